This is an optimization exercise on Yosys and OpenROAD, whose aim is small area and a short achievable clock period, not a production implementation.
The RTL was checked by simulation tests, not by an equivalence proof against the original design.
Order is by start time. A run may have started before the one above it ended, and the first run may already hold edits.
Some runs may be left out. An edit can pass the tests and still lose a function that they never use.
In runs 6 to 9 the design's own scripts or RTL, not TritonCTS, make the clock network.
No driver is modelled on the clock port, so clock power and skew are understated where the tree is cut down; a real chip needs a root buffer or a tree.
Power figures rest on the tool's default switching activity, not on a simulated workload.

File: flow/design.v
module hornet (
	input  clk, reset_n,
	output logic [17:0] s, r, t,
	input  logic [17:0] rsq, dsq,
	output logic  [8:0] mem_a,
	input  logic [17:0] mem_d
);
logic [8:0] mem_adr;
logic       mem_req, mem_ack;
always_ff @ (posedge clk or negedge reset_n) if (~reset_n) mem_req <= 0; else mem_req <= 1;
always_ff @ (posedge clk or negedge reset_n) if (~reset_n) mem_ack <= 0; else mem_ack <= mem_req;
logic [17:0] t_nxt, s_nxt, r_nxt, r_dec, a, a_nxt, i, i_nxt, mem_sda;
logic [18:0] ts, tsa;
logic  [9:0] p, p_nxt, p_inca;
logic  [8:0] b, b_nxt;
logic  [1:0] slot, slot_nxt;
logic  [6:0] p_inc;
logic cf;
assign cf = 1'b0;
logic  [4:0] slot0, slot1, slot2, slot3, instr;
assign slot0 =   i [17:13] ^ 5'b01010;
assign slot1 =   i [12: 8] ^ 5'b10101;
assign slot2 =   i [ 7: 3] ^ 5'b01010;
assign slot3 = {(i [ 2: 0] ^   3'b101), 2'b00};
always_comb
	case (slot)
		    0 : instr = slot0;
		    1 : instr = slot1;
		    2 : instr = slot2;
		default instr = slot3;
	endcase
logic [7:0] jumpa;
always_comb
	case (slot)
		    0 : jumpa = {           i [ 9: 0]};
		    1 : jumpa = {p [ 9: 8], i [ 7: 0]};
		    2 : jumpa = {p [ 9: 3], i [ 2: 0]};
		default jumpa = {           i [ 9: 0]};  
	endcase
assign p_inc = p[6:0] + 6'b000001;
assign r_dec = r - 1;
assign p_inca = {p [9:7], p_inc};
assign ts  = {t[17], t} + {s[17], s};
assign tsa = a[0] ? ts : {t[17], t};
always_comb
	case (instr)  
		   0 : r_nxt = rsq;
		   1 : r_nxt = {7'b0000000, p};
		   3 : r_nxt = {7'b0000000, p};
		   4 : r_nxt = |r ? r_dec : rsq;
		   5 : r_nxt = |r ? r_dec : rsq;
		  25 : r_nxt = rsq;
		  29 : r_nxt = t;
		default          r_nxt = r;
	endcase
always_comb
	case (instr)  
		   0 : p_nxt = r [9:0];
		   1 : p_nxt = r [9:0];
		   2 : p_nxt = jumpa;
		   3 : p_nxt = jumpa;
		   5 : p_nxt = |r           ? jumpa : p;
		   6 : p_nxt = (t     == 0) ? jumpa : p_inca;
		   7 : p_nxt = (t[17] == 0) ? jumpa : p_inca;
		   8 : p_nxt = p_inca;
		  12 : p_nxt = p_inca;
		default          p_nxt = p_inca;
	endcase
always_comb
	case (instr)  
		   8 : t_nxt = mem_sda;
		   9 : t_nxt = mem_sda;
		  10 : t_nxt = mem_sda;
		  11 : t_nxt = mem_sda;
		  12 : t_nxt = s;
		  13 : t_nxt = s;
		  14 : t_nxt = s;
		  15 : t_nxt = s;
		  16 : t_nxt = tsa[18:1];
		  17 : t_nxt = {t [16: 0], t [    0]};
		  18 : t_nxt = {t [17   ], t [17: 1]};
		  19 : t_nxt = ~t;
		  20 : t_nxt = p [9] ? (t + s + cf) : ts;
		  21 : t_nxt = t & s;
		  22 : t_nxt = t ^ s;
		  23 : t_nxt = s;
		  25 : t_nxt = r;
		  26 : t_nxt = mem_sda;
		  27 : t_nxt = a;
		default          t_nxt = t;
	endcase
always_comb
	case (instr)  
		  16 : a_nxt = {tsa[0], a[17:1]};
		  31 : a_nxt = t;
		default          a_nxt = a;
	endcase
always_comb
	case (instr)  
		  30 : b_nxt = t [8:0];
		default          b_nxt = b;
	endcase
always_comb
	case (instr)  
		   8 : s_nxt = t;
		   9 : s_nxt = t;
		  10 : s_nxt = t;
		  11 : s_nxt = t;
		  12 : s_nxt = dsq;
		  13 : s_nxt = dsq;
		  14 : s_nxt = dsq;
		  15 : s_nxt = dsq;
		  20 : s_nxt = dsq;
		  21 : s_nxt = dsq;
		  22 : s_nxt = dsq;
		  23 : s_nxt = dsq;
		  24 : s_nxt = t;
		  25 : s_nxt = t;
		  26 : s_nxt = t;
		  27 : s_nxt = t;
		  29 : s_nxt = dsq;
		  30 : s_nxt = dsq;
		  31 : s_nxt = dsq;
		default          s_nxt = s;
	endcase
always_comb
	case (instr)  
		   0 : mem_adr  = r [8:0];
		   2 : mem_adr  = jumpa;
		   3 : mem_adr  = jumpa;
		   5 : mem_adr  = |r           ? jumpa : p;
		   6 : mem_adr  = (t     == 0) ? jumpa : p;
		   7 : mem_adr  = (t[17] == 0) ? jumpa : p;
		   9 : mem_adr  = a;
		  10 : mem_adr  = b;
		  11 : mem_adr  = a;
		  13 : mem_adr  = a;
		  14 : mem_adr  = b;
		  15 : mem_adr  = a;
		default          mem_adr  = p;
	endcase
always_comb
	case (slot)
		    3 : i_nxt = mem_sda;
		default i_nxt = i;
	endcase
always_comb
	case (slot)
		    0 : slot_nxt = 1;
		    1 : slot_nxt = 2;
		    2 : slot_nxt = 3;
		default slot_nxt = mem_ack ? 0 : slot;
	endcase
always_ff @ (posedge clk or negedge reset_n)
	if (~reset_n)     i <= 18'b 101100100110110010;
	else if (mem_ack) i <= i_nxt;
always_ff @ (posedge clk or negedge reset_n)
	if (~reset_n)     p <= 0;
	else if (mem_ack) p <= p_nxt;
always_ff @ (posedge clk or negedge reset_n)
	if (~reset_n) slot <= 3;
	else          slot <= slot_nxt;
always_ff @ (posedge clk or negedge reset_n) if (~reset_n) t <= 0; else t <= t_nxt;
always_ff @ (posedge clk or negedge reset_n) if (~reset_n) s <= 0; else s <= s_nxt;
always_ff @ (posedge clk or negedge reset_n) if (~reset_n) r <= 0; else r <= r_nxt;
always_ff @ (posedge clk or negedge reset_n) if (~reset_n) a <= 0; else a <= a_nxt;
always_ff @ (posedge clk or negedge reset_n) if (~reset_n) b <= 0; else b <= b_nxt;
logic  [8:0] addr_mem;
always_ff @ (posedge clk or negedge reset_n) if (~reset_n) addr_mem <= 0; else if (mem_req) addr_mem <= mem_adr;
assign mem_a   = addr_mem;
assign mem_sda = mem_d;
endmodule  
File: flow/run.sh
#!/bin/bash
# synth_recipe.tcl (not shown) runs the flow's synth.tcl, then flattens the netlist and writes it again
# the make line also repeats each setting of config.mk as NAME=value (left out here)
make -C /OpenROAD-flow-scripts/flow DESIGN_CONFIG=/design/flow/config.mk WORK_HOME=/design/flow/orfs CLKGATE_MAP_FILE= SYNTH_SCRIPT=/design/flow/synth_recipe.tcl finish
File: flow/config.mk
export PLATFORM = sky130hd
export DESIGN_NAME = hornet
export DESIGN_NICKNAME = hornet
export VERILOG_FILES = /design/flow/design.v
export SDC_FILE = /design/flow/constraint.sdc
export NUM_CORES = 4
export LEC_CHECK = 0
export CAP_MARGIN = 20
export CORE_MARGIN = 2
export CORE_UTILIZATION = 40
export SLEW_MARGIN = 20
File: flow/constraint.sdc
create_clock -name core_clock -period 5.0 [get_ports {clk}]
set_input_delay 1.0000 -clock core_clock [delete_from_list [all_inputs] [get_ports {clk}]]
set_output_delay 1.0000 -clock core_clock [all_outputs]
set_load 0.01 [all_outputs]
==> reports/qor.csv, run 1 <==
metric,value,unit
status,timing/DRC/antenna clean,
Slew @ Worst Pin,0.859,ns
Final Max Slew Viols,0,
CORE AREA,23500,µm²
worst-path fanout max,20,
final hold violation count,0,
"area leader, netlist",dfrtp_1,
final worst path period share,0.813,
IO Port Bufs,118,
Post-DP HPWL,28.0,mm
CTS root buffer,clkbuf_16,
RSZ-0062 raised after global routing,false,
First-pass DRT Iterations,8,
total CTS buffers,17,
synthesized cell area,9590,µm²
Synth Net Count,1184,
post-route setup TNS,0,ns
H-tree levels,4,
Yosys cell types,93,
Worst setup EP type,flop,
Die Height,159,µm
die width,159,µm
post-CTS resize count,0,
synthesis-to-finish area growth,21.5,%
final setup vio count,0,
Initial Utilization,0.408,
clk buf depth,2,
Area contributors post-synth,"dfrtp_1, mux2i_1, mux2_2",
worst path required time,5.30,ns
Post-Syn Instances,1102,
antenna violations before repair,0,
multi-input logic area,6080,µm²
DRC violations left,0,
CTS tree,done,
gr usage total,0.305,
vias in the first global route,9691,
drt wl/cell,25.3,µm
Post-synth EDFFs,0,
initial DRC count,1053,
largest net degree at the start of global routing,50,
YS warnings,1,
# fillers,2247,
final setup skew,0.0137,ns
fin nets,1270,
sequential cell area fraction in the yosys report,0.320,
Tmin final,4.07,ns
number of synthesized register bits,122,
setup repair bufs after CTS,0,
layout cell share with drive strength beyond 1,0.130,
critical path class,flop to flop,
clock transition at the registers of the reported paths,0.06,ns
Hold Path Class,flop to flop,
synthesized area per cell,8.70,µm²
maximum clock frequency,246,MHz
arrival time worst endpoint,4.37,ns
remaining global-route overflow,0,
vias,9935,
Post-synth top flop,dfrtp_1,
IO Count,119,
clock latency on the worst-skew pair,0.44,ns
DRT antenna net count,0,
slew margin rel.,0.413,
die area,25200,µm²
post-synth top area share,0.290,
Clock Sinks,122,
final wirelength,38.5,mm
CTS Hold Bufs,0,
# rows,56,
Register Area,3070,µm²
crit start category,flop,
Max-cap violations,0,
Vias/cell,6.54,
async set or reset register ratio after synthesis,1.00,
RePlAce Congestion,0.960,
first-pass GRT wire length,59.5,mm
==> routing by layer <==
layer  global-route usage  routed length [µm]  up-vias
met2                0.484               17500      597
met4                0.153                2000        0
met5                    0                   0        -
met3               0.0687                3370      137
li1                     -                   -     4375
met1                0.390               15600     4826
==> final timing paths <==
kind / start / end / slack [ns] / cells after the start
setup / recovery: slot[1] / s[17] / 0.93 / 8
hold / removal: b[2] / b[2] / 0.51 / 1
min in group asynchronous: reset_n / i[2] / 0.58 / 1
setup reg to reg: slot[1] / s[17] / 0.93 / 8
max in group asynchronous: reset_n / a[15] / 3.42 / 2
hold reg to reg: b[2] / b[2] / 0.51 / 1
==> area by class of cell <==
type                    count  area share
inverters                  18     0.00580
multi-input cells         876       0.522
well taps                 319      0.0343
diodes                      1    0.000215
clock buffers              19      0.0389
clock inverters            12      0.0120
repair buffers            153       0.124
flip-flops and latches    122       0.263
==> flip-flops by register name, indices dropped and copies added, names as in the netlist <==
signal and cells:
mem_ack 1, r 18, t 18, p 10
mem_req 1, s 18, i 18, a 18
slot 2, addr_mem 9, b 9
==> critical path, cell delays in order, from the launching register on <==
cell	delay, ns
dfstp_2	0.57
ha_1	0.64
a221o_1	0.76
nand3_1	0.56
o21ai_1	0.28
a21oi_2	0.08
buf_4	0.23
and2_1	0.41
a221o_1	0.39
==> cell families (layout without fill, tap and decap cells) <==
group | Yosys count | in the layout | synth area share
AOI/OAI and AO/OA | 379 | 379 | 0.292
xor gates and xnor gates | 31 | 31 | 0.0283
adders and majority gates | 26 | 26 | 0.0347
buffers and inverters | 104 | 202 | 0.0474
DFF | 122 | 122 | 0.320
muxes | 78 | 78 | 0.0861
other | 1 | 2 | 0.000391
and+or+nand+nor | 361 | 361 | 0.191
==> cells in the final DEF (no fill, tap or decap), types with 18 or more instances in the layout <==
master,n
a21oi_1,75
a221o_1,32
a221oi_1,20
a22oi_1,37
buf_4,36
clkdlybuf4s50_1,117
dfrtp_1,111
ha_1,25
inv_1,18
mux2_2,36
mux2i_1,42
nand2_1,108
nand3_1,32
nor2_1,87
nor2b_1,32
nor3_1,20
o21ai_0,64
==> cell usage after synthesis, drive strengths merged, types with 7 or more instances <==
library cell  number
dfrtp            111
nand2            109
nor2              91
a21oi             78
o21ai             69
clkbuf            57
mux2i             42
a22oi             38
mux2              36
a221o             33
nand3             33
nor2b             32
buf               29
nor3              28
ha                25
a221oi            22
inv               18
xnor2             17
o22ai             14
xor2              14
nand2b            13
nor4              13
a222oi            11
dfstp             11
a31oi             10
a211oi             9
o31ai              9
a21o               8
nand4              8
o211ai             8
a2111oi            7
a22o               7
==> metrics by stage <==
| step | setup slack [ns] | util | instances | cell area (µm²) | hold WS, ns |
|---|---|---|---|---|---|
| floorplan | 2.01 | - | 1102 | 9590 | 0.352 |
| global placement | 1.04 | 0.471 | 1488 | 11100 | 0.481 |
| detailed placement | 0.977 | 0.471 | 1488 | 11100 | 0.495 |
| CTS | 0.967 | 0.496 | 1519 | 11600 | 0.508 |
| global route | 0.662 | 0.496 | 1519 | 11600 | 0.533 |
| finish | 0.934 | 0.496 | 1520 | 11600 | 0.507 |
Power of run 1 is not shown: the default activity estimate is doubtful for this run.
==> run 2, diff against run 1 <==
==> flow/design.v (replaced) <==
module hornet (
	input  clk, reset_n,
	output logic [17:0] s, r, t,
	input  logic [17:0] rsq, dsq,
	output logic  [8:0] mem_a,
	input  logic [17:0] mem_d
);
logic [1:0]  slot;
logic [4:0]  op, op_nxt;
logic [12:0] ir;
logic [9:0]  p, p_nxt, p_inca;
logic [17:0] a, t_nxt, s_nxt, r_nxt, a_nxt;
logic [8:0]  b, b_nxt, am_nxt;
logic [7:0]  jumpa;
logic [18:0] ts;
logic        rnz, tz;
assign jumpa  = slot[1] ? {p[7:3], ir[2:0]} : ir[7:0];
assign p_inca = {p[9:7], p[6:0] + 7'd1};
assign ts     = {t[17], t} + {s[17], s};
assign rnz    = |r;
assign tz     = ~|t;
always_comb
	case (slot)
		0 : op_nxt = ir[12:8] ^ 5'b10101;
		1 : op_nxt = ir[ 7:3] ^ 5'b01010;
		2 : op_nxt = {ir[2:0] ^ 3'b101, 2'b00};
		default op_nxt = mem_d[17:13] ^ 5'b01010;
	endcase
always_comb
	case (op)
		8, 9, 10, 11, 26 : t_nxt = mem_d;
		12, 13, 14, 15, 23 : t_nxt = s;
		16 : t_nxt = a[0] ? ts[18:1] : {t[17], t[17:1]};
		17 : t_nxt = {t[16:0], t[0]};
		18 : t_nxt = {t[17], t[17:1]};
		19 : t_nxt = ~t;
		20 : t_nxt = ts[17:0];
		21 : t_nxt = t & s;
		22 : t_nxt = t ^ s;
		25 : t_nxt = r;
		27 : t_nxt = a;
		default t_nxt = t;
	endcase
always_comb
	case (op)
		8, 9, 10, 11, 24, 25, 26, 27 : s_nxt = t;
		12, 13, 14, 15, 20, 21, 22, 23, 29, 30, 31 : s_nxt = dsq;
		default s_nxt = s;
	endcase
always_comb
	case (op)
		0, 25 : r_nxt = rsq;
		1, 3  : r_nxt = {8'd0, p};
		4, 5  : r_nxt = rnz ? r - 18'd1 : rsq;
		29    : r_nxt = t;
		default r_nxt = r;
	endcase
always_comb
	case (op)
		16 : a_nxt = {a[0] ? ts[0] : t[0], a[17:1]};
		31 : a_nxt = t;
		default a_nxt = a;
	endcase
assign b_nxt = (op == 30) ? t[8:0] : b;
always_comb
	case (op)
		0, 1 : p_nxt = r[9:0];
		2, 3 : p_nxt = {2'b00, jumpa};
		5    : p_nxt = rnz    ? {2'b00, jumpa} : p;
		6    : p_nxt = tz     ? {2'b00, jumpa} : p_inca;
		7    : p_nxt = ~t[17] ? {2'b00, jumpa} : p_inca;
		default p_nxt = p_inca;
	endcase
always_comb
	case (op)
		0    : am_nxt = r[8:0];
		2, 3 : am_nxt = {1'b0, jumpa};
		5    : am_nxt = rnz    ? {1'b0, jumpa} : p[8:0];
		6    : am_nxt = tz     ? {1'b0, jumpa} : p[8:0];
		7    : am_nxt = ~t[17] ? {1'b0, jumpa} : p[8:0];
		9, 11, 13, 15 : am_nxt = a[8:0];
		10, 14 : am_nxt = b;
		default am_nxt = p[8:0];
	endcase
always_ff @ (posedge clk or negedge reset_n)
	if (~reset_n) begin
		slot  <= 2'd1;
		op    <= 5'd1;
		p     <= 0;
		t     <= 0;
		s     <= 0;
		r     <= 0;
		a     <= 0;
		b     <= 0;
		mem_a <= 0;
		ir[7:0] <= 8'b01011010;
	end else begin
		slot  <= slot + 2'd1;
		op    <= op_nxt;
		p     <= p_nxt;
		t     <= t_nxt;
		s     <= s_nxt;
		r     <= r_nxt;
		a     <= a_nxt;
		b     <= b_nxt;
		mem_a <= am_nxt;
		if (slot == 3) ir[7:0] <= mem_d[7:0];
	end
always_ff @ (posedge clk)
	if (slot == 3) ir[12:8] <= mem_d[12:8];
endmodule  
==> run 2 against run 1 <==
Sequential share of layout area increased by 0.93 points. First-iteration DRC count increased by 35%. Utilization decreased by 0.44 points. Clock skew decreased by 0.0045 ns. Die area decreased by 3.8%. Highest routed layer unchanged. Synthesized cell count increased by 3.5%. Worst hold slack got worse by 0.0035 ns. Register-to-register slack improved by 0.61 ns.
==> reports/qor.csv, run 2 <==
metric,value,unit,change
status,timing/DRC/antenna clean,,
# rows,55,,-1.8%
CTS root buffer,clkbuf_16,,
Post-DP HPWL,29.8,mm,+6.4%
crit start category,flop,,
first-pass GRT wire length,61.8,mm,+3.9%
worst path required time,5.36,ns,+0.06 ns
arrival time worst endpoint,3.81,ns,-0.56 ns
CP max-delay cell,and2_0,,
fin nets,1295,,+2.0%
worst-path fanout max,21,,+5.0%
largest net degree at the start of global routing,66,,+32%
RePlAce Congestion,1.01,,+5.3%
die width,156,µm,-1.9%
Worst setup EP type,flop,,
"Cell Chain, Critical Path",buf_4 > or3b_1 > nor3_4 > and2_0 > a22oi_1 > and3_1 > o21ai_1,,
Max-cap violations,0,,unchanged
antenna cells,0,,-1
# fillers,2227,,-0.89%
clock transition at the registers of the reported paths,0.06,ns,about the same
H-tree levels,4,,unchanged
DRC violations left,0,,unchanged
multi-input logic area,5660,µm²,-6.9%
vias in the first global route,9619,,-0.74%
synthesis-to-finish area growth,20.8,%,
CTS Hold Bufs,0,,unchanged
Area contributors post-synth,"dfrtp_1, a21oi_1, nand2_1",,
Synth Net Count,1223,,+3.3%
post-CTS resize count,0,,unchanged
maximum clock frequency,289,MHz,+18%
IO Count,119,,unchanged
die area,24300,µm²,-3.8%
Crit path buffers/inverters,1,,unchanged
RSZ-0062 raised after global routing,false,,
synthesized area per cell,8.08,µm²,-7.2%
Seq pwr share,0.363,,
Vias/cell,6.68,,+2.2%
Post-synth EDFFs,5,,+5
IO Port Bufs,118,,unchanged
vias,10100,,+1.6%
"most common cell after layout, fill and taps aside",nand2_1,,
final worst path period share,0.691,,-0.122
post-route setup TNS,0,ns,unchanged
critical path class,flop to flop,,
First-pass DRT Iterations,6,,-2
Post-Syn Instances,1141,,+3.5%
PD cells,429,nW/µm²,
Internal Power,2690,µW,
Yosys cell types,80,,-14%
clk buf depth,2,,unchanged
"Largest stage delay, worst path",0.84,ns,+0.08 ns
drt wl/cell,27.5,µm,+8.5%
slew margin rel.,0.261,,-0.152
Initial Utilization,0.407,,-0.00140
critical path's top delay family,simple AND/OR/NAND/NOR gates,,
post-synth top area share,0.296,,+0.00625
CTS tree,done,,
CORE AREA,22600,µm²,-3.5%
Register Area,3040,µm²,-1.0%
top post-synthesis cells by count,"nand2_1, a21oi_1, dfrtp_1, nor2_1, o21ai_0",,
remaining global-route overflow,0,,unchanged
most frequent cell after synthesis,nand2_1,,
"commonest non-fill, non-tap cells in the layout","nand2_1, clkdlybuf4s50_1, a21oi_1, dfrtp_1, nor2_1",,
Post-synth top flop,dfrtp_1,,
layout cell share with drive strength beyond 1,0.0914,,-0.0386
synthesized cell area,9220,µm²,-3.9%
final core occ,0.492,,-0.00437
leakage power,0.00451,µW,
gr usage total,0.341,,+0.0367
sequential cell area fraction in the yosys report,0.329,,+0.00951
total CTS buffers,17,,unchanged
async set or reset register ratio after synthesis,0.958,,-0.0417
antenna violations before repair,0,,unchanged
Tot Pwr,4780,µW,
setup repair bufs after CTS,0,,unchanged
Comb power frac,0.388,,
Hold Path Class,flop to flop,,
"area leader, netlist",dfrtp_1,,
number of synthesized register bits,120,,-1.6%
Clock Sinks,120,,-1.6%
clock latency on the worst-skew pair,0.43,ns,about the same
maximum vdd drop,0.230,mV,
DRT antenna net count,0,,unchanged
Slew @ Worst Pin,1.10,ns,+0.244 ns
final wirelength,41.5,mm,+7.8%
Tmin final,3.46,ns,-0.609 ns
final setup vio count,0,,unchanged
P_sw,2090,µW,
clock power share,0.249,,
Final Max Slew Viols,0,,unchanged
Net Sw Frac,0.437,,
final setup skew,0.00918,ns,-0.00452 ns
Die Height,156,µm,-1.9%
final hold violation count,0,,unchanged
YS warnings,1,,unchanged
initial DRC count,1425,,+35%
## run 2: cell types whose count changed in the layout (fill, tap and decap cells not counted), moves of 6 or more
cell      change
a21oi_1      +37
a221o_1      -24
a221oi_1      +7
a31oi_1       +6
and3_1        +6
inv_1         +7
mux2_2       -18
nand2_1      +41
nand3_1      +10
nor2b_1      -19
nor3_1        -8
o211ai_1      +8
o22ai_1      +12
xor2_1        -8
## run 2: cell type report
class                      count  share of cell area
timing repair buffer         152               0.129
sequential                   120               0.273
multi-input combinational    893               0.508
tap                          285              0.0320
clock inverter                14              0.0101
clock buffer                  18              0.0385
inverter                      29             0.00978
## run 2: metrics by stage
| step | setup WS (ns) | area (µm²) | std cells | hold WS (ns) |
|---|---|---|---|---|
| after floorplan | 2.39 | 9220 | 1141 | 0.465 |
| after global placement | 1.69 | 10600 | 1479 | 0.487 |
| after detailed placement | 1.62 | 10600 | 1479 | 0.495 |
| after CTS | 1.61 | 11100 | 1511 | 0.509 |
| after global routing | 1.29 | 11100 | 1511 | 0.524 |
| final | 1.54 | 11100 | 1511 | 0.504 |
## run 2: worst reg2reg max path: cells and delay by family (launching register included)
| family | cells | cell delay [ns] |
|---|---|---|
| flops | 1 | 0.68 |
| compound gates | 2 | 0.32 |
| buf+inv | 1 | 0.34 |
| simple gates | 4 | 2.04 |
## run 2: worst paths after layout
kind	startpoint	end	slack, ns	depth (start not counted)
setup / recovery	op[3]	t[3]	1.54	7
min in group asynchronous	reset_n	s[4]	0.65	1
setup reg to reg	op[3]	t[3]	1.54	7
hold / removal	p[9]	p[9]	0.50	1
max in group asynchronous	reset_n	t[5]	3.38	2
hold reg to reg	p[9]	p[9]	0.50	1
## run 2: logic make-up after synthesis
logic type,after synthesis,share of synthesized area
XOR/XNOR,25,0.0238
buffers and inverters,128,0.0577
AND/OR/NAND/NOR,377,0.193
adder cells (fa/ha/maj),26,0.0361
AO/OA/AOI/OAI,409,0.297
flip-flops,120,0.329
multiplexers,56,0.0633
## run 2: routing by layer
layer	wire (µm)	vias up	track usage
li1	-	4422	-
met1	17700	4873	0.474
met2	17800	687	0.510
met3	4190	111	0.0778
met4	1740	0	0.147
met5	0	-	0
## run 2: power groups by stage
| stage | Combinational, µW | Clock [µW] | Sequential, µW |
|---|---|---|---|
| 2_1_floorplan | 1180 | 0 | 1480 |
| 3_3_place_gp | 1800 | 0 | 1730 |
| 3_5_place_dp | 1810 | 0 | 1720 |
| 4_1_cts | 1820 | 1210 | 1710 |
| 5_1_grt | 2000 | 1240 | 1760 |
| 6_report | 1850 | 1190 | 1740 |
==> run 3, diff against run 2 <==
==> flow/design.v (replaced) <==
module hornet (
	input  clk, reset_n,
	output logic [17:0] s, r, t,
	input  logic [17:0] rsq, dsq,
	output logic  [8:0] mem_a,
	input  logic [17:0] mem_d
);
localparam int TMEM = 0, TS = 1, TAND = 2, TR = 3, TA = 4, TSHL = 5, TSHR = 6, ADD = 7, MS = 8, TXOR = 9, TNOT = 10, ST = 11, SD = 12, RRSQ = 13, RP = 14, RNX = 15, RT = 16, AT = 17, BT = 18, J = 19, NX = 20, TIF = 21, MIF = 22, PR = 23, AMR = 24, AMA = 25, AMB = 26;
localparam int NC = 27;
function automatic [NC-1:0] dec(input logic [4:0] o);
	dec = {NC{1'b0}};
	case (o)
		0  : begin dec[RRSQ] = 1'b1; dec[PR] = 1'b1; dec[AMR] = 1'b1; end
		1  : begin dec[RP] = 1'b1; dec[PR] = 1'b1; end
		2  : begin dec[J] = 1'b1; end
		3  : begin dec[J] = 1'b1; dec[RP] = 1'b1; end
		4  : begin dec[RNX] = 1'b1; end
		5  : begin dec[RNX] = 1'b1; dec[NX] = 1'b1; end
		6  : begin dec[TIF] = 1'b1; end
		7  : begin dec[MIF] = 1'b1; end
		8  : begin dec[TMEM] = 1'b1; dec[ST] = 1'b1; end
		9  : begin dec[TMEM] = 1'b1; dec[ST] = 1'b1; dec[AMA] = 1'b1; end
		10 : begin dec[TMEM] = 1'b1; dec[ST] = 1'b1; dec[AMB] = 1'b1; end
		11 : begin dec[TMEM] = 1'b1; dec[ST] = 1'b1; dec[AMA] = 1'b1; end
		12 : begin dec[TS] = 1'b1; dec[SD] = 1'b1; end
		13 : begin dec[TS] = 1'b1; dec[SD] = 1'b1; dec[AMA] = 1'b1; end
		14 : begin dec[TS] = 1'b1; dec[SD] = 1'b1; dec[AMB] = 1'b1; end
		15 : begin dec[TS] = 1'b1; dec[SD] = 1'b1; dec[AMA] = 1'b1; end
		16 : begin dec[TSHR] = 1'b1; dec[MS] = 1'b1; end
		17 : begin dec[TSHL] = 1'b1; end
		18 : begin dec[TSHR] = 1'b1; end
		19 : begin dec[TNOT] = 1'b1; end
		20 : begin dec[ADD] = 1'b1; dec[SD] = 1'b1; end
		21 : begin dec[TAND] = 1'b1; dec[SD] = 1'b1; end
		22 : begin dec[TXOR] = 1'b1; dec[SD] = 1'b1; end
		23 : begin dec[TS] = 1'b1; dec[SD] = 1'b1; end
		24 : begin dec[ST] = 1'b1; end
		25 : begin dec[TR] = 1'b1; dec[ST] = 1'b1; dec[RRSQ] = 1'b1; end
		26 : begin dec[TMEM] = 1'b1; dec[ST] = 1'b1; end
		27 : begin dec[TA] = 1'b1; dec[ST] = 1'b1; end
		28 : ;
		29 : begin dec[RT] = 1'b1; dec[SD] = 1'b1; end
		30 : begin dec[BT] = 1'b1; dec[SD] = 1'b1; end
		31 : begin dec[AT] = 1'b1; dec[SD] = 1'b1; end
	endcase
endfunction
localparam [NC-1:0] C_EX = (NC'(1) << RP) | (NC'(1) << PR);
logic [1:0]  slot;
logic [NC-1:0] c;
logic [4:0]  op_nxt;
logic [12:0] ir;
logic [9:0]  p, p_nxt, p_inca;
logic [17:0] a, t_nxt, s_nxt, r_nxt, a_nxt, r_dec;
logic [8:0]  b, b_nxt, am_nxt;
logic [7:0]  jumpa;
logic        rnz, tz;
always_comb
	case (slot)
		0 : op_nxt = ir[12:8] ^ 5'b10101;
		1 : op_nxt = ir[ 7:3] ^ 5'b01010;
		2 : op_nxt = {ir[2:0] ^ 3'b101, 2'b00};
		default op_nxt = mem_d[17:13] ^ 5'b01010;
	endcase
assign jumpa  = slot[1] ? {p[7:3], ir[2:0]} : ir[7:0];
assign p_inca = {p[9:7], p[6:0] + 7'd1};
assign r_dec  = r - 18'd1;
assign rnz    = |r;
assign tz     = ~|t;
logic        addx;
logic [18:0] ts, m, x;
assign addx = c[ADD] | (c[MS] & a[0]);
assign ts   = {t[17], t} + {s[17], s};
assign m    = ({19{addx}} & (ts ^ {t[17], t})) | ({19{c[TXOR]}} & {1'b0, s}) | {19{c[TNOT]}};
assign x    = {t[17], t} ^ m;
logic tx;
assign tx = ~(c[TMEM] | c[TS] | c[TAND] | c[TR] | c[TA] | c[TSHL] | c[TSHR]);
assign t_nxt = ({18{c[TMEM]}} & mem_d)
             | ({18{c[TS]  }} & s)
             | ({18{c[TAND]}} & (t & s))
             | ({18{c[TR]  }} & r)
             | ({18{c[TA]  }} & a)
             | ({18{c[TSHL]}} & {t[16:0], t[0]})
             | ({18{c[TSHR]}} & x[18:1])
             | ({18{tx    }} & x[17:0]);
assign s_nxt = ({18{c[ST]}} & t) | ({18{c[SD]}} & dsq) | ({18{~(c[ST] | c[SD])}} & s);
logic r_rsq, r_dc, r_h;
assign r_dc  = c[RNX] & rnz;
assign r_rsq = c[RRSQ] | (c[RNX] & ~rnz);
assign r_h   = ~(c[RRSQ] | c[RP] | c[RNX] | c[RT]);
assign r_nxt = ({18{r_rsq}} & rsq) | ({18{c[RP]}} & {8'd0, p}) | ({18{r_dc}} & r_dec)
             | ({18{c[RT]}} & t) | ({18{r_h}} & r);
assign a_nxt = c[MS] ? {x[0], a[17:1]} : c[AT] ? t : a;
assign b_nxt = c[BT] ? t[8:0] : b;
logic jmp, p_h, p_i, am_p;
assign jmp    = c[J] | (c[NX] & rnz) | (c[TIF] & tz) | (c[MIF] & ~t[17]);
assign p_h    = c[NX] & ~rnz;
assign p_i    = ~(c[PR] | c[J] | c[NX]) & ~jmp;
assign p_nxt  = ({10{c[PR]}} & r[9:0]) | ({10{jmp}} & {2'b00, jumpa}) | ({10{p_h}} & p) | ({10{p_i}} & p_inca);
assign am_p   = ~(c[AMR] | c[AMA] | c[AMB]) & ~jmp;
assign am_nxt = ({9{c[AMR]}} & r[8:0]) | ({9{jmp}} & {1'b0, jumpa}) | ({9{c[AMA]}} & a[8:0])
              | ({9{c[AMB]}} & b) | ({9{am_p}} & p[8:0]);
always_ff @ (posedge clk or negedge reset_n)
	if (~reset_n) begin
		slot  <= 2'd1;
		c     <= C_EX;
		p     <= 0;
		t     <= 0;
		s     <= 0;
		r     <= 0;
		a     <= 0;
		b     <= 0;
		mem_a <= 0;
		ir[7:0] <= 8'b01011010;
	end else begin
		slot  <= slot + 2'd1;
		c     <= dec(op_nxt);
		p     <= p_nxt;
		t     <= t_nxt;
		s     <= s_nxt;
		r     <= r_nxt;
		a     <= a_nxt;
		b     <= b_nxt;
		mem_a <= am_nxt;
		if (slot == 3) ir[7:0] <= mem_d[7:0];
	end
always_ff @ (posedge clk)
	if (slot == 3) ir[12:8] <= mem_d[12:8];
endmodule  
==> flow/flow/run.sh (new file) <==
#!/bin/bash
# Layout flow: the standard layout (standard.sh), with the standard
# synthesis unchanged, but with the smallest buffer on each port instead of
# the one buffer_ports picks by itself.
set -euo pipefail
bash standard.sh synth > synth.log 2>&1
bash standard.sh "BUFFER_PORTS_ARGS=-buffer_cell sky130_fd_sc_hd__buf_1" finish > layout.log 2>&1
==> flow/standard.sh (new file) <==
#!/bin/bash
# synth_recipe.tcl (not shown) runs the flow's synth.tcl, then flattens the netlist and writes it again
# the make line also repeats each setting of config.mk as NAME=value (left out here)
make -C /OpenROAD-flow-scripts/flow DESIGN_CONFIG=/design/flow/config.mk WORK_HOME=/design/flow/orfs CLKGATE_MAP_FILE= SYNTH_SCRIPT=/design/flow/synth_recipe.tcl "${@:-finish}"
--- a/flow/config.mk
+++ b/flow/config.mk
@@ -8,4 +8,6 @@
 export CAP_MARGIN = 20
 export CORE_MARGIN = 2
 export CORE_UTILIZATION = 40
+export CTS_BUF_LIST = sky130_fd_sc_hd__clkbuf_8
+export SETUP_SLACK_MARGIN = 2.0
 export SLEW_MARGIN = 20
removed: flow/run.sh
==> run 3 against run 2 <==
Clock skew rose by 0.0088 ns. Worst hold slack worse by 0.084 ns. Utilization decreased by 2.7 points. First-iteration DRC count is 38% lower. Critical path type unchanged. Count of clock-buffer cells in the layout down 1. Fmax increased by 18%. Global-route usage decreased by 7.0 points.
==> reports/qor.csv, run 3 <==
metric,value,unit,change
status,timing/DRC/antenna clean,,
die area,22000,µm²,-9.2%
worst-path fanout max,5,,-76%
post-synthesis mux area share,0.0528,,-0.0105
Max-cap violations,0,,unchanged
sequential cell area fraction in the yosys report,0.430,,+0.101
arrival time worst endpoint,3.28,ns,-0.53 ns
Post-synth top flop,dfrtp_1,,
final setup skew,0.0180,ns,+0.00878 ns
async set or reset register ratio after synthesis,0.965,,+0.00646
Die Height,148,µm,-4.7%
RR Endpoint,t[15],,
DRT antenna net count,0,,unchanged
# rows,52,,-5.5%
reg2reg setup slack,2.07,ns,+0.53 ns
largest family of logic cells by synthesized area,compound AO/OA/AOI/OAI gates,,
largest register by flop count,c,,
H-tree levels,4,,unchanged
max FFs per register,27,,
final hold violation count,0,,unchanged
CORE AREA,20400,µm²,-10%
first-pass GRT wire length,44.9,mm,-27%
post-route cell area,9470,µm²,-15%
post-synthesis simple-gate area fraction,0.160,,-0.0329
Final Max Slew Viols,0,,unchanged
fraction of the mapped netlist area in adder cells,0.0399,,+0.00378
post-synth top area share,0.390,,+0.0940
Initial Utilization,0.410,,+0.00260
fin nets,1072,,-17%
initial DRC count,886,,-38%
final core occ,0.465,,-0.0268
largest net degree at the start of global routing,70,,+6.1%
IO Count,119,,unchanged
DP Area,8950,µm²,-16%
multi-input logic area,4450,µm²,-21%
die width,148,µm,-4.7%
critical path class,flop to flop,,
Synth Area in Compound Gates,0.255,,-0.0425
clock latency on the worst-skew pair,0.48,ns,+0.05 ns
Yosys cell types,68,,-15%
leakage power,0.00389,µW,-14%
Worst setup EP type,flop,,
CTS root buffer,clkbuf_8,,
antenna violations before repair,0,,unchanged
antenna cells,0,,unchanged
number of synthesized register bits,142,,+18%
R2R depth,10,,+3
YS warnings,1,,unchanged
final setup vio count,0,,unchanged
final worst path period share,0.585,,-0.106
"commonest non-fill, non-tap cells in the layout","dfrtp_1, nand2_1, buf_1, a22oi_1, o21ai_0",,
Register Area,3590,µm²,+18%
Post-Syn Instances,906,,-21%
Post-Synth XOR/XNOR Area,0.0199,,-0.00381
DRC violations left,0,,unchanged
worst reg2reg startpoint,s[0],,
Clock Sinks,142,,+18%
First-pass DRT Iterations,7,,+1
Tmin final,2.93,ns,-0.530 ns
clock transition at the registers of the reported paths,0.10,ns,+0.04 ns
layout cell share with drive strength beyond 1,0.0957,,+0.00436
most frequent cell after synthesis,dfrtp_1,,
slew margin rel.,0.303,,+0.0422
Post-synth EDFFs,5,,unchanged
Post-DP HPWL,21.7,mm,-27%
Hold Path Class,primary input to async pin,,
final wirelength,29.8,mm,-28%
IO Port Bufs,118,,unchanged
gr usage total,0.271,,-0.0703
maximum clock frequency,342,MHz,+18%
RePlAce Congestion,0.910,,-9.9%
CTS tree,done,,
"most common cell after layout, fill and taps aside",dfrtp_1,,
post-route setup TNS,0,ns,unchanged
crit start category,flop,,
Synth Net Count,988,,-19%
drt wl/cell,23.4,µm,-15%
PD cells,467,nW/µm²,+8.7%
Vias/cell,6.25,,-6.4%
synthesis-to-finish area growth,13.5,%,
synthesized cell area,8340,µm²,-9.5%
# fillers,2037,,-8.5%
synthesized area per cell,9.21,µm²,+14%
total CTS buffers,17,,unchanged
worst path required time,5.35,ns,about the same
remaining global-route overflow,0,,unchanged
vias,7961,,-21%
maximum vdd drop,0.196,mV,-15%
Slew @ Worst Pin,1.05,ns,-0.0579 ns
clk buf depth,2,,unchanged
RSZ-0062 raised after global routing,false,,
vias in the first global route,7353,,-24%
"area leader, netlist",dfrtp_1,,
Area contributors post-synth,"dfrtp_1, a22oi_1, nand2_1",,
CTS Hold Bufs,0,,unchanged
top post-synthesis cells by count,"dfrtp_1, nand2_1, a22oi_1, o21ai_0, clkbuf_1",,
run 3: cell count changes after synthesis, sizes merged, moves of 12 or more:
cell    delta
a221oi    -20
nor2      -43
mux2i     -12
dfrtp     +21
nand2     -29
buf       -24
a22oi     +34
a21oi     -70
o22ai     -25
run 3: final cells by class:
class                      count  share of cell area
timing repair buffer         133              0.0612
tap                          270              0.0357
clock inverter                15              0.0197
inverter                      24             0.00951
sequential                   142               0.379
multi-input combinational    672               0.470
clock buffer                  17              0.0247
run 3: how the worst max path moves through the flow:
stage | from | to | slack [ns]
floorplan | s[0] | t[15] | 2.23
global placement | t[0] | t[15] | 1.86
finish | s[0] | t[15] | 2.07
global route | s[0] | t[15] | 1.93
detailed placement | t[0] | t[15] | 1.82
CTS | t[0] | t[15] | 2.06
run 3: routing by layer:
metal  GRT usage  part of all wire  routed length (µm)  up-vias
met4      0.0862             0.027                 808        0
met2       0.412              0.46               13600      378
met1       0.386              0.43               12900     3938
li1            -                 -                   -     3593
met3      0.0604             0.083                2470       52
met5           0                 0                   0        -
run 3: cells by family (layout without fill, tap and decap cells):
logic type                 Yosys count  count (layout)
adders and majority gates           26              26
muxes                               42              42
DFF                                142             142
xor gates and xnor gates            19              19
AOI/OAI and AO/OA                  299             299
buffers and inverters               92             189
and+or+nand+nor                    286             286
run 3: worst max-delay path: stages (launching register included):
cell and delay (ns):
dfrtp_1 0.44, ha_1 0.27, fa_1 0.42, a21o_1 0.24, a221oi_4 0.34, a211oi_2 0.16
o31ai_2 0.26, xnor2_1 0.19, a21oi_1 0.10, a211oi_1 0.29, o31ai_1 0.11
run 3: what timing repair did:
action                                  4_1_cts  5_1_grt
setup buffers                                 0        3
endpoints found under the setup margin        7       16
hold endpoints to repair                      0        0
pin swaps                                     2        1
resized for setup                             4        9
run 3: stage by stage:
| stage | std cells | worst slack (ns) | total power (µW) | hold slack, ns |
|---|---|---|---|---|
| floorplan | 906 | 2.23 | 2770 | 0.464 |
| global placement | 1237 | 1.86 | 3350 | 0.482 |
| detailed placement | 1237 | 1.82 | 3360 | 0.488 |
| CTS | 1269 | 2.06 | 4380 | 0.503 |
| global route | 1273 | 1.93 | 4670 | 0.415 |
| finish | 1273 | 2.07 | 4420 | 0.420 |
run 3: power by group:
group	internal [µW]	switching (µW)
clock	432	563
combinational	630	854
sequential	1420	519
==> run 4, diff against run 3 <==
--- a/flow/design.v
+++ b/flow/design.v
@@ -63,25 +63,60 @@
 	endcase
 assign jumpa  = slot[1] ? {p[7:3], ir[2:0]} : ir[7:0];
 assign p_inca = {p[9:7], p[6:0] + 7'd1};
-assign r_dec  = r - 18'd1;
-assign rnz    = |r;
+genvar gl, gi;
+logic [17:0] ro [0:5];
+assign ro[0] = r;
+generate
+	for (gl = 0; gl < 5; gl++) begin : rlvl
+		for (gi = 0; gi < 18; gi++) begin : bit_
+			if (gi >= (1 << gl)) begin : comb
+				assign ro[gl+1][gi] = ro[gl][gi] | ro[gl][gi - (1 << gl)];
+			end else begin : pass
+				assign ro[gl+1][gi] = ro[gl][gi];
+			end
+		end
+	end
+endgenerate
+assign r_dec  = r ^ ~{ro[5][16:0], 1'b0};
+assign rnz    = ro[5][17];
 assign tz     = ~|t;
-logic        addx;
-logic [18:0] ts, m, x;
-assign addx = c[ADD] | (c[MS] & a[0]);
-assign ts   = {t[17], t} + {s[17], s};
-assign m    = ({19{addx}} & (ts ^ {t[17], t})) | ({19{c[TXOR]}} & {1'b0, s}) | {19{c[TNOT]}};
-assign x    = {t[17], t} ^ m;
-logic tx;
-assign tx = ~(c[TMEM] | c[TS] | c[TAND] | c[TR] | c[TA] | c[TSHL] | c[TSHR]);
-assign t_nxt = ({18{c[TMEM]}} & mem_d)
-             | ({18{c[TS]  }} & s)
-             | ({18{c[TAND]}} & (t & s))
-             | ({18{c[TR]  }} & r)
-             | ({18{c[TA]  }} & a)
-             | ({18{c[TSHL]}} & {t[16:0], t[0]})
-             | ({18{c[TSHR]}} & x[18:1])
-             | ({18{tx    }} & x[17:0]);
+logic [17:0] pr, gk [0:5], pk [0:5];
+logic [18:0] cy;
+assign pr    = t ^ s;
+assign gk[0] = t & s;
+assign pk[0] = pr;
+generate
+	for (gl = 0; gl < 5; gl++) begin : lvl
+		for (gi = 0; gi < 18; gi++) begin : bit_
+			if (gi >= (1 << gl)) begin : comb
+				assign gk[gl+1][gi] = gk[gl][gi] | (pk[gl][gi] & gk[gl][gi - (1 << gl)]);
+				assign pk[gl+1][gi] = pk[gl][gi] & pk[gl][gi - (1 << gl)];
+			end else begin : pass
+				assign gk[gl+1][gi] = gk[gl][gi];
+				assign pk[gl+1][gi] = pk[gl][gi];
+			end
+		end
+	end
+endgenerate
+assign cy = {gk[5], 1'b0};
+logic sel_ms1, sel_asr, sel_x;
+assign sel_ms1 = c[MS] & a[0];
+assign sel_asr = c[TSHR] & ~sel_ms1;
+assign sel_x   = ~(c[TMEM] | c[TS] | c[TAND] | c[TR] | c[TA] | c[TSHL] | c[TSHR] | c[ADD]);
+logic [17:0] rest, q;
+assign rest = ({18{c[TMEM]}} & mem_d)
+            | ({18{c[TS]  }} & s)
+            | ({18{c[TAND]}} & (t & s))
+            | ({18{c[TR]  }} & r)
+            | ({18{c[TA]  }} & a)
+            | ({18{c[TSHL]}} & {t[16:0], t[0]})
+            | ({18{sel_asr}} & {t[17], t[17:1]})
+            | ({18{sel_x  }} & (t ^ (({18{c[TXOR]}} & s) | {18{c[TNOT]}})));
+assign q    = {pr[17], pr[17:1]};
+always_comb
+	for (int i = 0; i < 18; i++)
+		t_nxt[i] = (cy[i]   ? (rest[i] | (c[ADD] & ~pr[i])) : (rest[i] | (c[ADD] & pr[i])))
+		         | (cy[i+1] ? (sel_ms1 & ~q[i])             : (sel_ms1 & q[i]));
 assign s_nxt = ({18{c[ST]}} & t) | ({18{c[SD]}} & dsq) | ({18{~(c[ST] | c[SD])}} & s);
 logic r_rsq, r_dc, r_h;
 assign r_dc  = c[RNX] & rnz;
@@ -89,7 +124,7 @@
 assign r_h   = ~(c[RRSQ] | c[RP] | c[RNX] | c[RT]);
 assign r_nxt = ({18{r_rsq}} & rsq) | ({18{c[RP]}} & {8'd0, p}) | ({18{r_dc}} & r_dec)
              | ({18{c[RT]}} & t) | ({18{r_h}} & r);
-assign a_nxt = c[MS] ? {x[0], a[17:1]} : c[AT] ? t : a;
+assign a_nxt = c[MS] ? {a[0] ? pr[0] : t[0], a[17:1]} : c[AT] ? t : a;
 assign b_nxt = c[BT] ? t[8:0] : b;
 logic jmp, p_h, p_i, am_p;
 assign jmp    = c[J] | (c[NX] & rnz) | (c[TIF] & tz) | (c[MIF] & ~t[17]);
==> flow/config.mk (replaced) <==
export PLATFORM = sky130hd
export DESIGN_NAME = hornet
export DESIGN_NICKNAME = hornet
export VERILOG_FILES = /design/flow/design.v
export SDC_FILE = /design/flow/constraint.sdc
export NUM_CORES = 4
export LEC_CHECK = 0
export ABC_AREA = 1
export CAP_MARGIN = 20
export CORE_MARGIN = 2
export CORE_UTILIZATION = 60
export CTS_BUF_LIST = sky130_fd_sc_hd__clkbuf_8
export SETUP_SLACK_MARGIN = 3.0
export SLEW_MARGIN = 20
==> run 4 against run 3 <==
Synthesized area rose by 7.8%. Fmax rose by 39%. Sequential power fell by 6%. Final cell count rose by 25%. Critical path type is now flop to primary output. Largest cell class unchanged. Utilization rose by 31 points.
==> reports/qor.csv, run 4 <==
metric,value,unit,change
initial DRC count,1645,,+86%
maximum vdd drop,0.412,mV,+110%
"most common cell after layout, fill and taps aside",nand2_1,,
final worst path period share,0.421,,-0.164
slew margin rel.,0.430,,+0.127
pre-CTS WS,2.78,ns,+0.958 ns
worst-path fanout max,5,,unchanged
Internal Power,3370,µW,+36%
CTS tree,done,,
die area,16000,µm²,-27%
CTS Hold Bufs,0,,unchanged
antenna cells,0,,unchanged
DRT antenna net count,0,,unchanged
Hold Path Origin,ir[6],,
Post-synth top flop,dfrtp_1,,
# rows,44,,-15%
IO Port Bufs,118,,unchanged
vias in the first global route,8988,,+22%
Post-Syn Instances,1204,,+33%
"Largest stage delay, worst path",0.46,ns,+0.02 ns
maximum clock frequency,475,MHz,+39%
critical path's top delay family,flip-flops,,
DP Area,9490,µm²,+6.1%
vias,10100,,+27%
synthesized cell area,8990,µm²,+7.8%
remaining global-route overflow,0,,unchanged
# fillers,1114,,-45%
Net Sw Frac,0.451,,+0.0126
worst path required time,4.00,ns,-1.35 ns
top post-synthesis cells by count,"nand2_1, dfrtp_1, inv_1, a21oi_1, nor2_1",,
CP Launch Point,s[6],,
leakage power,0.00510,µW,+31%
Register Area,3640,µm²,+1.5%
RePlAce Congestion,1.04,,+14%
DRC violations left,0,,unchanged
largest family of logic cells by synthesized area,simple AND/OR/NAND/NOR gates,,
post-synthesis simple-gate area fraction,0.264,,+0.104
Layout Cells excl Fill,1585,,+25%
post-route setup TNS,0,ns,unchanged
status,timing/DRC/antenna clean,,
Worst setup EP type,primary output,,
max FFs per register,27,,unchanged
CP max-delay cell,dfrtp_2,,
Top Usage Layer GRT,met2,,
Area contributors post-synth,"dfrtp_1, nand2_1, a21oi_1",,
met3 Track Usage GR,0.0831,,+0.0227
Hold Path Class,flop to flop,,
worst reg2reg startpoint,t[17],,
YS warnings,4,,+3
arrival time worst endpoint,1.11,ns,-2.17 ns
H-tree levels,4,,unchanged
post-synthesis mux area share,0.00125,,-0.0515
synthesis-to-finish area growth,25.2,%,
"area leader, netlist",dfrtp_1,,
fraction of the mapped netlist area in adder cells,0.0370,,-0.00289
total CTS buffers,17,,unchanged
layout cell share with drive strength beyond 1,0.236,,+0.140
Max-cap violations,0,,unchanged
clock latency on the worst-skew pair,0.48,ns,about the same
final wirelength,34.0,mm,+14%
Tmin final,2.11,ns,-0.820 ns
Post-Synth XOR/XNOR Area,0.0302,,+0.0102
Synth Net Count,1286,,+30%
Slew @ Worst Pin,0.849,ns,-0.196 ns
async set or reset register ratio after synthesis,0.965,,unchanged
sequential cell area fraction in the yosys report,0.399,,-0.0312
final setup vio count,0,,unchanged
placed insts,1463,,+18%
clock power share,0.185,,-0.040
drt wl/cell,21.5,µm,-8.5%
"Cell Chain, Critical Path",buf_1,,
fin nets,1470,,+37%
Comb power frac,0.519,,+0.183
first-pass GRT wire length,49.7,mm,+11%
critical path class,flop to primary output,,
largest register by flop count,c,,
number of synthesized register bits,142,,unchanged
clock transition at the registers of the reported paths,0.08,ns,-0.02 ns
Tot Pwr,6140,µW,+39%
Clock Sinks,142,,unchanged
P_sw,2770,µW,+43%
RSZ-0062 raised after global routing,true,,
Initial Utilization,0.616,,+0.207
"commonest non-fill, non-tap cells in the layout","nand2_1, inv_1, a21oi_1, nor2_1, buf_4",,
First-pass DRT Iterations,6,,-1
Seq pwr share,0.296,,-0.143
Post-synth EDFFs,5,,unchanged
Crit path buffers/inverters,1,,+1
Die Height,126,µm,-15%
CTS root buffer,clkbuf_8,,
die width,126,µm,-15%
post-route cell area,11300,µm²,+19%
synthesized area per cell,7.47,µm²,-19%
Yosys cell types,50,,-26%
multi-input logic area,5050,µm²,+13%
largest net degree at the start of global routing,77,,+10%
antenna violations before repair,0,,unchanged
met1 Usage GRT,0.557,,+0.171
Post-DP HPWL,23.4,mm,+7.6%
Synth Area in Compound Gates,0.194,,-0.0612
CORE AREA,14600,µm²,-28%
gr usage total,0.405,,+0.134
Vias/cell,6.38,,+2.0%
clk buf depth,2,,unchanged
most frequent cell after synthesis,nand2_1,,
Final Max Slew Viols,0,,unchanged
IO Count,119,,unchanged
post-synth top area share,0.362,,-0.0283
met2 Use GR,0.628,,+0.216
final hold violation count,0,,unchanged
crit start category,flop,,
final setup skew,0.0135,ns,-0.00449 ns
PD cells,546,nW/µm²,+17%
final worst slack,2.89,ns,+0.820 ns
-- run 4: final timing paths --
kind | endpoint | slack [ns] | depth (start not counted)
max | s[6] | 2.89 | 1
min reg2reg | ir[6] | 0.49 | 2
max reg2reg | t[17] | 2.94 | 11
max in group asynchronous | t[12] | 3.44 | 2
min in group asynchronous | p[3] | 0.64 | 1
min | ir[6] | 0.49 | 2
-- run 4: timing repair --
item	in CTS	in global routing
setup buffers	73	16
gates cloned	0	1
pin swaps	2	13
resized for setup	76	147
hold endpoints to repair	0	0
setup endpoints to repair	100	111
-- run 4: cell type report --
cell class                      instances  share of cell area
Sequential cell                       142               0.324
Inverter                              123              0.0436
Tap cell                              184              0.0205
Multi-Input combinational cell        894               0.448
Clock inverter                         15              0.0217
Clock buffer                           17              0.0208
Timing Repair Buffer                  210               0.121
-- run 4: kinds of logic (layout without fill, tap and decap cells) --
| logic type | count (synthesis) | count (layout) |
|---|---|---|
| simple gates | 552 | 553 |
| compound gates | 283 | 283 |
| xor+xnor | 31 | 31 |
| fa+ha+maj | 26 | 26 |
| mux | 1 | 1 |
| flops | 142 | 142 |
| buf+inv | 169 | 365 |
-- run 4: power by group through the flow --
stage	Clock [µW]	Sequential, µW	Combinational [µW]
after global placement	0	1950	2130
after global routing	1170	1840	3400
final	1130	1820	3190
after detailed placement	0	1950	2140
after floorplan	0	1840	1460
after CTS	1120	1780	2720
-- run 4: metal layers --
| metal | vias to the layer above | share of wire |
|---|---|---|
| met5 | - | 0 |
| met4 | 0 | 0.052 |
| met3 | 152 | 0.12 |
| met2 | 854 | 0.45 |
| met1 | 4636 | 0.38 |
| li1 | 4467 | - |
-- run 4: metrics by stage --
stage	hold slack, ns	utilization
floorplan	0.442	-
detailed placement	0.468	0.650
finish	0.495	0.772
global route	0.520	0.772
CTS	0.493	0.733
global placement	0.473	0.650
==> run 5, diff against run 4 <==
--- a/flow/design.v
+++ b/flow/design.v
@@ -136,26 +136,30 @@
               | ({9{c[AMB]}} & b) | ({9{am_p}} & p[8:0]);
 always_ff @ (posedge clk or negedge reset_n)
 	if (~reset_n) begin
-		slot  <= 2'd1;
-		c     <= C_EX;
-		p     <= 0;
 		t     <= 0;
 		s     <= 0;
 		r     <= 0;
-		a     <= 0;
-		b     <= 0;
 		mem_a <= 0;
+	end else begin
+		t     <= t_nxt;
+		s     <= s_nxt;
+		r     <= r_nxt;
+		mem_a <= am_nxt;
+	end
+always_ff @ (posedge clk)
+	if (~reset_n) begin
+		slot    <= 2'd1;
+		c       <= C_EX;
+		p       <= 0;
+		a       <= 0;
+		b       <= 0;
 		ir[7:0] <= 8'b01011010;
 	end else begin
 		slot  <= slot + 2'd1;
 		c     <= dec(op_nxt);
 		p     <= p_nxt;
-		t     <= t_nxt;
-		s     <= s_nxt;
-		r     <= r_nxt;
 		a     <= a_nxt;
 		b     <= b_nxt;
-		mem_a <= am_nxt;
 		if (slot == 3) ir[7:0] <= mem_d[7:0];
 	end
 always_ff @ (posedge clk)
==> run 5 against run 4 <==
Final area shrank 1.8%. Register-to-register slack is essentially flat. Worst hold slack lost 0.056 ns. Critical path type unchanged. Largest cell class unchanged.
==> reports/qor.csv, run 5 <==
metric,value,unit,change
layout cell share with drive strength beyond 1,0.238,,+0.00272
vias,10200,,+0.79%
clock latency on the worst-skew pair,0.46,ns,-0.02 ns
initial DRC count,1596,,-3.0%
top post-synthesis cells by count,"nand2_1, a21oi_1, inv_1, nor2_1, nand3_1",,
"most common cell after layout, fill and taps aside",nand2_1,,
Worst setup EP type,primary output,,
max FFs per register,27,,unchanged
"area leader, netlist",dfrtp_1,,
Initial Utilization,0.617,,+0.00102
first-pass GRT wire length,48.1,mm,-3.3%
Final Max Slew Viols,0,,unchanged
Max-cap violations,0,,unchanged
Hold Path Class,flop to flop,,
final setup vio count,0,,unchanged
Post-DP HPWL,22.7,mm,-2.9%
die area,15300,µm²,-4.2%
post-synth top area share,0.183,,-0.178
number of synthesized register bits,142,,unchanged
Slew @ Worst Pin,0.998,ns,+0.149 ns
Crit path buffers/inverters,2,,+1
final worst path period share,0.424,,+0.00327
largest register by flop count,c,,
critical path class,flop to primary output,,
Tmin final,2.12,ns,+0.0164 ns
synthesized area per cell,7.21,µm²,-3.4%
Area contributors post-synth,"dfrtp_1, dfxtp_1, nand2_1",,
CTS Hold Bufs,0,,unchanged
Fin Hold WS,0.439,ns,-0.0560 ns
CP max-delay cell,dfrtp_2,,
antenna cells,0,,unchanged
slew margin rel.,0.334,,-0.0957
total CTS buffers,17,,unchanged
"Largest stage delay, worst path",0.43,ns,-0.03 ns
DP Area,9070,µm²,-4.4%
antenna violations before repair,0,,unchanged
most frequent cell after synthesis,nand2_1,,
# fillers,986,,-11%
remaining global-route overflow,0,,unchanged
H-tree levels,4,,unchanged
CORE AREA,13900,µm²,-4.5%
Tot Pwr,6810,µW,+11%
worst path required time,4.00,ns,about the same
post-synthesis simple-gate area fraction,0.260,,-0.00407
"Cell Chain, Critical Path",buf_6 > buf_6,,
crit start category,flop,,
post-synthesis mux area share,0,,-0.00125
most common cell type on the critical path,buf_6,,
worst-path fanout max,2,,-3
sequential cell area fraction in the yosys report,0.373,,-0.0260
YS warnings,4,,unchanged
CTS root buffer,clkbuf_8,,
RePlAce Congestion,0.980,,-5.6%
fin nets,1454,,-1.1%
final hold violation count,0,,unchanged
final worst slack,2.88,ns,-0.0164 ns
Post-synth top flop,dfxtp_1,,
final setup skew,0.0132,ns,-0.000297 ns
Synth Area in Compound Gates,0.213,,+0.0199
maximum clock frequency,471,MHz,-0.77%
Die Height,124,µm,-2.1%
clk buf depth,2,,unchanged
IO Count,119,,unchanged
fraction of the mapped netlist area in adder cells,0.0387,,+0.00167
DRC violations left,0,,unchanged
pre-CTS WS,2.22,ns,-0.560 ns
final wirelength,33.9,mm,-0.43%
synthesized cell area,8600,µm²,-4.3%
leakage power,0.00478,µW,-6.3%
Post-Syn Instances,1193,,-0.91%
critical path's top delay family,flip-flops,,
Post-Synth XOR/XNOR Area,0.0407,,+0.0105
vias in the first global route,8827,,-1.8%
Yosys cell types,50,,unchanged
RSZ-0062 raised after global routing,true,,
largest family of logic cells by synthesized area,simple AND/OR/NAND/NOR gates,,
post-route cell area,11100,µm²,-1.8%
maximum vdd drop,0.492,mV,+20%
Clock Sinks,142,,unchanged
PD cells,616,nW/µm²,+13%
post-route setup TNS,0,ns,unchanged
# rows,43,,-2.3%
Vias/cell,6.51,,+2.1%
die width,124,µm,-2.1%
largest net degree at the start of global routing,59,,-23%
DRT antenna net count,0,,unchanged
IO Port Bufs,118,,unchanged
status,timing/DRC/antenna clean,,
synthesis-to-finish area growth,28.4,%,
"commonest non-fill, non-tap cells in the layout","nand2_1, a21oi_1, inv_1, nor2_1, buf_4",,
arrival time worst endpoint,1.12,ns,about the same
CTS tree,done,,
gr usage total,0.421,,+0.0153
First-pass DRT Iterations,8,,+2
drt wl/cell,21.6,µm,+0.85%
async set or reset register ratio after synthesis,0.444,,-0.521
Post-synth EDFFs,5,,unchanged
clock transition at the registers of the reported paths,0.09,ns,about the same
Synth Net Count,1275,,-0.86%
==> run 5: changes by cell type after synthesis, sizes merged, moves of 13 or more <==
cell,delta
dfxtp,+74
o22ai,-20
o221ai,+13
o21ai,+16
nand2,-29
dfrtp,-67
==> run 5: routing by layer <==
layer | up-vias | share of wire | GRT usage
met1 | 4677 | 0.37 | 0.564
met5 | - | 0 | 0
met4 | 0 | 0.062 | 0.226
met3 | 190 | 0.13 | 0.101
li1 | 4453 | - | -
met2 | 869 | 0.43 | 0.627
==> run 5: logic make-up after synthesis <==
group | Yosys count
AO/OA/AOI/OAI | 302
XOR/XNOR | 40
adder cells (fa/ha/maj) | 26
buffers and inverters | 165
flip-flops | 142
AND/OR/NAND/NOR | 518
==> run 5: path summary, 6_finish.rpt <==
kind / start / endpoint / slack, ns / cells past startpoint
max: t[0] / t[0] / 2.88 / 2
min: slot[0] / slot[0] / 0.44 / 1
max reg2reg: c[12] / s[3] / 2.93 / 3
min reg2reg: slot[0] / slot[0] / 0.44 / 1
max in group asynchronous: reset_n / r[3] / 3.73 / 2
min in group asynchronous: reset_n / t[4] / 0.51 / 1
==> run 5: where the power goes <==
part	switching, µW	internal (µW)	leakage [µW]
clock	481	592	0.000220
sequential	292	1430	0.00142
combinational	2400	1610	0.00314
total	3180	3640	0.00478
==> run 5: repair_timing <==
| action | in CTS | in global routing |
|---|---|---|
| resized for setup | 85 | 183 |
| gates cloned | 1 | 0 |
| endpoints found under the setup margin | 146 | 141 |
| pin swaps | 4 | 21 |
| setup buffers | 68 | 22 |
==> run 5: metrics by stage <==
step / std cells / utilization
after floorplan: 1193 / -
after global placement: 1442 / 0.651
after detailed placement: 1442 / 0.651
after CTS: 1543 / 0.737
after global routing: 1565 / 0.793
final: 1565 / 0.793
==> run 5: layout make-up <==
class,count,area [µm²],share of cell area
Timing Repair Buffer,209,1410,0.127
Multi-Input combinational cell,887,5250,0.475
Inverter,115,458,0.0414
Sequential cell,142,3260,0.295
Tap cell,180,225,0.0204
Clock buffer,17,234,0.0212
Clock inverter,15,218,0.0197
==> run 6, diff against run 5 <==
==> flow/flow/run.sh (replaced) <==
#!/bin/bash
# Layout flow: the standard layout (standard.sh) with these changes:
#  - synthesis maps the adder to plain gates (ADDER_MAP_FILE empty) instead of
#    full/half-adder cells; the registers are the standard synthesis's;
#  - every port gets the smallest buffer (buf_1) instead of the one
#    buffer_ports picks by itself; timing repair resizes them as needed;
#  - after CTS, flow/post_cts.tcl rebuilds the clock tree as two balanced
#    levels of clkbuf_16 (4 on the clock port, 12 leaves) and repairs timing.
# Each tool's output goes to the ORFS logs under orfs/logs; make's output to
# synth.log and layout.log here.
set -euo pipefail
here=$(pwd)
bash standard.sh ADDER_MAP_FILE= synth > synth.log 2>&1
bash standard.sh ADDER_MAP_FILE= "BUFFER_PORTS_ARGS=-buffer_cell sky130_fd_sc_hd__buf_1" \
  POST_CTS_TCL="$here/flow/post_cts.tcl" finish > layout.log 2>&1
==> flow/flow/flatclk.tcl (new file) <==
proc walk {net sinksVar bufsVar netsVar} {
  upvar $sinksVar sinks $bufsVar bufs $netsVar nets
  foreach it [$net getITerms] {
    if {[$it isOutputSignal]} continue
    set inst [$it getInst]
    set m [[$inst getMaster] getName]
    if {[string match "*clkbuf*" $m] || [string match "*clkinv*" $m]} {
      lappend bufs $inst
      foreach o [$inst getITerms] {
        if {[$o isOutputSignal] && [$o getNet] ne "NULL"} {
          lappend nets [$o getNet]
          walk [$o getNet] sinks bufs nets
        }
      }
    } else {
      lappend sinks $it
    }
  }
}

# Rebuild the clock tree as a single level: the clock port drives NB clkbuf_16
# buffers, each driving one cluster of the flip-flops (k-means on location).
proc flat_clock_tree {nb bufcell} {
  set block [ord::get_db_block]
  set clknet [$block findNet clk]
  # collect sinks (flop clock pins) behind the current clock tree
  set sinks {}
  set oldbufs {}
  set oldnets {}
  walk $clknet sinks oldbufs oldnets
  puts "flat_clock_tree: [llength $sinks] sinks, removing [llength $oldbufs] buffers"
  # sink locations
  set pts {}
  foreach it $sinks {
    set inst [$it getInst]
    set loc [$inst getLocation]
    lappend pts [list [lindex $loc 0] [lindex $loc 1]]
  }
  # k-means
  set n [llength $pts]
  set cx {}; set cy {}
  for {set k 0} {$k < $nb} {incr k} {
    set p [lindex $pts [expr {($k * $n) / $nb}]]
    lappend cx [lindex $p 0]; lappend cy [lindex $p 1]
  }
  # init with quadrant-ish spread: sort by angle around center
  set mx 0; set my 0
  foreach p $pts {set mx [expr {$mx + [lindex $p 0]}]; set my [expr {$my + [lindex $p 1]}]}
  set mx [expr {$mx / double($n)}]; set my [expr {$my / double($n)}]
  set cx {}; set cy {}
  for {set k 0} {$k < $nb} {incr k} {
    set ang [expr {2*3.14159265*($k+0.5)/$nb}]
    lappend cx [expr {$mx + 20000*cos($ang)}]; lappend cy [expr {$my + 20000*sin($ang)}]
  }
  set assign {}
  for {set iter 0} {$iter < 30} {incr iter} {
    set assign {}
    foreach p $pts {
      set best 0; set bd 1e30
      for {set k 0} {$k < $nb} {incr k} {
        set d [expr {abs([lindex $p 0]-[lindex $cx $k]) + abs([lindex $p 1]-[lindex $cy $k])}]
        if {$d < $bd} {set bd $d; set best $k}
      }
      lappend assign $best
    }
    for {set k 0} {$k < $nb} {incr k} {set sx($k) 0; set sy($k) 0; set sc($k) 0}
    foreach p $pts a $assign {set sx($a) [expr {$sx($a)+[lindex $p 0]}]; set sy($a) [expr {$sy($a)+[lindex $p 1]}]; incr sc($a)}
    set cx {}; set cy {}
    for {set k 0} {$k < $nb} {incr k} {
      if {$sc($k) == 0} {lappend cx $mx; lappend cy $my; continue}
      lappend cx [expr {$sx($k)/double($sc($k))}]; lappend cy [expr {$sy($k)/double($sc($k))}]
    }
  }
  # disconnect sinks, remove old buffers and nets
  foreach it $sinks { $it disconnect }
  foreach b $oldbufs { odb::dbInst_destroy $b }
  foreach nt $oldnets { if {[$nt getITermCount] == 0} { odb::dbNet_destroy $nt } }
  set lib [[ord::get_db] findMaster $bufcell]
  for {set k 0} {$k < $nb} {incr k} {
    set inst [odb::dbInst_create $block $lib "clkflat_$k"]
    $inst setLocation [expr {int([lindex $cx $k])}] [expr {int([lindex $cy $k])}]
    $inst setPlacementStatus PLACED
    set net [odb::dbNet_create $block "clknet_flat_$k"]
    $net setSigType CLOCK
    [$inst findITerm A] connect $clknet
    [$inst findITerm X] connect $net
    set cnt 0
    foreach it $sinks a $assign { if {$a == $k} { $it connect $net; incr cnt } }
    puts "  buffer $k at ([expr {int([lindex $cx $k])}], [expr {int([lindex $cy $k])}]) drives $cnt sinks"
  }
}

# k-means on a list of {x y} points; returns {assignments centers}
proc kmeans {pts nb} {
  set n [llength $pts]
  set mx 0; set my 0
  foreach p $pts {set mx [expr {$mx + [lindex $p 0]}]; set my [expr {$my + [lindex $p 1]}]}
  set mx [expr {$mx / double($n)}]; set my [expr {$my / double($n)}]
  set cx {}; set cy {}
  for {set k 0} {$k < $nb} {incr k} {
    set ang [expr {2*3.14159265*($k+0.5)/$nb}]
    lappend cx [expr {$mx + 20000*cos($ang)}]; lappend cy [expr {$my + 20000*sin($ang)}]
  }
  for {set iter 0} {$iter < 50} {incr iter} {
    set assign {}
    foreach p $pts {
      set best 0; set bd 1e30
      for {set k 0} {$k < $nb} {incr k} {
        set d [expr {abs([lindex $p 0]-[lindex $cx $k]) + abs([lindex $p 1]-[lindex $cy $k])}]
        if {$d < $bd} {set bd $d; set best $k}
      }
      lappend assign $best
    }
    for {set k 0} {$k < $nb} {incr k} {set sx($k) 0; set sy($k) 0; set sc($k) 0}
    foreach p $pts a $assign {set sx($a) [expr {$sx($a)+[lindex $p 0]}]; set sy($a) [expr {$sy($a)+[lindex $p 1]}]; incr sc($a)}
    set cx {}; set cy {}
    for {set k 0} {$k < $nb} {incr k} {
      if {$sc($k) == 0} {lappend cx $mx; lappend cy $my; continue}
      lappend cx [expr {$sx($k)/double($sc($k))}]; lappend cy [expr {$sy($k)/double($sc($k))}]
    }
  }
  return [list $assign $cx $cy]
}

# Two levels: the clock port drives n1 buffers, each driving n2/n1 leaf buffers,
# each leaf buffer driving one k-means cluster of the flip-flops.
proc two_level_clock_tree {n1 n2 bufcell} {
  set block [ord::get_db_block]
  set clknet [$block findNet clk]
  set sinks {}; set oldbufs {}; set oldnets {}
  walk $clknet sinks oldbufs oldnets
  puts "two_level_clock_tree: [llength $sinks] sinks, removing [llength $oldbufs] buffers"
  set pts {}
  foreach it $sinks {
    set loc [[$it getInst] getLocation]
    lappend pts [list [lindex $loc 0] [lindex $loc 1]]
  }
  foreach it $sinks { $it disconnect }
  foreach b $oldbufs { odb::dbInst_destroy $b }
  foreach nt $oldnets { if {[$nt getITermCount] == 0} { odb::dbNet_destroy $nt } }
  # dummy loads that CTS added (cells whose outputs drive nothing) go too
  set keep {}
  set kpts {}
  foreach it $sinks p $pts {
    set inst [$it getInst]
    set used 0
    foreach o [$inst getITerms] { if {[$o isOutputSignal] && [$o getNet] ne "NULL"} { set used 1 } }
    if {$used} { lappend keep $it; lappend kpts $p } else { puts "  removing dummy load [$inst getName]"; odb::dbInst_destroy $inst }
  }
  set sinks $keep
  set pts $kpts
  lassign [kmeans $pts $n2] assign cx cy
  set lpts {}
  for {set k 0} {$k < $n2} {incr k} {lappend lpts [list [lindex $cx $k] [lindex $cy $k]]}
  lassign [kmeans $lpts $n1] lassign rx ry
  set lib [[ord::get_db] findMaster $bufcell]
  set rnets {}
  for {set j 0} {$j < $n1} {incr j} {
    set inst [odb::dbInst_create $block $lib "clkroot_$j"]
    $inst setLocation [expr {int([lindex $rx $j])}] [expr {int([lindex $ry $j])}]
    $inst setPlacementStatus PLACED
    set net [odb::dbNet_create $block "clknet_root_$j"]
    $net setSigType CLOCK
    [$inst findITerm A] connect $clknet
    [$inst findITerm X] connect $net
    lappend rnets $net
  }
  for {set k 0} {$k < $n2} {incr k} {
    set inst [odb::dbInst_create $block $lib "clkleaf_$k"]
    $inst setLocation [expr {int([lindex $cx $k])}] [expr {int([lindex $cy $k])}]
    $inst setPlacementStatus PLACED
    set net [odb::dbNet_create $block "clknet_leaf_$k"]
    $net setSigType CLOCK
    [$inst findITerm A] connect [lindex $rnets [lindex $lassign $k]]
    [$inst findITerm X] connect $net
    set cnt 0
    foreach it $sinks a $assign { if {$a == $k} { $it connect $net; incr cnt } }
    puts "  leaf $k (root [lindex $lassign $k]) drives $cnt sinks"
  }
}
==> flow/flow/post_cts.tcl (new file) <==
# POST_CTS_TCL hook: replace the clock tree that CTS built by a two-level tree
# (the clock port drives 4 clkbuf_16, each driving 3 clkbuf_16 leaves at the
# centres of k-means clusters of the flip-flops), then legalize and repair
# timing again as cts.tcl does.
source [file join [file dirname [info script]] flatclk.tcl]
two_level_clock_tree 4 12 sky130_fd_sc_hd__clkbuf_16
detailed_placement
estimate_parasitics -placement
report_clock_skew
repair_timing_helper
detailed_placement
check_placement -verbose
estimate_parasitics -placement
report_worst_slack -max
report_worst_slack -min
--- a/flow/config.mk
+++ b/flow/config.mk
@@ -9,6 +9,6 @@
 export CAP_MARGIN = 20
 export CORE_MARGIN = 2
 export CORE_UTILIZATION = 60
-export CTS_BUF_LIST = sky130_fd_sc_hd__clkbuf_8
-export SETUP_SLACK_MARGIN = 3.0
+export CTS_BUF_LIST = sky130_fd_sc_hd__clkbuf_16
+export SETUP_SLACK_MARGIN = 3.1
 export SLEW_MARGIN = 20
==> run 6 against run 5 <==
Largest cell class unchanged. Wire length increased by 4.5%. Total power is 2.9% lower. Global-route usage rose by 1.7 points. Fmax grew 8.5%. Sequential share of layout area down 0.10 points. Sequential cell count is the same. Register-to-register slack better by 0.13 ns. Clock power fell by 9%. First-iteration DRC count is 3.5% lower. Sequential power about the same. Largest power group unchanged. Final cell count increased by 4.0%. Synthesized area is 1.5% higher.
==> reports/qor.csv, run 6 <==
metric,value,unit,change
Net Sw Frac,0.483,,+0.0167
Comb power frac,0.595,,+0.005
fin nets,1501,,+3.2%
initial DRC count,1540,,-3.5%
post-route cell area,11100,µm²,+0.58%
YS warnings,4,,unchanged
RSZ-0062 raised after global routing,true,,
DP Area,9180,µm²,+1.1%
Post-synth top flop,dfxtp_1,,
Final Max Slew Viols,0,,unchanged
post-route setup TNS,0,ns,unchanged
final setup vio count,0,,unchanged
largest register by flop count,c,,
largest net degree at the start of global routing,41,,-31%
vias,10500,,+3.4%
Hold Path Class,flop to flop,,
first-pass GRT wire length,53.4,mm,+11%
final core occ,0.774,,-0.0195
antenna violations before repair,0,,unchanged
"commonest non-fill, non-tap cells in the layout","nand2_1, nor2_1, buf_1, buf_4, inv_1",,
Internal Power,3420,µW,-6.0%
arrival time worst endpoint,2.11,ns,+0.99 ns
worst-path fanout max,2,,unchanged
worst path required time,5.15,ns,+1.15 ns
Clock Sinks,142,,unchanged
Synth Net Count,1308,,+2.6%
antenna cells,0,,unchanged
die width,125,µm,+0.72%
P_sw,3190,µW,+0.57%
Area contributors post-synth,"dfrtp_1, dfxtp_1, nand2_1",,
Post-DP HPWL,23.5,mm,+3.5%
Tmin final,1.96,ns,-0.166 ns
Post-Syn Instances,1252,,+4.9%
clock transition at the registers of the reported paths,0.06,ns,-0.03 ns
maximum clock frequency,511,MHz,+8.5%
final hold violation count,0,,unchanged
leakage power,0.00488,µW,+2.2%
pre-CTS WS,2.11,ns,-0.102 ns
CORE AREA,14400,µm²,+3.1%
top post-synthesis cells by count,"nand2_1, nor2_1, inv_1, nand3_1, a21oi_1",,
post-synth top area share,0.181,,-0.00268
DRC violations left,0,,unchanged
vias in the first global route,9694,,+9.8%
Die Height,125,µm,+0.72%
Vias/cell,6.47,,-0.58%
clock latency on the worst-skew pair,0.31,ns,-0.15 ns
synthesis-to-finish area growth,27.3,%,
drt wl/cell,21.8,µm,+0.54%
IO Port Bufs,118,,unchanged
gr usage total,0.437,,+0.0166
number of synthesized register bits,142,,unchanged
DRT antenna net count,0,,unchanged
remaining global-route overflow,0,,unchanged
final worst slack,3.04,ns,+0.166 ns
synthesized cell area,8730,µm²,+1.5%
synthesized area per cell,6.97,µm²,-3.3%
Seq pwr share,0.258,,+0.005
IO Count,119,,unchanged
sequential cell area fraction in the yosys report,0.367,,-0.00545
PD cells,595,nW/µm²,-3.5%
Slew @ Worst Pin,0.895,ns,-0.103 ns
Worst setup EP type,flop,,
final wirelength,35.4,mm,+4.5%
die area,15500,µm²,+1.4%
status,timing/DRC/antenna clean,,
maximum vdd drop,0.480,mV,-2.6%
most frequent cell after synthesis,nand2_1,,
# rows,44,,+2.3%
async set or reset register ratio after synthesis,0.444,,unchanged
clock power share,0.147,,-0.011
Initial Utilization,0.608,,-0.00978
crit start category,primary input,,
"most common cell after layout, fill and taps aside",nand2_1,,
max FFs per register,27,,unchanged
First-pass DRT Iterations,7,,-1
final setup skew,0.0488,ns,+0.0357 ns
Max-cap violations,0,,unchanged
RePlAce Congestion,0.967,,-1.4%
critical path class,primary input to flop,,
"area leader, netlist",dfrtp_1,,
Post-synth EDFFs,5,,unchanged
layout cell share with drive strength beyond 1,0.265,,+0.0265
Fin Hold WS,0.465,ns,+0.0260 ns
Yosys cell types,54,,+8.0%
slew margin rel.,0.399,,+0.0646
final worst path period share,0.391,,-0.0333
==> run 6: through the flow <==
| step | instances | total power [µW] |
|---|---|---|
| after global routing | 1627 | 6900 |
| after global placement | 1504 | 4310 |
| final | 1627 | 6610 |
| after floorplan | 1252 | 3480 |
| after detailed placement | 1504 | 4330 |
==> run 6: critical path, stage by stage <==
cell	delay [ns]
buf_1	0.18
a221oi_1	0.42
o211ai_1	0.17
a21oi_1	0.22
nand3_1	0.11
==> run 6: cell families (layout without fill, tap and decap cells) <==
| logic type | Yosys count | in the layout | synth area share |
|---|---|---|---|
| AO/OA/AOI/OAI | 281 | 281 | 0.212 |
| XOR/XNOR | 25 | 25 | 0.0251 |
| buffers and inverters | 187 | 377 | 0.0863 |
| flip-flops | 142 | 142 | 0.367 |
| AND/OR/NAND/NOR | 617 | 618 | 0.309 |
==> run 6: layer usage <==
metal  track usage  up-vias  share of wire
met5             0        -              0
met4         0.188        0          0.048
met3         0.122      159           0.14
met2         0.650      845           0.43
met1         0.598     4894           0.38
li1              -     4633              -
==> run 6: final timing paths <==
| path | start | endpoint | slack [ns] | cells past startpoint |
|---|---|---|---|---|
| hold / removal | p[9] | p[9] | 0.46 | 2 |
| setup reg to reg | s[6] | t[14] | 3.06 | 13 |
| min in group asynchronous | reset_n | r[1] | 0.59 | 1 |
| max in group asynchronous | reset_n | t[15] | 3.79 | 2 |
| setup / recovery | mem_d[3] | t[3] | 3.04 | 5 |
| hold reg to reg | p[9] | p[9] | 0.46 | 2 |
==> run 6: area by class of cell <==
type                       instances  area [µm²]
timing repair inverter             1        7.51
timing repair buffer             225        1400
multi-input combinational        924        5210
inverter                         135         596
buffer                            16         400
tap                              184         230
sequential                       142        3270
fill                            1056        3250
==> run 6: power by group through the flow <==
stage / clock network, µW / registers [µW] / logic [µW]
2_1_floorplan: 0 / 1790 / 1690
3_3_place_gp: 0 / 1910 / 2400
3_5_place_dp: 0 / 1900 / 2420
5_1_grt: 1010 / 1720 / 4160
6_report: 972 / 1710 / 3930
==> run 7, diff against run 6 <==
--- a/flow/flow/run.sh
+++ b/flow/flow/run.sh
@@ -5,7 +5,7 @@
 #  - every port gets the smallest buffer (buf_1) instead of the one
 #    buffer_ports picks by itself; timing repair resizes them as needed;
 #  - after CTS, flow/post_cts.tcl rebuilds the clock tree as two balanced
-#    levels of clkbuf_16 (4 on the clock port, 12 leaves) and repairs timing.
+#    levels (4 clkbuf_16 on the clock port, 12 clkbuf_8 leaves) and repairs timing.
 # Each tool's output goes to the ORFS logs under orfs/logs; make's output to
 # synth.log and layout.log here.
 set -euo pipefail
--- a/flow/flow/flatclk.tcl
+++ b/flow/flow/flatclk.tcl
@@ -124,7 +124,8 @@
 
 # Two levels: the clock port drives n1 buffers, each driving n2/n1 leaf buffers,
 # each leaf buffer driving one k-means cluster of the flip-flops.
-proc two_level_clock_tree {n1 n2 bufcell} {
+proc two_level_clock_tree {n1 n2 bufcell {leafcell ""}} {
+  if {$leafcell eq ""} {set leafcell $bufcell}
   set block [ord::get_db_block]
   set clknet [$block findNet clk]
   set sinks {}; set oldbufs {}; set oldnets {}
@@ -165,8 +166,9 @@
     [$inst findITerm X] connect $net
     lappend rnets $net
   }
+  set llib [[ord::get_db] findMaster $leafcell]
   for {set k 0} {$k < $n2} {incr k} {
-    set inst [odb::dbInst_create $block $lib "clkleaf_$k"]
+    set inst [odb::dbInst_create $block $llib "clkleaf_$k"]
     $inst setLocation [expr {int([lindex $cx $k])}] [expr {int([lindex $cy $k])}]
     $inst setPlacementStatus PLACED
     set net [odb::dbNet_create $block "clknet_leaf_$k"]
==> flow/flow/post_cts.tcl (replaced) <==
# POST_CTS_TCL hook: replace the clock tree that CTS built by a two-level tree
# (the clock port drives 4 clkbuf_16, each driving 3 clkbuf_8 leaves at the
# centres of k-means clusters of the flip-flops), then legalize and repair
# timing again as cts.tcl does.
source [file join [file dirname [info script]] flatclk.tcl]
two_level_clock_tree 4 12 sky130_fd_sc_hd__clkbuf_16 sky130_fd_sc_hd__clkbuf_8
detailed_placement
estimate_parasitics -placement
report_clock_skew
repair_timing_helper
detailed_placement
check_placement -verbose
estimate_parasitics -placement
report_worst_slack -max
report_worst_slack -min
==> run 7 against run 6 <==
Sequential cell count did not move. Register-to-register slack got worse by 0.02 ns. Sequential power barely moved. First-iteration DRC count rose by 8.9%. Critical path type is now flop to primary output. Critical endpoint is now t[11]. Largest power group unchanged.
==> reports/qor.csv, run 7 <==
metric,value,unit,change
largest net degree at the start of global routing,68,,+66%
"Cell Chain, Critical Path",buf_4 > buf_1,,
Vias/cell,6.44,,-0.56%
YS warnings,4,,unchanged
DRT antenna net count,0,,unchanged
top post-synthesis cells by count,"nand2_1, nor2_1, inv_1, nand3_1, a21oi_1",,
sequential cell area fraction in the yosys report,0.367,,unchanged
Tmin final,1.97,ns,+0.0132 ns
Area contributors post-synth,"dfrtp_1, dfxtp_1, nand2_1",,
RePlAce Congestion,0.967,,unchanged
# rows,44,,unchanged
IO Port Bufs,118,,unchanged
status,timing/DRC/antenna clean,,
Max-cap violations,0,,unchanged
antenna violations before repair,0,,unchanged
leakage power,0.00495,µW,+1.3%
final worst slack,3.03,ns,-0.0132 ns
clock power share,0.115,,-0.032
final setup skew,0.0667,ns,+0.0178 ns
Internal Power,3230,µW,-5.4%
worst-path fanout max,2,,unchanged
largest register by flop count,c,,
drt wl/cell,21.9,µm,+0.68%
PD cells,578,nW/µm²,-2.8%
Crit path buffers/inverters,2,,+1
Slew @ Worst Pin,0.889,ns,-0.00587 ns
critical path class,flop to primary output,,
slew margin rel.,0.406,,+0.00770
synthesis-to-finish area growth,27.7,%,
Clock Sinks,142,,unchanged
vias in the first global route,9601,,-0.96%
reg2reg setup slack,3.04,ns,-0.02 ns
IO Count,119,,unchanged
# fillers,1056,,unchanged
Post-synth top flop,dfxtp_1,,
max FFs per register,27,,unchanged
Post-synth EDFFs,5,,unchanged
crit start category,flop,,
P_sw,3210,µW,+0.61%
layout cell share with drive strength beyond 1,0.272,,+0.00681
"most common cell after layout, fill and taps aside",nand2_1,,
CORE AREA,14400,µm²,unchanged
Post-Syn Instances,1252,,unchanged
Die Height,125,µm,unchanged
Hold Crit Depth,2,,unchanged
initial DRC count,1677,,+8.9%
final wirelength,35.8,mm,+1.2%
Post-DP HPWL,23.5,mm,unchanged
pre-CTS WS,2.11,ns,unchanged
Fin Hold WS,0.466,ns,+0.00156 ns
Hold Path Class,flop to flop,,
gr usage total,0.433,,-0.00377
vias,10500,,-0.076%
"Largest stage delay, worst path",0.41,ns,about the same
Yosys cell types,54,,unchanged
Initial Utilization,0.608,,unchanged
fin nets,1509,,+0.53%
"area leader, netlist",dfrtp_1,,
maximum clock frequency,508,MHz,-0.67%
R2R depth,13,,unchanged
final setup vio count,0,,unchanged
DRC violations left,0,,unchanged
synthesized area per cell,6.97,µm²,unchanged
final hold violation count,0,,unchanged
CP Depth,2,,-3
First-pass DRT Iterations,8,,+1
remaining global-route overflow,0,,unchanged
critical path's top delay family,flip-flops,,
number of synthesized register bits,142,,unchanged
die width,125,µm,unchanged
Synth Net Count,1308,,unchanged
Net Sw Frac,0.498,,+0.0154
RSZ-0062 raised after global routing,true,,
post-route setup TNS,0,ns,unchanged
post-synth top area share,0.181,,unchanged
worst path required time,4.00,ns,-1.15 ns
maximum vdd drop,0.416,mV,-13%
clock latency on the worst-skew pair,0.32,ns,about the same
die area,15500,µm²,unchanged
synthesized cell area,8730,µm²,unchanged
Comb power frac,0.621,,+0.026
Seq pwr share,0.264,,+0.006
async set or reset register ratio after synthesis,0.444,,unchanged
most frequent cell after synthesis,nand2_1,,
arrival time worst endpoint,0.97,ns,-1.14 ns
antenna cells,0,,unchanged
final worst path period share,0.394,,+0.00263
Final Max Slew Viols,0,,unchanged
clock transition at the registers of the reported paths,0.08,ns,+0.02 ns
"commonest non-fill, non-tap cells in the layout","nand2_1, nor2_1, buf_1, buf_4, inv_1",,
Worst setup EP type,primary output,,
first-pass GRT wire length,52.9,mm,-1.0%
CP max-delay cell,dfrtp_2,,
[run 7: cell counts after synthesis]
Identical to the previous run, type by type.
[run 7: cells by family (layout without fill, tap and decap cells)]
group                     after synthesis  in the layout  synth area share
AOI/OAI and AO/OA                     281            281             0.212
xor gates and xnor gates               25             25            0.0251
buffers and inverters                 187            385            0.0863
DFF                                   142            142             0.367
and+or+nand+nor                       617            618             0.309
[run 7: layout make-up]
class	count	area, µm²	area share
Multi-Input combinational cell	924	5310	0.476
Tap cell	184	230	0.0206
Inverter	135	601	0.0539
Buffer	16	265	0.0238
Timing Repair Buffer	233	1470	0.132
Timing Repair inverter	1	7.51	0.000673
Sequential cell	142	3270	0.293
[run 7: per-layer routing]
metal  track usage  vias to the layer above  wire, µm
met5             0                        -         0
met4         0.175                        0      1600
met3         0.125                      168      5200
met2         0.648                      878     15700
met1         0.592                     4842     13400
li1              -                     4635         -
[run 7: path summary, 6_finish.rpt]
kind / startpoint / to
setup / recovery: t[11] / t[11]
hold / removal: p[9] / p[9]
setup reg to reg: s[6] / t[14]
hold reg to reg: p[9] / p[9]
max in group asynchronous: reset_n / t[15]
min in group asynchronous: reset_n / r[15]
[run 7: through the flow]
| step | power [µW] | util | instance area, µm² | instances |
|---|---|---|---|---|
| 2_1_floorplan | 3480 | - | 8730 | 1252 |
| 5_1_grt | 6720 | 0.776 | 11100 | 1635 |
| 3_3_place_gp | 4310 | 0.639 | 9180 | 1504 |
| 3_5_place_dp | 4330 | 0.639 | 9180 | 1504 |
| 6_report | 6450 | 0.776 | 11100 | 1635 |
[run 7: worst min-delay path, stage by stage, from the launching register on]
cell,delay [ns]
dfxtp_1,0.32
nand2_1,0.06
a21oi_1,0.05
[run 7: power groups by stage]
stage | registers, µW | logic (µW) | clock network, µW
3_3_place_gp | 1910 | 2400 | 0
5_1_grt | 1720 | 4230 | 776
6_report | 1700 | 4000 | 743
2_1_floorplan | 1790 | 1690 | 0
3_5_place_dp | 1900 | 2420 | 0
==> run 8, diff against run 7 <==
==> flow/flow/run.sh (replaced) <==
#!/bin/bash
# Layout flow: the standard layout (standard.sh) with these changes:
#  - synthesis maps the adder to plain gates (ADDER_MAP_FILE empty) instead of
#    full/half-adder cells; the registers are the standard synthesis's;
#  - every port gets the smallest buffer (buf_1) instead of the one
#    buffer_ports picks by itself; timing repair resizes them as needed;
#  - after CTS, flow/post_cts.tcl rebuilds the clock tree as two balanced
#    levels of clkbuf_16 (4 on the clock port, 12 leaves) and repairs timing
#    there (the repair CTS would do before it is skipped);
#  - global routing repairs setup with a smaller margin (2.9 ns) than the
#    placement and CTS steps (config.mk's 3.1 ns).
# Each tool's output goes to the ORFS logs under orfs/logs; make's output to
# synth.log, cts.log and layout.log here.
set -euo pipefail
here=$(pwd)
ports="BUFFER_PORTS_ARGS=-buffer_cell sky130_fd_sc_hd__buf_1"
bash standard.sh ADDER_MAP_FILE= synth > synth.log 2>&1
bash standard.sh ADDER_MAP_FILE= "$ports" POST_CTS_TCL="$here/flow/post_cts.tcl" \
  SKIP_CTS_REPAIR_TIMING=1 cts > cts.log 2>&1
bash standard.sh ADDER_MAP_FILE= "$ports" SETUP_SLACK_MARGIN=2.9 finish > layout.log 2>&1
==> flow/flow/post_cts.tcl (replaced) <==
# POST_CTS_TCL hook: replace the clock tree that CTS built by a two-level tree
# (the clock port drives 4 clkbuf_16, each driving 3 clkbuf_16 leaves at the
# centres of k-means clusters of the flip-flops), then legalize and repair
# timing again as cts.tcl does.
source [file join [file dirname [info script]] flatclk.tcl]
two_level_clock_tree 4 12 sky130_fd_sc_hd__clkbuf_16
detailed_placement
estimate_parasitics -placement
report_clock_skew
repair_timing_helper
detailed_placement
check_placement -verbose
estimate_parasitics -placement
report_worst_slack -max
report_worst_slack -min
==> run 8 against run 7 <==
Clock power is 32% higher. Synthesized cell count did not move. Clock skew fell by 0.015 ns. Synthesized area is the same. Final cell count decreased by 5.6%. Register-to-register slack got worse by 0.05 ns. Sequential power rose by 12%. Highest routed layer unchanged. Via count shrank 7.1%.
==> reports/qor.csv, run 8 <==
metric,value,unit,change
clock latency on the worst-skew pair,0.30,ns,-0.02 ns
critical path class,flop to flop,,
"area leader, netlist",dfrtp_1,,
worst path required time,5.13,ns,+1.13 ns
clock transition at the registers of the reported paths,0.07,ns,about the same
largest family of logic cells by synthesized area,simple AND/OR/NAND/NOR gates,,
post-synthesis simple-gate area fraction,0.309,,unchanged
status,timing/DRC/antenna clean,,
YS warnings,4,,unchanged
Yosys cell types,54,,unchanged
fin nets,1417,,-6.1%
post-synth top area share,0.181,,unchanged
gr usage total,0.413,,-0.0204
post-route cell area,9880,µm²,-11%
drt wl/cell,21.1,µm,-3.6%
max FFs per register,27,,unchanged
fraction of the mapped netlist area in adder cells,0,,unchanged
Post-DP HPWL,23.5,mm,unchanged
Final Max Slew Viols,0,,unchanged
Post-Synth XOR/XNOR Area,0.0251,,unchanged
IO Count,119,,unchanged
maximum clock frequency,497,MHz,-2.1%
final setup skew,0.0515,ns,-0.0151 ns
Register Area,3260,µm²,-0.38%
final hold violation count,0,,unchanged
first-pass GRT wire length,50.5,mm,-4.4%
DRC violations left,0,,unchanged
Tmin final,2.01,ns,+0.0430 ns
First-pass DRT Iterations,8,,unchanged
"commonest non-fill, non-tap cells in the layout","nand2_1, nor2_1, buf_1, inv_1, nand3_1",,
die width,125,µm,unchanged
worst-path fanout max,13,,+11
Fin Hold WS,0.460,ns,-0.00642 ns
Layout Cells excl Fill,1543,,-5.6%
post-synthesis mux area share,0,,unchanged
initial DRC count,1275,,-24%
Slew @ Worst Pin,0.894,ns,+0.00486 ns
Synth Net Count,1308,,unchanged
Post-Syn Instances,1252,,unchanged
final worst slack,2.99,ns,-0.0430 ns
Worst setup EP type,flop,,
final wirelength,32.6,mm,-9.1%
most common cell type on the critical path,nand2_1,,
Initial Utilization,0.608,,unchanged
maximum vdd drop,0.406,mV,-2.5%
# rows,44,,unchanged
synthesized area per cell,6.97,µm²,unchanged
Hold Path Class,flop to flop,,
pre-CTS WS,2.11,ns,unchanged
Clock Sinks,142,,unchanged
IO Port Bufs,118,,unchanged
remaining global-route overflow,0,,unchanged
largest register by flop count,c,,
sequential cell area fraction in the yosys report,0.367,,unchanged
final setup vio count,0,,unchanged
multi-input logic area,4790,µm²,-9.7%
layout cell share with drive strength beyond 1,0.129,,-0.143
# fillers,1234,,+17%
synthesis-to-finish area growth,13.1,%,
CP max-delay cell,dfxtp_1,,
DRT antenna net count,0,,unchanged
async set or reset register ratio after synthesis,0.444,,unchanged
slew margin rel.,0.403,,-0.00324
antenna cells,0,,unchanged
CORE AREA,14400,µm²,unchanged
DP Area,9180,µm²,unchanged
placed insts,1504,,unchanged
largest net degree at the start of global routing,68,,unchanged
die area,15500,µm²,unchanged
RePlAce Congestion,0.967,,unchanged
crit start category,flop,,
antenna violations before repair,0,,unchanged
Post-synth EDFFs,5,,unchanged
vias in the first global route,9135,,-4.9%
synthesized cell area,8730,µm²,unchanged
number of synthesized register bits,142,,unchanged
arrival time worst endpoint,2.14,ns,+1.17 ns
Area contributors post-synth,"dfrtp_1, dfxtp_1, nand2_1",,
Synth Area in Compound Gates,0.212,,unchanged
"most common cell after layout, fill and taps aside",nand2_1,,
Die Height,125,µm,unchanged
most frequent cell after synthesis,nand2_1,,
final worst path period share,0.402,,+0.00859
Max-cap violations,0,,unchanged
leakage power,0.00430,µW,-13%
top post-synthesis cells by count,"nand2_1, nor2_1, inv_1, nand3_1, a21oi_1",,
"Cell Chain, Critical Path",nand2_1 > nand2_4 > inv_1 > a211oi_1 > o21ai_0 > nor2_1 > nand2_1,,
PD cells,568,nW/µm²,-1.9%
post-route setup TNS,0,ns,unchanged
Post-synth top flop,dfxtp_1,,
RSZ-0062 raised after global routing,false,,
"Largest stage delay, worst path",0.45,ns,+0.04 ns
vias,9777,,-7.1%
Vias/cell,6.34,,-1.5%
==> run 8: cell counts after synthesis <==
No cell type changed its count.
==> run 8: power by group <==
group	leakage [µW]	total [µW]	internal [µW]	switching, µW
clock	0.000197	979	566	413
combinational	0.00268	2720	876	1840
sequential	0.00142	1910	1420	484
==> run 8: area by class of cell <==
cell class                      count  share of cell area
Sequential cell                   142               0.330
Multi-Input combinational cell    923               0.485
Tap cell                          184              0.0233
Timing Repair Buffer              143              0.0679
Inverter                          135              0.0533
Buffer                             16              0.0405
==> run 8: path summary, 6_finish.rpt <==
path                            startpoint       end  slack [ns]  cells after the start
worst max-delay path                  a[0]     t[16]        2.99                      7
worst min-delay path               slot[0]   slot[0]        0.46                      1
worst max register to register        a[0]     t[16]        2.99                      7
worst min register to register     slot[0]   slot[0]        0.46                      1
max in group asynchronous          reset_n     t[13]        3.62                      2
min in group asynchronous          reset_n  mem_a[1]        0.61                      1
==> run 8: per-layer routing <==
layer	global-route usage	vias up	wire length [µm]
met1	0.576	4526	13100
li1	-	4445	-
met2	0.617	714	13900
met4	0.156	0	1280
met5	0	-	0
met3	0.110	92	4300
==> run 8: logic make-up after synthesis <==
kind of cell | count (synthesis)
DFF | 142
and+or+nand+nor | 617
xor gates and xnor gates | 25
AOI/OAI and AO/OA | 281
buffers and inverters | 187
==> run 8: critical path, delay by kind of cell (launching register included) <==
kind / cells / cell delay (ns)
AND/OR/NAND/NOR: 4 / 0.78
flip-flops: 1 / 0.45
buffers and inverters: 1 / 0.20
AO/OA/AOI/OAI: 2 / 0.39
==> run 8: stage by stage <==
stage	total power, µW	utilization
global placement	4310	0.639
detailed placement	4330	0.639
finish	5610	0.687
floorplan	3480	-
global route	5910	0.687
==> run 9, diff against run 8 <==
--- a/flow/flow/run.sh
+++ b/flow/flow/run.sh
@@ -5,7 +5,7 @@
 #  - every port gets the smallest buffer (buf_1) instead of the one
 #    buffer_ports picks by itself; timing repair resizes them as needed;
 #  - after CTS, flow/post_cts.tcl rebuilds the clock tree as two balanced
-#    levels of clkbuf_16 (4 on the clock port, 12 leaves) and repairs timing
+#    levels (4 clkbuf_16 on the clock port, 12 clkbuf_8 leaves) and repairs timing
 #    there (the repair CTS would do before it is skipped);
 #  - global routing repairs setup with a smaller margin (2.9 ns) than the
 #    placement and CTS steps (config.mk's 3.1 ns).
==> flow/flow/post_cts.tcl (replaced) <==
# POST_CTS_TCL hook: replace the clock tree that CTS built by a two-level tree
# (the clock port drives 4 clkbuf_16, each driving 3 clkbuf_8 leaves at the
# centres of k-means clusters of the flip-flops), then legalize and repair
# timing again as cts.tcl does.
source [file join [file dirname [info script]] flatclk.tcl]
two_level_clock_tree 4 12 sky130_fd_sc_hd__clkbuf_16 sky130_fd_sc_hd__clkbuf_8
detailed_placement
estimate_parasitics -placement
report_clock_skew
repair_timing_helper
detailed_placement
check_placement -verbose
estimate_parasitics -placement
report_worst_slack -max
report_worst_slack -min
==> run 9 against run 8 <==
Final cell count is 0.32% higher. Register-to-register slack hardly changed. Die area stayed put. Sequential cell count stayed put. Worst hold slack better by 0.0065 ns. Combinational power is 2% higher. Synthesized area stayed put. Sequential power hardly changed. Total power is 3.6% lower. Clock skew is 0.014 ns higher. Sequential share of layout area is 0.33 points higher.
==> reports/qor.csv, run 9 <==
metric,value,unit,change
# rows,44,,unchanged
DP Area,9180,µm²,unchanged
CORE AREA,14400,µm²,unchanged
final setup vio count,0,,unchanged
Synth Net Count,1308,,unchanged
Hold Path Origin,p[9],,
Vias/cell,6.36,,+0.37%
maximum vdd drop,0.402,mV,-0.83%
PD cells,552,nW/µm²,-2.8%
die width,125,µm,unchanged
DRC violations left,0,,unchanged
"most common cell after layout, fill and taps aside",nand2_1,,
Clock Sinks,142,,unchanged
synthesis-to-finish area growth,12.1,%,
crit start category,flop,,
async set or reset register ratio after synthesis,0.444,,unchanged
Net Sw Frac,0.503,,+0.0149
post-synth top area share,0.181,,unchanged
Final Max Slew Viols,0,,unchanged
clock latency on the worst-skew pair,0.31,ns,about the same
drt wl/cell,21.0,µm,-0.35%
Seq pwr share,0.351,,+0.010
layout cell share with drive strength beyond 1,0.134,,+0.00539
final wirelength,32.6,mm,about the same
# fillers,1238,,+0.32%
DRT antenna net count,0,,unchanged
placed insts,1504,,unchanged
YS warnings,4,,unchanged
final core occ,0.681,,-0.00627
remaining global-route overflow,0,,unchanged
Initial Utilization,0.608,,unchanged
IO Count,119,,unchanged
Max-cap violations,0,,unchanged
final worst path period share,0.404,,+0.00130
Comb power frac,0.513,,+0.028
Hold Crit Depth,2,,+1
clock transition at the registers of the reported paths,0.11,ns,+0.04 ns
Layout Cells excl Fill,1548,,+0.32%
first-pass GRT wire length,50.5,mm,-0.11%
post-route cell area,9790,µm²,-0.91%
worst-path fanout max,13,,unchanged
gr usage total,0.413,,-0.000460
number of synthesized register bits,142,,unchanged
Internal Power,2680,µW,-6.5%
antenna violations before repair,0,,unchanged
synthesized area per cell,6.97,µm²,unchanged
vias,9845,,+0.70%
Yosys cell types,54,,unchanged
Post-DP HPWL,23.5,mm,unchanged
final setup skew,0.0657,ns,+0.0142 ns
hold endpoint,p[9],,
Worst setup EP type,flop,,
Area contributors post-synth,"dfrtp_1, dfxtp_1, nand2_1",,
Slew @ Worst Pin,0.922,ns,+0.0281 ns
status,timing/DRC/antenna clean,,
largest net degree at the start of global routing,68,,unchanged
largest register by flop count,c,,
reg2reg setup slack,2.98,ns,about the same
Post-Syn Instances,1252,,unchanged
leakage power,0.00426,µW,-0.81%
worst path required time,5.16,ns,+0.03 ns
post-route setup TNS,0,ns,unchanged
RR Endpoint,t[6],,
synthesized cell area,8730,µm²,unchanged
Tot Pwr,5400,µW,-3.6%
critical path class,flop to flop,,
antenna cells,0,,unchanged
top post-synthesis cells by count,"nand2_1, nor2_1, inv_1, nand3_1, a21oi_1",,
final hold violation count,0,,unchanged
arrival time worst endpoint,2.18,ns,+0.04 ns
"area leader, netlist",dfrtp_1,,
fin nets,1422,,+0.35%
RePlAce Congestion,0.967,,unchanged
Die Height,125,µm,unchanged
Tmin final,2.02,ns,+0.00648 ns
First-pass DRT Iterations,6,,-2
slew margin rel.,0.384,,-0.0187
Hold Path Class,flop to flop,,
P_sw,2720,µW,-0.71%
worst reg2reg startpoint,a[0],,
most frequent cell after synthesis,nand2_1,,
maximum clock frequency,496,MHz,-0.32%
Post-synth top flop,dfxtp_1,,
"commonest non-fill, non-tap cells in the layout","nand2_1, nor2_1, buf_1, inv_1, nand3_1",,
RSZ-0062 raised after global routing,true,,
IO Port Bufs,118,,unchanged
Post-synth EDFFs,5,,unchanged
vias in the first global route,9177,,+0.46%
die area,15500,µm²,unchanged
R2R depth,7,,unchanged
max FFs per register,27,,unchanged
sequential cell area fraction in the yosys report,0.367,,unchanged
initial DRC count,1353,,+6.1%
clock power share,0.137,,-0.038
==> run 9: cell count changes in the layout (fill, tap and decap cells not counted), sizes merged <==
cell / previous run / this run
buf: 142 / 147
==> run 9: area by class of cell <==
cell class	instances	area [µm²]	share of cell area
Buffer	16	265	0.0271
Inverter	135	529	0.0541
Multi-Input combinational cell	923	4790	0.490
Sequential cell	142	3260	0.333
Timing Repair Buffer	148	708	0.0724
Tap cell	184	230	0.0235
==> run 9: power groups by stage <==
stage	clock network (µW)	registers [µW]	logic, µW
6_report	737	1890	2770
2_1_floorplan	0	1790	1690
3_5_place_dp	0	1900	2420
3_3_place_gp	0	1910	2400
5_1_grt	775	1920	3020
==> run 9: worst max-delay path, cell delays in order, from the launching register on <==
cell and delay (ns):
dfxtp_1 0.47, nand2_1 0.29, nand2_4 0.28, inv_1 0.19
a221oi_1 0.27, nand2_1 0.08, a21oi_1 0.18, nand3_1 0.10
==> run 9: how the worst max path moves through the flow <==
stage,endpoint,from,cells after the start,slack (ns)
floorplan,a[7],reset_n,4,3.17
global placement,c[6],reset_n,5,2.17
detailed placement,c[1],reset_n,5,2.11
global route,t[16],a[0],7,2.90
finish,t[6],a[0],7,2.98
==> run 9: cell families (layout without fill, tap and decap cells) <==
group,Yosys count,count (layout),share of synthesized area
compound gates,281,281,0.212
xor+xnor,25,25,0.0251
buf+inv,187,299,0.0863
flops,142,142,0.367
simple gates,617,617,0.309
==> run 9: routing by layer <==
| layer | vias to the layer above | share of wire | global-route usage | routed length [µm] |
|---|---|---|---|---|
| met4 | 0 | 0.040 | 0.162 | 1320 |
| li1 | 4451 | - | - | - |
| met3 | 106 | 0.15 | 0.125 | 4740 |
| met1 | 4532 | 0.39 | 0.564 | 12700 |
| met2 | 756 | 0.42 | 0.615 | 13800 |
| met5 | - | 0 | 0 | 0 |
==> run 9: metrics by stage <==
| step | worst slack (ns) | hold WS, ns |
|---|---|---|
| 6_report | 2.98 | 0.466 |
| 5_1_grt | 2.90 | 0.509 |
| 3_5_place_dp | 2.11 | 0.436 |
| 3_3_place_gp | 2.17 | 0.451 |
| 2_1_floorplan | 3.17 | 0.409 |

[afterwards: timing with drivers on the ports]
The results above use ideal ports. As a check the final layouts listed here were re-extracted and re-timed, cells and wires unchanged. Step 1 assumes that a clkbuf_16 drives the clock port and a buf_2 every other input. Step 2 also shifts input and output timing later by t, the mid clock arrival at the registers, as if the neighbouring blocks saw the same clock. a / b / c = no drivers / after step 1 / after step 2; a / b = the first two.
run	shift t [ns]	setup slack, ns	worst hold slack (ns)	worst setup path after step 2	latest minus earliest clock arrival (ns)
run 1	0.478	0.934 / 0.934 / 0.934	0.507 / 0.507 / 0.507	register to register	0.014 / 0.014
run 2	0.473	1.544 / 1.544 / 1.544	0.504 / 0.504 / 0.504	register to register	0.009 / 0.010
run 3	0.510	2.074 / 2.074 / 2.074	0.420 / 0.400 / 0.505	register to register	0.018 / 0.018
run 4	0.509	2.894 / 2.855 / 2.874	0.495 / 0.495 / 0.495	input to register	0.013 / 0.014
run 5	0.496	2.878 / 2.839 / 2.666	0.439 / 0.439 / 0.439	input to register	0.015 / 0.015
run 6	0.382	3.045 / 2.958 / 2.742	0.465 / 0.465 / 0.465	input to register	0.050 / 0.050
run 7	0.385	3.031 / 2.934 / 2.792	0.466 / 0.466 / 0.466	input to register	0.067 / 0.067
run 8	0.367	2.988 / 2.932 / 2.738	0.460 / 0.460 / 0.460	input to register	0.052 / 0.051
run 9	0.369	2.982 / 2.976 / 2.769	0.466 / 0.466 / 0.466	input to register	0.066 / 0.066
After both steps every run listed still meets setup and hold. The setup slack of run 6, which loses most, moves by -0.087 ns with the drivers and by -0.303 ns with both steps.
